This is an optimization exercise on Yosys and OpenROAD, whose aim is small area, a short achievable clock period and few clock cycles per item, not a production implementation.
Only simulation tests tie the RTL to the original design; equivalence was not proved.
The runs stand in the order in which they began. Some may have run side by side, so a run need not build on the results above it, and the first need not be the original design.
Not every run is shown, and edits may drop behaviour that the tests do not exercise.
No activity file was given, so power comes from the tool's default toggle rates.

**flow/run.sh**
```bash
#!/bin/bash
# synth_recipe.tcl (not shown) runs the flow's synth.tcl, then flattens the netlist and writes it again
# the make line also repeats each setting of config.mk as NAME=value (left out here)
make -C /OpenROAD-flow-scripts/flow DESIGN_CONFIG=/design/flow/config.mk WORK_HOME=/design/flow/orfs CLKGATE_MAP_FILE= SYNTH_SCRIPT=/design/flow/synth_recipe.tcl finish
```
**flow/config.mk**
```make
export PLATFORM = sky130hd
export DESIGN_NAME = systolic_array_top
export DESIGN_NICKNAME = systolic_array_top
export VERILOG_FILES = /design/flow/design.v
export SDC_FILE = /design/flow/constraint.sdc
export NUM_CORES = 4
export LEC_CHECK = 0
export CAP_MARGIN = 20
export CORE_MARGIN = 2
export CORE_UTILIZATION = 40
export SLEW_MARGIN = 20
```
**flow/constraint.sdc**
```tcl
create_clock -name core_clock -period 10.0 [get_ports {sys_clk}]
set_input_delay 2.0000 -clock core_clock [delete_from_list [all_inputs] [get_ports {sys_clk}]]
set_output_delay 2.0000 -clock core_clock [all_outputs]
set_load 0.01 [all_outputs]
```
**flow/design.v**
```verilog
`timescale 1ns / 1ps
module multip_adder#(
           parameter BITWIDTH = 8,
           parameter IS_BITWIDTH_DOUBLE_SCALE = 1
       )
       (
           input wire signed [BITWIDTH - 1: 0] in_a,
           input wire signed [BITWIDTH - 1: 0] in_b,
           input wire signed [BITWIDTH * (IS_BITWIDTH_DOUBLE_SCALE + 1) - 1: 0] in_c,
           output wire signed [BITWIDTH * (IS_BITWIDTH_DOUBLE_SCALE + 1) - 1: 0] product
       );
assign product = in_c + (in_a * in_b);
endmodule
`timescale 1ns / 1ps
module pe_bit#(
           parameter BITWIDTH = 8,
           parameter IS_BITWIDTH_DOUBLE_SCALE = 1
       )(
           input wire clk,
           input wire rst_n,
           input wire en,
           input wire clr,  
           input wire signed [BITWIDTH - 1: 0] in_a,
           input wire signed [BITWIDTH - 1: 0] in_b,
           output reg signed [BITWIDTH - 1: 0] out_a_delay,  
           output reg signed [BITWIDTH - 1: 0] out_b_delay,  
           output wire signed [BITWIDTH * (IS_BITWIDTH_DOUBLE_SCALE + 1) - 1: 0] result  
       );
reg signed [BITWIDTH * (IS_BITWIDTH_DOUBLE_SCALE + 1) - 1: 0] product_acc;
wire signed [BITWIDTH * (IS_BITWIDTH_DOUBLE_SCALE + 1) - 1: 0] product;
assign result = product_acc;
multip_adder #(
                 .BITWIDTH ( BITWIDTH ),
                 .IS_BITWIDTH_DOUBLE_SCALE(IS_BITWIDTH_DOUBLE_SCALE)
                 )
             u_multip_adder(
                 .in_a ( in_a ),
                 .in_b ( in_b ),
                 .in_c ( product_acc ),
                 .product ( product )
             );
always @(posedge clk or negedge rst_n) begin
    if (!rst_n) begin
        product_acc <= {(BITWIDTH * (IS_BITWIDTH_DOUBLE_SCALE + 1)){1'b0}};
        out_a_delay <= {BITWIDTH{1'b0}};
        out_b_delay <= {BITWIDTH{1'b0}};
    end
    else begin
        if (clr) begin
            product_acc <= {(BITWIDTH * (IS_BITWIDTH_DOUBLE_SCALE + 1)){1'b0}};
            out_a_delay <= {BITWIDTH{1'b0}};
            out_b_delay <= {BITWIDTH{1'b0}};
        end
        else if (en) begin
            product_acc <= product;
            out_a_delay <= in_a;
            out_b_delay <= in_b;
        end
        else begin
            product_acc <= product_acc;
            out_a_delay <= out_a_delay;
            out_b_delay <= out_b_delay;
        end
    end
end
endmodule
`timescale 1ns / 1ps 
module pe_row#(
           parameter BITWIDTH = 8,
           parameter IS_BITWIDTH_DOUBLE_SCALE = 1,
           parameter Y_COL = 3
       )(
           input wire clk,
           input wire rst_n,
           input wire en,
           input wire clr,
           input wire signed [BITWIDTH - 1: 0] in_row,  
           input wire signed [Y_COL * BITWIDTH - 1: 0] in_col,  
           output wire signed [Y_COL * BITWIDTH - 1: 0] out_col,  
           output wire signed [Y_COL * BITWIDTH * (IS_BITWIDTH_DOUBLE_SCALE + 1) - 1: 0] row_result  
       );
wire signed [BITWIDTH - 1: 0] PulsedArray_ROW [0: Y_COL - 1];  
genvar i;
generate
    for (i = 0;i < Y_COL;i = i + 1) begin
        if (i == 0) begin  
            pe_bit #(
                       .BITWIDTH ( BITWIDTH ),
                       .IS_BITWIDTH_DOUBLE_SCALE(IS_BITWIDTH_DOUBLE_SCALE)
                       )
                   u_PE_top(
                       .clk ( clk ),
                       .rst_n ( rst_n ),
                       .en ( en ),
                       .clr ( clr ),
                       .in_a ( in_row ),   
                       .in_b ( in_col[Y_COL * BITWIDTH - 1 -: BITWIDTH] ),   
                       .out_a_delay ( PulsedArray_ROW[i] ),   
                       .out_b_delay ( out_col[(Y_COL * BITWIDTH - 1) -: BITWIDTH] ),   
                       .result ( row_result[Y_COL * BITWIDTH * (IS_BITWIDTH_DOUBLE_SCALE + 1) - 1 -: BITWIDTH * (IS_BITWIDTH_DOUBLE_SCALE + 1)] )  
                   );
        end
        else begin  
            pe_bit #(
                       .BITWIDTH ( BITWIDTH ),
                       .IS_BITWIDTH_DOUBLE_SCALE(IS_BITWIDTH_DOUBLE_SCALE)
                       )
                   u_PE_top(
                       .clk ( clk ),
                       .rst_n ( rst_n ),
                       .en ( en ),
                       .clr ( clr ),
                       .in_a ( PulsedArray_ROW[i - 1] ),
                       .in_b ( in_col[((Y_COL * BITWIDTH - 1) - (i * BITWIDTH)) -: BITWIDTH] ),
                       .out_a_delay ( PulsedArray_ROW[i] ),
                       .out_b_delay ( out_col[(Y_COL * BITWIDTH - 1) - (i * BITWIDTH) -: BITWIDTH] ),
                       .result ( row_result[(Y_COL * BITWIDTH * (IS_BITWIDTH_DOUBLE_SCALE + 1)) - 1 - (i * BITWIDTH * (IS_BITWIDTH_DOUBLE_SCALE + 1)) -: BITWIDTH * (IS_BITWIDTH_DOUBLE_SCALE + 1)] )
                   );
        end
    end
endgenerate
endmodule
`timescale 1ns / 1ps
module pe_array#(
           parameter BITWIDTH = 8,
           parameter IS_BITWIDTH_DOUBLE_SCALE = 1,
           parameter X_ROW = 3,
           parameter Y_COL = 3
       )(
           input clk,
           input rst_n,
           input en,
           input clr,
           input wire signed [X_ROW * BITWIDTH - 1: 0] in_row,  
           input wire signed [Y_COL * BITWIDTH - 1: 0] in_col,  
           output wire signed [X_ROW * Y_COL * BITWIDTH * (IS_BITWIDTH_DOUBLE_SCALE + 1) - 1: 0] result  
       );
wire signed [Y_COL * BITWIDTH - 1: 0] PulsedArray_COL [0: X_ROW - 1];  
genvar i;
generate
    for (i = 0;i < X_ROW;i = i + 1) begin
        if (i == 0) begin  
            pe_row #(
                       .BITWIDTH ( BITWIDTH ),
                       .IS_BITWIDTH_DOUBLE_SCALE(IS_BITWIDTH_DOUBLE_SCALE),
                       .Y_COL ( Y_COL ))
                   u_pe_row(
                       .clk ( clk ),
                       .rst_n ( rst_n ),
                       .en ( en ),
                       .clr ( clr ),
                       .in_row ( in_row[(X_ROW * BITWIDTH - 1) -: BITWIDTH] ),
                       .in_col ( in_col ),
                       .out_col ( PulsedArray_COL[i] ),
                       .row_result ( result[((X_ROW * Y_COL * BITWIDTH * (IS_BITWIDTH_DOUBLE_SCALE + 1)) - 1) -: (Y_COL * BITWIDTH * (IS_BITWIDTH_DOUBLE_SCALE + 1))] )  
                   );
        end
        else begin  
            pe_row #(
                       .BITWIDTH ( BITWIDTH ),
                       .IS_BITWIDTH_DOUBLE_SCALE(IS_BITWIDTH_DOUBLE_SCALE),
                       .Y_COL ( Y_COL ))
                   u_pe_row(
                       .clk ( clk ),
                       .rst_n ( rst_n ),
                       .en ( en ),
                       .clr ( clr ),
                       .in_row ( in_row[((X_ROW * BITWIDTH - 1) - (i * BITWIDTH)) -: BITWIDTH] ),
                       .in_col ( PulsedArray_COL[i - 1] ),
                       .out_col ( PulsedArray_COL[i] ),
                       .row_result ( result[(((X_ROW * Y_COL * BITWIDTH * (IS_BITWIDTH_DOUBLE_SCALE + 1)) - 1) - (i * Y_COL * BITWIDTH * (IS_BITWIDTH_DOUBLE_SCALE + 1))) -: (Y_COL * BITWIDTH * (IS_BITWIDTH_DOUBLE_SCALE + 1))] )
                   );
        end
    end
endgenerate
endmodule
`timescale 1ns / 1ps
module array_regenerate#(
           parameter BITWIDTH = 8,
           parameter X_ROW = 3,
           parameter XCOL_YROW = 3,
           parameter Y_COL = 3
       )(
           input wire sys_clk,
           input wire sys_rst_n,
           input wire calculate_flag,
           input wire signed [BITWIDTH * X_ROW * XCOL_YROW - 1: 0] X,  
           input wire signed [BITWIDTH * XCOL_YROW * Y_COL - 1: 0] Y,  
           output wire signed [Y_COL * BITWIDTH - 1: 0] in_col,
           output wire signed [X_ROW * BITWIDTH - 1: 0] in_row
       );
reg signed [BITWIDTH - 1: 0] data_buffer_row [0: XCOL_YROW + X_ROW - 2][0: X_ROW - 1];  
reg signed [BITWIDTH - 1: 0] data_buffer_col [0: XCOL_YROW + Y_COL - 2][0: Y_COL - 1];  
genvar r, s;
generate
    for (s = 0;s < X_ROW;s = s + 1) begin
        assign in_row[(X_ROW * BITWIDTH - 1) - (s * BITWIDTH) -: BITWIDTH] = data_buffer_row[0][s];
    end
    for (r = 0;r < XCOL_YROW + X_ROW - 1;r = r + 1) begin
        for (s = 0;s < X_ROW;s = s + 1) begin
            always @(posedge sys_clk or negedge sys_rst_n) begin
                if (!sys_rst_n) begin
                    data_buffer_row[r][s] <= {BITWIDTH{1'b0}};
                end
                else if (calculate_flag) begin
                    if (r < XCOL_YROW + X_ROW - 2) begin
                        data_buffer_row[r][s] <= data_buffer_row[r + 1][s];
                    end
                    else begin
                        data_buffer_row[r][s] <= {BITWIDTH{1'b0}};
                    end
                end
                else begin
                    if ((s <= r) && (s >= r - (XCOL_YROW - 1))) begin
                        data_buffer_row[r][s] <= X[((BITWIDTH * XCOL_YROW * X_ROW - 1) - ((s * BITWIDTH * XCOL_YROW) + ((r - s) * BITWIDTH))) -: BITWIDTH];
                    end
                    else begin
                        data_buffer_row[r][s] <= {BITWIDTH{1'b0}};
                    end
                end
            end
        end
    end
endgenerate
genvar p, q;
generate
    for (q = 0;q < Y_COL;q = q + 1) begin
        assign in_col[(Y_COL * BITWIDTH - 1) - (q * BITWIDTH) -: BITWIDTH] = data_buffer_col[0][q];
    end
    for (p = 0;p < XCOL_YROW + Y_COL - 1;p = p + 1) begin
        for (q = 0;q < Y_COL;q = q + 1) begin
            always @(posedge sys_clk or negedge sys_rst_n) begin
                if (!sys_rst_n) begin
                    data_buffer_col[p][q] <= {BITWIDTH{1'b0}};
                end
                else if (calculate_flag) begin
                    if (p < XCOL_YROW + Y_COL - 2) begin
                        data_buffer_col[p][q] <= data_buffer_col[p + 1][q];
                    end
                    else begin
                        data_buffer_col[p][q] <= {BITWIDTH{1'b0}};
                    end
                end
                else begin
                    if ((q <= p) && (q >= p - (XCOL_YROW - 1))) begin
                        data_buffer_col[p][q] <= Y[((BITWIDTH * Y_COL * XCOL_YROW - 1) - (((p - q) * BITWIDTH * Y_COL) + (q * BITWIDTH))) -: BITWIDTH];
                    end
                    else begin
                        data_buffer_col[p][q] <= {BITWIDTH{1'b0}};
                    end
                end
            end
        end
    end
endgenerate
endmodule
`timescale 1ns / 1ps 
module systolic_array_top#(
           parameter BITWIDTH = 8,
           parameter IS_BITWIDTH_DOUBLE_SCALE = 1,
           parameter X_ROW = 8,
           parameter XCOL_YROW = 8,
           parameter Y_COL = 8
       )(
           input sys_clk,
           input sys_rst_n,
           input start,
           output reg done,
           input signed [BITWIDTH * X_ROW * XCOL_YROW - 1: 0] X,   
           input signed [BITWIDTH * XCOL_YROW * Y_COL - 1: 0] Y,   
           output signed [BITWIDTH * (IS_BITWIDTH_DOUBLE_SCALE + 1) * X_ROW * Y_COL - 1: 0] Z  
       );
localparam IDLE = 2'b01;
localparam BUSY = 2'b10;
reg [1: 0] current_state;
reg [1: 0] next_state;
reg cal_en;
wire cal_clr;
wire signed [Y_COL * BITWIDTH - 1: 0] in_col;
wire signed [X_ROW * BITWIDTH - 1: 0] in_row;
pe_array #(
             .BITWIDTH ( BITWIDTH ),
             .IS_BITWIDTH_DOUBLE_SCALE(IS_BITWIDTH_DOUBLE_SCALE),
             .X_ROW ( X_ROW ),
             .Y_COL ( Y_COL )
         )
         u_pe_array(
             .clk ( sys_clk ),
             .rst_n ( sys_rst_n ),
             .en ( cal_en ),
             .clr ( cal_clr ),
             .in_row ( in_row ),
             .in_col ( in_col ),
             .result ( Z )
         );
reg calculate_flag;
array_regenerate #(
                     .BITWIDTH ( BITWIDTH ),
                     .X_ROW ( X_ROW ),
                     .XCOL_YROW ( XCOL_YROW ),
                     .Y_COL ( Y_COL )
                 )
                 u_array_regenerate(
                     .sys_clk ( sys_clk ),
                     .sys_rst_n ( sys_rst_n ),
                     .calculate_flag ( calculate_flag ),
                     .X ( X ),
                     .Y ( Y ),
                     .in_col ( in_col ),
                     .in_row ( in_row )
                 );
wire start_pos_sig;
assign start_pos_sig = start & (current_state == IDLE);
assign cal_clr = start_pos_sig;  
reg [31: 0] cal_cnt;
always @(posedge sys_clk or negedge sys_rst_n) begin
    if (!sys_rst_n) begin
        cal_cnt <= 32'b0;
    end
    else begin
        if (cal_cnt > XCOL_YROW + X_ROW + Y_COL - 4) begin
            cal_cnt <= 32'b0;
        end
        else if (current_state == BUSY) begin
            cal_cnt <= cal_cnt + 1'd1;
        end
        else begin
            cal_cnt <= 32'b0;
        end
    end
end
always @(posedge sys_clk or negedge sys_rst_n) begin
    if (!sys_rst_n) begin
        current_state <= IDLE;
    end
    else begin
        current_state <= next_state;
    end
end
always @( * ) begin
    case (current_state)
        IDLE: begin
            if (start_pos_sig) begin  
                next_state = BUSY;
            end
            else begin
                next_state = IDLE;
            end
        end
        BUSY: begin
            if (cal_cnt > XCOL_YROW + X_ROW + Y_COL - 4) begin  
                next_state = IDLE;
            end
            else begin
                next_state = BUSY;
            end
        end
        default: begin
            next_state = IDLE;
        end
    endcase
end
always @(posedge sys_clk or negedge sys_rst_n) begin
    if (!sys_rst_n) begin
        calculate_flag <= 1'b0;
        cal_en <= 1'b0;
        done <= 1'b1;
    end
    else begin
        case (next_state)
            IDLE: begin
                calculate_flag <= 1'b0;
                cal_en <= 1'b0;
                done <= 1'b1;
            end
            BUSY: begin
                calculate_flag <= 1'b1;
                cal_en <= 1'b1;
                done <= 1'b0;
            end
            default: begin
                calculate_flag <= 1'b0;
                cal_en <= 1'b0;
                done <= 1'b1;
            end
        endcase
    end
end
endmodule
```
==> results of run 1 <==
[layout make-up]
cell class	count	area, µm²
fillers	70600	412000
multi-input cells	18700	198000
flip-flops and latches	3428	85800
repair buffers	2222	22400
inverters	4738	17800
well taps	10200	12700
clock buffers	576	12100
clock inverters	209	2960
diodes	112	280
[power by group through the flow]
stage / Clock (mW) / Sequential, mW / Combinational (mW)
6_report: 16.9 / 16.8 / 13.3
4_1_cts: 17.3 / 16.8 / 13.5
5_1_grt: 17.8 / 16.9 / 14.8
3_3_place_gp: 0 / 17.0 / 13.2
3_5_place_dp: 0 / 17.1 / 13.3
2_1_floorplan: 0 / 16.0 / 8.99
[kinds of logic (layout without fill, tap and decap cells)]
group | after synthesis | count (layout) | share of synthesized area (%)
buffers and inverters | 6154 | 7745 | 7.56
DFF | 3428 | 3428 | 28.0
xor gates and xnor gates | 1088 | 1088 | 3.11
muxes | 960 | 960 | 3.52
adders and majority gates | 6916 | 6916 | 39.3
and+or+nand+nor | 6245 | 6245 | 10.5
AOI/OAI and AO/OA | 3462 | 3462 | 7.99
other | 1 | 139 | 0.00122
[layout by cell type, fill, tap and decap left out, types with 75 or more instances in the layout]
cell type,Yosys,routed
inv_1,4738,4738
buf_4,0,130
a21o_1,91,91
o21a_1,122,122
dfrtp_1,3426,3425
o21ai_0,901,901
diode_2,0,112
ha_1,2372,2372
fa_1,4544,4544
a31oi_1,102,102
o31ai_1,98,98
a211oi_1,222,222
clkdlybuf4s50_1,0,2047
nand2_1,2202,2201
nor2_1,410,410
and2_1,2498,2498
xnor2_1,891,891
a22o_1,1271,1271
a32o_1,75,75
a21oi_1,383,382
mux2_2,960,960
xor2_1,197,197
nand2b_1,135,135
clkbuf_16,0,432
nor3_1,170,170
nor2b_1,576,576
[routing by layer]
metal	wire, µm	global-route usage [%]
met1	397000	32.6
met5	681	0
met4	78500	15.9
met3	69300	6.12
met2	471000	42.5
[path summary, 6_finish.rpt]
path	from	to	depth (start not counted)
setup / recovery	flop	flop	14
max in group asynchronous	sys_rst_n	u_array_regenerate.data_buffer_row[69][1]	3
hold reg to reg	u_array_regenerate.data_buffer_row[23][1]	u_array_regenerate.data_buffer_row[15][1]	1
min in group asynchronous	sys_rst_n	async pin	1
setup reg to reg	flop	flop	14
hold / removal	u_array_regenerate.data_buffer_row[23][1]	u_array_regenerate.data_buffer_row[15][1]	1
[synth_stat cells (all sizes together) (10+ instances only)]
master,count
nor2b,576
nand3,48
nor3,170
a21o,91
o21a,122
ha,2372
mux2,960
nor4,14
fa,4544
a32o,75
o31ai,98
nor2,410
nand2b,135
xnor2,891
or3,35
a211oi,223
buf,80
and3b,10
nand3b,45
a21oi,383
clkbuf,1336
and2,2499
or2,50
a22o,1271
o21bai,57
dfrtp,3426
o211ai,58
a31oi,102
o21ai,914
xor2,197
o31a,10
nand4,46
inv,4738
nand2,2202
==> flow_summary.yaml, run 1 <==
status:
  status: "timing/DRC/antenna clean"
synthesis:
  yosysWarnings: 7
  synth_ff_type: "dfrtp_1"
  synth_area_leader_cell: "fa_1"
  yosys-top-cells-area: "fa_1 (30%), dfrtp_1 (28%), ha_1 (9.7%), inv_1 (5.8%), and2_1 (5.1%)"
  netlist_area_mm2: 0.307
  ys_ff_latch: 3428
  synthDistinctLibCells: 58
  async_flop_share_pct: 100
  netlist_instances: 28300
  avgSynthCellArea_um2: 10.9
  synth-seq-area-share_pct: 28.0
  synth_edf_count: 0
  synth_top_area_share_pct: 29.6
clock_network:
  clkLatencyLatePin_ns: 1.12
  post_cts_resize_count: 0
  clk_path_buf_depth: 4
  h-tree-depth: 5
  post-cts-setup-buffers: 0
  clk_pin_slew_ns: 0.06
  cts_sinks: 3428
  cts_root_buf: "clkbuf_16"
  cts_buffers: 430
  cts_tree: "built"
  cts_hold_buf: 0
sta:
  finalSetupViolations: 0
  worst_slack_ns: 4.05
  drv_slew: 0
  worstMarginPinSlew_ns: 1.20
  rsz0062_at_grt: "no"
  fin_skew_ns: 0.0969
  max_freq_mhz: 168
  tns_ns: 0
  fin_worst_hold_slack_ns: 0.438
  period_share_pct: 59.5
  max_slew_margin_pct: 19.6
  fin_crit_ns: 5.95
  hold_viol_final: 0
floorplan:
  start_util_pct: 40.1
  die_x_um: 880
  die_y_um: 880
  rows: 321
  fp.dieArea_mm2: 0.774
  core_region_area_mm2: 0.764
  ioPinCount: 2052
worst_setup_path:
  crit_path_start_kind: "flop"
  cp_cell_sequence: "and2_1, inv_1, fa_1, inv_1, fa_1, fa_1, fa_1, fa_1, ha_1, o21a_1, o21ai_0, a31oi_1, or2_2, a32o_1"
  slowest_delay_ns: 0.99
  crit_path_frequent_cell: "fa_1"
  critical_path_class: "flop to flop"
  worst_ep_arrival_time_ns: 6.86
  slowest_stage: "dfrtp_1"
  required_ns: 10.91
  worst_setup_path_end_kind: "flop"
  crit_family: "adder cells"
  rrSetupSlack_ns: 4.05
  path_buf_inv: 2
  cp_max_fo: 10
hold_path:
  min_path_type: "flop to flop"
pwr:
  powerDensity_mw_per_mm2: 133
  ir_worst_vdd_v: 0.000375
  p_leak_nw: 178
  pwr-share-comb_pct: 28.3
  p_seq_share_pct: 35.8
  intPower_mw: 30.3
  switching_share_pct: 35.5
  netSwitchingPower_mw: 16.7
  p_total_mw: 46.9
  power_frac_clock_pct: 35.9
global_route:
  grt_pass1_wl_mm: 1520
  grt_pass1_vias: 224000
  grt_usage_pct: 26.4
  grt_max_degree: 213
  antenna_found_initial: 173
  grt_overflow: 0
detailed_routing:
  vias_per_cell: 5.13
  drt_iter0_drc: 12300
  postRouteAntennaNets: 0
  wl_mm: 1020
  avgRoutedWirePerCell_um: 25.3
  vias: 206000
  firstDrtPassIters: 6
  drc_errors: 0
cells_and_area:
  drive_gt1_share_pct: 6.41
  stdcell_count: 40200
  final_util_pct: 46.0
  synthToLayoutAreaGrowth_pct: 14.7
  design_area_mm2: 0.352
  nNetsFinal: 37500
placed_design:
  placed_cell_area_mm2: 0.337
  numPortBuffers: 2051
  dp_slack_ns: 4.02
  dpl.cell_count: 39300
  dp_hpwl_mm: 833
  place_congestion: 0.950
job:
  maxCapViolCount: 0
Testbench counts, summed over its fixed seeds: cycles 36,800, items 1,600.
==> run 2, diff against run 1 <==
==> flow/design.v (replaced) <==
`timescale 1ns / 1ps
module systolic_array_top (
    input sys_clk,
    input sys_rst_n,
    input start,
    output done,
    input [511:0] X,
    input [511:0] Y,
    output [1023:0] Z
);
reg [3:0] cnt;
reg first;
assign done = (cnt == 4'd0);
wire accept = start & done;
always @(posedge sys_clk or negedge sys_rst_n) begin
    if (!sys_rst_n) begin
        cnt <= 4'd0;
        first <= 1'b0;
    end else begin
        first <= accept;
        if (accept) cnt <= 4'd1;
        else if (cnt == 4'd8) cnt <= 4'd0;
        else if (cnt != 4'd0) cnt <= cnt + 4'd1;
    end
end
wire load = accept | (cnt != 4'd0 && cnt != 4'd8);
wire [2:0] k = cnt[2:0];
reg [7:0] opx [0:7];
reg [7:0] opy [0:7];
genvar s, q;
generate
    for (s = 0; s < 8; s = s + 1) begin : g_op
        wire [63:0] xr = X[512 - 64 * s - 1 -: 64];
        wire [7:0] xs = xr[63 - 8 * k -: 8];
        wire [63:0] yr;
        for (q = 0; q < 8; q = q + 1) begin : g_yr
            assign yr[63 - 8 * q -: 8] = Y[8 * (64 - 8 * q - s) - 1 -: 8];
        end
        wire [7:0] ys = yr[63 - 8 * k -: 8];
        always @(posedge sys_clk) begin
            opx[s] <= load ? xs : 8'd0;
            opy[s] <= ys;
        end
    end
    for (s = 0; s < 8; s = s + 1) begin : g_row
        for (q = 0; q < 8; q = q + 1) begin : g_col
            mac_pe u_pe (
                .clk(sys_clk),
                .first(first),
                .x(opx[s]),
                .y(opy[q]),
                .acc(Z[16 * (64 - 8 * s - q) - 1 -: 16])
            );
        end
    end
endgenerate
endmodule
module mac_pe (
    input wire clk,
    input wire first,
    input wire [7:0] x,
    input wire [7:0] y,
    output reg [15:0] acc
);
wire [15:0] a = first ? 16'h0000 : acc;
wire p0_0 = x[0] & y[0];
wire p0_1 = x[0] & y[1];
wire p0_2 = x[0] & y[2];
wire p0_3 = x[0] & y[3];
wire p0_4 = x[0] & y[4];
wire p0_5 = x[0] & y[5];
wire p0_6 = x[0] & y[6];
wire p0_7 = ~(x[0] & y[7]);
wire p1_0 = x[1] & y[0];
wire p1_1 = x[1] & y[1];
wire p1_2 = x[1] & y[2];
wire p1_3 = x[1] & y[3];
wire p1_4 = x[1] & y[4];
wire p1_5 = x[1] & y[5];
wire p1_6 = x[1] & y[6];
wire p1_7 = ~(x[1] & y[7]);
wire p2_0 = x[2] & y[0];
wire p2_1 = x[2] & y[1];
wire p2_2 = x[2] & y[2];
wire p2_3 = x[2] & y[3];
wire p2_4 = x[2] & y[4];
wire p2_5 = x[2] & y[5];
wire p2_6 = x[2] & y[6];
wire p2_7 = ~(x[2] & y[7]);
wire p3_0 = x[3] & y[0];
wire p3_1 = x[3] & y[1];
wire p3_2 = x[3] & y[2];
wire p3_3 = x[3] & y[3];
wire p3_4 = x[3] & y[4];
wire p3_5 = x[3] & y[5];
wire p3_6 = x[3] & y[6];
wire p3_7 = ~(x[3] & y[7]);
wire p4_0 = x[4] & y[0];
wire p4_1 = x[4] & y[1];
wire p4_2 = x[4] & y[2];
wire p4_3 = x[4] & y[3];
wire p4_4 = x[4] & y[4];
wire p4_5 = x[4] & y[5];
wire p4_6 = x[4] & y[6];
wire p4_7 = ~(x[4] & y[7]);
wire p5_0 = x[5] & y[0];
wire p5_1 = x[5] & y[1];
wire p5_2 = x[5] & y[2];
wire p5_3 = x[5] & y[3];
wire p5_4 = x[5] & y[4];
wire p5_5 = x[5] & y[5];
wire p5_6 = x[5] & y[6];
wire p5_7 = ~(x[5] & y[7]);
wire p6_0 = x[6] & y[0];
wire p6_1 = x[6] & y[1];
wire p6_2 = x[6] & y[2];
wire p6_3 = x[6] & y[3];
wire p6_4 = x[6] & y[4];
wire p6_5 = x[6] & y[5];
wire p6_6 = x[6] & y[6];
wire p6_7 = ~(x[6] & y[7]);
wire p7_0 = ~(x[7] & y[0]);
wire p7_1 = ~(x[7] & y[1]);
wire p7_2 = ~(x[7] & y[2]);
wire p7_3 = ~(x[7] & y[3]);
wire p7_4 = ~(x[7] & y[4]);
wire p7_5 = ~(x[7] & y[5]);
wire p7_6 = ~(x[7] & y[6]);
wire p7_7 = x[7] & y[7];
wire t0, t1, t2, t3, t4, t5, t6, t7, t8, t9, t10, t11, t12, t13, t14, t15, t16, t17, t18, t19, t20, t21, t22, t23, t24, t25, t26, t27, t28, t29, t30, t31, t32, t33, t34, t35, t36, t37, t38, t39, t40, t41, t42, t43, t44, t45, t46, t47, t48, t49, t50, t51, t52, t53, t54, t55, t56, t57, t58, t59, t60, t61, t62, t63, t64, t65, t66, t67, t68, t69, t70, t71, t72, t73, t74, t75, t76, t77, t78, t79, t80, t81, t82, t83, t84, t85, t86, t87, t88, t89, t90, t91, t92, t93, t94, t95, t96, t97, t98, t99, t100, t101, t102, t103, t104, t105, t106, t107, t108, t109, t110, t111, t112, t113;
assign t0 = p0_5 ^ p1_4;
assign t1 = p0_5 & p1_4;
assign t2 = p0_6 ^ p1_5 ^ p2_4;
assign t3 = (p0_6 & p1_5) | (p0_6 & p2_4) | (p1_5 & p2_4);
assign t4 = p3_3 ^ p4_2;
assign t5 = p3_3 & p4_2;
assign t6 = p0_7 ^ p1_6 ^ p2_5;
assign t7 = (p0_7 & p1_6) | (p0_7 & p2_5) | (p1_6 & p2_5);
assign t8 = p3_4 ^ p4_3 ^ p5_2;
assign t9 = (p3_4 & p4_3) | (p3_4 & p5_2) | (p4_3 & p5_2);
assign t10 = p6_1 ^ p7_0;
assign t11 = p6_1 & p7_0;
assign t12 = p1_7 ^ p2_6 ^ p3_5;
assign t13 = (p1_7 & p2_6) | (p1_7 & p3_5) | (p2_6 & p3_5);
assign t14 = p4_4 ^ p5_3 ^ p6_2;
assign t15 = (p4_4 & p5_3) | (p4_4 & p6_2) | (p5_3 & p6_2);
assign t16 = p7_1 ^ a[8] ^ 1'b1;
assign t17 = (p7_1 & a[8]) | (p7_1 & 1'b1) | (a[8] & 1'b1);
assign t18 = p2_7 ^ p3_6 ^ p4_5;
assign t19 = (p2_7 & p3_6) | (p2_7 & p4_5) | (p3_6 & p4_5);
assign t20 = p5_4 ^ p6_3 ^ p7_2;
assign t21 = (p5_4 & p6_3) | (p5_4 & p7_2) | (p6_3 & p7_2);
assign t22 = p3_7 ^ p4_6 ^ p5_5;
assign t23 = (p3_7 & p4_6) | (p3_7 & p5_5) | (p4_6 & p5_5);
assign t24 = p0_3 ^ p1_2;
assign t25 = p0_3 & p1_2;
assign t26 = p0_4 ^ p1_3 ^ p2_2;
assign t27 = (p0_4 & p1_3) | (p0_4 & p2_2) | (p1_3 & p2_2);
assign t28 = p3_1 ^ p4_0;
assign t29 = p3_1 & p4_0;
assign t30 = t0 ^ p2_3 ^ p3_2;
assign t31 = (t0 & p2_3) | (t0 & p3_2) | (p2_3 & p3_2);
assign t32 = p4_1 ^ p5_0 ^ a[5];
assign t33 = (p4_1 & p5_0) | (p4_1 & a[5]) | (p5_0 & a[5]);
assign t34 = t2 ^ t4 ^ p5_1;
assign t35 = (t2 & t4) | (t2 & p5_1) | (t4 & p5_1);
assign t36 = p6_0 ^ a[6] ^ t1;
assign t37 = (p6_0 & a[6]) | (p6_0 & t1) | (a[6] & t1);
assign t38 = t6 ^ t8 ^ t10;
assign t39 = (t6 & t8) | (t6 & t10) | (t8 & t10);
assign t40 = a[7] ^ t3 ^ t5;
assign t41 = (a[7] & t3) | (a[7] & t5) | (t3 & t5);
assign t42 = t12 ^ t14 ^ t16;
assign t43 = (t12 & t14) | (t12 & t16) | (t14 & t16);
assign t44 = t7 ^ t9 ^ t11;
assign t45 = (t7 & t9) | (t7 & t11) | (t9 & t11);
assign t46 = t18 ^ t20 ^ a[9];
assign t47 = (t18 & t20) | (t18 & a[9]) | (t20 & a[9]);
assign t48 = t13 ^ t15 ^ t17;
assign t49 = (t13 & t15) | (t13 & t17) | (t15 & t17);
assign t50 = t22 ^ p6_4 ^ p7_3;
assign t51 = (t22 & p6_4) | (t22 & p7_3) | (p6_4 & p7_3);
assign t52 = a[10] ^ t19 ^ t21;
assign t53 = (a[10] & t19) | (a[10] & t21) | (t19 & t21);
assign t54 = p4_7 ^ p5_6 ^ p6_5;
assign t55 = (p4_7 & p5_6) | (p4_7 & p6_5) | (p5_6 & p6_5);
assign t56 = p7_4 ^ a[11] ^ t23;
assign t57 = (p7_4 & a[11]) | (p7_4 & t23) | (a[11] & t23);
assign t58 = p5_7 ^ p6_6 ^ p7_5;
assign t59 = (p5_7 & p6_6) | (p5_7 & p7_5) | (p6_6 & p7_5);
assign t60 = p0_2 ^ p1_1;
assign t61 = p0_2 & p1_1;
assign t62 = t24 ^ p2_1 ^ p3_0;
assign t63 = (t24 & p2_1) | (t24 & p3_0) | (p2_1 & p3_0);
assign t64 = t26 ^ t28 ^ a[4];
assign t65 = (t26 & t28) | (t26 & a[4]) | (t28 & a[4]);
assign t66 = t30 ^ t32 ^ t27;
assign t67 = (t30 & t32) | (t30 & t27) | (t32 & t27);
assign t68 = t34 ^ t36 ^ t31;
assign t69 = (t34 & t36) | (t34 & t31) | (t36 & t31);
assign t70 = t38 ^ t40 ^ t35;
assign t71 = (t38 & t40) | (t38 & t35) | (t40 & t35);
assign t72 = t42 ^ t44 ^ t39;
assign t73 = (t42 & t44) | (t42 & t39) | (t44 & t39);
assign t74 = t46 ^ t48 ^ t43;
assign t75 = (t46 & t48) | (t46 & t43) | (t48 & t43);
assign t76 = t50 ^ t52 ^ t47;
assign t77 = (t50 & t52) | (t50 & t47) | (t52 & t47);
assign t78 = t54 ^ t56 ^ t51;
assign t79 = (t54 & t56) | (t54 & t51) | (t56 & t51);
assign t80 = t58 ^ a[12] ^ t55;
assign t81 = (t58 & a[12]) | (t58 & t55) | (a[12] & t55);
assign t82 = p6_7 ^ p7_6 ^ a[13];
assign t83 = (p6_7 & p7_6) | (p6_7 & a[13]) | (p7_6 & a[13]);
assign t84 = p0_1 ^ p1_0;
assign t85 = p0_1 & p1_0;
assign t86 = t60 ^ p2_0 ^ a[2];
assign t87 = (t60 & p2_0) | (t60 & a[2]) | (p2_0 & a[2]);
assign t88 = t62 ^ a[3] ^ t61;
assign t89 = (t62 & a[3]) | (t62 & t61) | (a[3] & t61);
assign t90 = t64 ^ t25 ^ t63;
assign t91 = (t64 & t25) | (t64 & t63) | (t25 & t63);
assign t92 = t66 ^ t29 ^ t65;
assign t93 = (t66 & t29) | (t66 & t65) | (t29 & t65);
assign t94 = t68 ^ t33 ^ t67;
assign t95 = (t68 & t33) | (t68 & t67) | (t33 & t67);
assign t96 = t70 ^ t37 ^ t69;
assign t97 = (t70 & t37) | (t70 & t69) | (t37 & t69);
assign t98 = t72 ^ t41 ^ t71;
assign t99 = (t72 & t41) | (t72 & t71) | (t41 & t71);
assign t100 = t74 ^ t45 ^ t73;
assign t101 = (t74 & t45) | (t74 & t73) | (t45 & t73);
assign t102 = t76 ^ t49 ^ t75;
assign t103 = (t76 & t49) | (t76 & t75) | (t49 & t75);
assign t104 = t78 ^ t53 ^ t77;
assign t105 = (t78 & t53) | (t78 & t77) | (t53 & t77);
assign t106 = t80 ^ t57 ^ t79;
assign t107 = (t80 & t57) | (t80 & t79) | (t57 & t79);
assign t108 = t82 ^ t59 ^ t81;
assign t109 = (t82 & t59) | (t82 & t81) | (t59 & t81);
assign t110 = p7_7 ^ a[14] ^ t83;
assign t111 = (p7_7 & a[14]) | (p7_7 & t83) | (a[14] & t83);
assign t112 = a[15] ^ 1'b1;
assign t113 = a[15] & 1'b1;
wire [15:0] ra = {t112, t110, t108, t106, t104, t102, t100, t98, t96, t94, t92, t90, t88, t86, t84, p0_0};
wire [15:0] rb = {t111, t109, t107, t105, t103, t101, t99, t97, t95, t93, t91, t89, t87, t85, a[1], a[0]};
always @(posedge clk) acc <= ra + rb;
endmodule
==> flow_summary.yaml, run 2 <==
sta:
  worstMarginPinSlew_ns: 1.65
  tns_ns: 0
  finalSetupViolations: 0
  hold_viol_final: 0
  max_slew_margin_pct: -10.2
  drv_slew: 13
  period_share_pct: 57.4
  fin_crit_ns: 5.74
  rsz0062_at_grt: "no"
  max_freq_mhz: 174
  fin_skew_ns: 0.0901
synthesis:
  yosysWarnings: 6
  synthDistinctLibCells: 91
  synth_edf_count: 0
  yosys-top-cells-count: "inv_1 (4251), fa_1 (3136), nand2_1 (2485)"
  yosys-top-cells-area: "fa_1 (34%), dfxtp_1 (12%), ha_1 (9.9%), inv_1 (8.5%), and2_1 (6.7%)"
  netlist_area_mm2: 0.187
  avgSynthCellArea_um2: 8.70
  synth_top_area_share_pct: 33.6
  ys_ff_latch: 1157
  async_flop_share_pct: 0.432
  synth-seq-area-share_pct: 12.4
  synth.most_common_cell: "inv_1"
  synth_ff_type: "dfxtp_1"
  synth_area_leader_cell: "fa_1"
  netlist_instances: 21500
floorplan:
  ioPinCount: 2052
  core_region_area_mm2: 0.464
  start_util_pct: 40.2
  die_x_um: 687
  fp.dieArea_mm2: 0.472
  die_y_um: 687
  rows: 250
status:
  so_faults: "capacitance limit, slew limit"
  status: "complete, but fails checks"
worst_setup_path:
  worst_ep_arrival_time_ns: 6.56
  required_ns: 10.82
  crit_path_start_kind: "flop"
  worst_setup_path_end_kind: "flop"
  critical_path_class: "flop to flop"
  cp_max_fo: 41
  reg2regPathDepth: 17
placed_design:
  numPortBuffers: 2051
  place_congestion: 1.08
  dpl.cell_count: 28700
  dp_hpwl_mm: 699
cells_and_area:
  fillers: 45200
  final_cell_mix: "inv_1 (4251), fa_1 (3136), nand2_1 (2485)"
  synthToLayoutAreaGrowth_pct: 18.2
  multiInputGateArea_mm2: 0.143
  regArea_mm2: 0.0235
  stdcell_count: 29800
  final_common_cell: "inv_1"
  nNetsFinal: 28400
  largest_reg_flops: 1024
  largest-register: "g_row.g_col.u_pe.acc"
  drive_gt1_share_pct: 4.27
  reg.largest.list: "g_row.g_col.u_pe.acc: 1024 flops, opx: 64 flops, opy: 64 flops"
global_route:
  grt_pass1_wl_mm: 1210
  grt_usage_pct: 36.3
  antenna_found_initial: 316
  grt_max_degree: 121
  grt_pass1_vias: 160000
  grt_overflow: 0
detailed_routing:
  avgRoutedWirePerCell_um: 29.1
  vias: 157000
  vias_per_cell: 5.28
  wl_mm: 867
  drc_errors: 0
  drt_iter0_drc: 12400
  postRouteAntennaNets: 0
  firstDrtPassIters: 6
clock_network:
  clk_pin_slew_ns: 0.07
  clkLatencyLatePin_ns: 0.98
  cts_tree: "built"
  cts_sinks: 1157
  post_cts_resize_count: 0
  cts_buffers: 176
  h-tree-depth: 4
  post-cts-setup-buffers: 0
  cts_hold_buf: 0
  clk_path_buf_depth: 4
  cts_root_buf: "clkbuf_16"
hold_path:
  min_path_cells: 1
  min_path_type: "flop to flop"
job:
  maxCapViolCount: 1
## run 2: cell types whose count changed after synthesis, moves of 257 or more
cell      previous run  this run
dfrtp_1           3426         5
fa_1              4544      3136
a22o_1            1271         0
dfxtp_1              0      1152
ha_1              2372      1474
mux2_2             960       125
o21ai_0            901       295
and2_1            2498      1987
inv_1             4738      4251
a21oi_1            383       764
nand2_1           2202      2485
xnor2_1            891       613
nand2b_1           135       392
## run 2: cell families after synthesis
| family | after synthesis | synth area share (%) |
|---|---|---|
| AND/OR/NAND/NOR | 6756 | 18.5 |
| buffers and inverters | 5431 | 10.9 |
| adder cells (fa/ha/maj) | 4610 | 43.5 |
| AO/OA/AOI/OAI | 2370 | 8.20 |
| flip-flops | 1157 | 12.4 |
| XOR/XNOR | 847 | 3.97 |
| multiplexers | 288 | 2.49 |
## run 2: path summary, 6_finish.rpt
check,start,to,slack (ns)
worst max register to register,opy[2][4],g_row[6].g_col[2].u_pe.acc[13],4.26
min in group asynchronous,sys_rst_n,cnt[3],1.64
worst max-delay path,opy[2][4],g_row[6].g_col[2].u_pe.acc[13],4.26
worst min register to register,cnt[3],cnt[0],0.57
max in group asynchronous,sys_rst_n,first,7.64
worst min-delay path,cnt[3],cnt[0],0.57
## run 2: worst max-delay path: stages, from the launching register on
cell	delay [ns]
dfxtp_4	0.83
buf_4	0.50
nand2_1	0.14
fa_1	0.55
inv_1	0.05
fa_1	0.47
inv_1	0.05
fa_1	0.49
inv_1	0.06
fa_1	0.44
ha_1	0.34
a21o_1	0.19
or3_1	0.35
o211ai_2	0.19
a21oi_2	0.11
o31ai_4	0.20
or4b_1	0.46
o311ai_1	0.10
## run 2: stage by stage
| stage | setup WS, ns | util (%) | instance area [µm²] | hold slack, ns |
|---|---|---|---|---|
| after CTS | 4.31 | 47.2 | 219000 | 0.566 |
| after floorplan | 4.95 | - | 187000 | 0.510 |
| final | 4.26 | 47.6 | 221000 | 0.567 |
| after global placement | 4.36 | 45.9 | 213000 | 0.543 |
| after global routing | 4.03 | 47.5 | 221000 | 0.588 |
| after detailed placement | 4.29 | 45.9 | 213000 | 0.559 |
## run 2: cell type report
type	instances	share of cell area [%]
multi-input combinational	14900	64.9
sequential	1157	10.7
timing repair buffer	2284	10.2
inverter	4252	7.23
tap	6174	3.50
clock buffer	255	2.39
antenna	699	0.792
clock inverter	63	0.351
## run 2: metal layers
metal	global-route usage (%)	part of all wire (%)
met5	0	0.081
met2	57.5	46
met4	34.7	11
met1	39.6	34
met3	9.21	8.7
Testbench counts for the RTL of run 2, summed over its fixed seeds: cycles 14,400, items 1,600.
Power of run 2 is not shown: default switching activity piles up to over one toggle a cycle in this logic, so the estimate is an artifact.
==> run 3, diff against run 2 <==
--- a/flow/config.mk
+++ b/flow/config.mk
@@ -5,7 +5,8 @@
 export SDC_FILE = /design/flow/constraint.sdc
 export NUM_CORES = 4
 export LEC_CHECK = 0
-export CAP_MARGIN = 20
+export CAP_MARGIN = 35
 export CORE_MARGIN = 2
 export CORE_UTILIZATION = 40
-export SLEW_MARGIN = 20
+export SETUP_SLACK_MARGIN = 4.0
+export SLEW_MARGIN = 35
==> flow_summary.yaml, run 3 <==
status:
  status: "timing/DRC/antenna clean"
floorplan:
  ioPinCount: 2052
  start_util_pct: 40.2
  die_y_um: 687
  core_region_area_mm2: 0.464
  die_x_um: 687
  rows: 250
  fp.dieArea_mm2: 0.472
clock_network:
  h-tree-depth: 4
  cts_buffers: 179
  post-cts-setup-buffers: 0
  cts_tree: "built"
  clkLatencyLatePin_ns: 0.99
  cts_root_buf: "clkbuf_16"
  post_cts_resize_count: 0
  clk_path_buf_depth: 4
  clk_pin_slew_ns: 0.06
  cts_sinks: 1157
  cts_hold_buf: 0
worst_setup_path:
  crit_path_frequent_cell: "fa_1"
  rr_startpoint: "opy[2][4]"
  worst_ep_arrival_time_ns: 6.57
  rrSetupSlack_ns: 4.27
  slowest_delay_ns: 0.82
  worst_setup_path_end_kind: "flop"
  reg2regPathDepth: 17
  cp_max_fo: 41
  critical_path_class: "flop to flop"
  required_ns: 10.84
  cp_cell_sequence: "buf_4, nand2_1, fa_1, inv_1, fa_1, inv_1, fa_1, inv_1, fa_1, ha_1, a21o_1, or3_1, o211ai_2, a21oi_2, o31ai_4, or4b_1, o311ai_1"
  crit_start: "opy[2][4]"
  crit_path_start_kind: "flop"
  rr_endpoint: "g_row[6].g_col[2].u_pe.acc[13]"
  slowest_stage: "dfxtp_4"
synthesis:
  synth_top_area_share_pct: 33.6
  async_flop_share_pct: 0.432
  yosysWarnings: 6
  yosys-top-cells-area: "fa_1 (34%), dfxtp_1 (12%), ha_1 (9.9%), inv_1 (8.5%), and2_1 (6.7%)"
  netlist_instances: 21500
  synth-seq-area-share_pct: 12.4
  synth_edf_count: 0
  synth_area_leader_cell: "fa_1"
  synthDistinctLibCells: 91
  avgSynthCellArea_um2: 8.70
  synth.most_common_cell: "inv_1"
  synth_ff_type: "dfxtp_1"
  yosys-top-cells-count: "inv_1 (4251), fa_1 (3136), nand2_1 (2485)"
  netlist_area_mm2: 0.187
  ys_ff_latch: 1157
global_route:
  grt_max_degree: 121
  grt_overflow: 0
  grt_pass1_vias: 159000
  grt_usage_pct: 36.3
  grt_pass1_wl_mm: 1200
  antenna_found_initial: 315
detailed_routing:
  postRouteAntennaNets: 0
  vias_per_cell: 5.27
  firstDrtPassIters: 7
  vias: 158000
  drc_errors: 0
  avgRoutedWirePerCell_um: 29.0
  wl_mm: 867
  drt_iter0_drc: 12300
cells_and_area:
  largest_reg_flops: 1024
  fillers: 45100
  multiInputGateArea_mm2: 0.143
  synthToLayoutAreaGrowth_pct: 18.5
  regArea_mm2: 0.0235
  reg.largest.list: "g_row.g_col.u_pe.acc: 1024 flops, opx: 64 flops, opy: 64 flops"
  final_cell_mix: "inv_1 (4251), fa_1 (3136), nand2_1 (2485)"
  final_common_cell: "inv_1"
  drive_gt1_share_pct: 4.35
  nNetsFinal: 28400
  largest-register: "g_row.g_col.u_pe.acc"
placed_design:
  place_congestion: 1.08
  dp_hpwl_mm: 699
  numPortBuffers: 2051
sta:
  drv_slew: 0
  finalSetupViolations: 0
  period_share_pct: 57.3
  rsz0062_at_grt: "no"
  max_freq_mhz: 175
  fin_worst_hold_slack_ns: 0.556
  worstMarginPinSlew_ns: 1.20
  tns_ns: 0
  fin_skew_ns: 0.121
  fin_crit_ns: 5.73
  max_slew_margin_pct: 19.4
  hold_viol_final: 0
hold_path:
  min_from: "cnt[3]"
  min_path_type: "flop to flop"
  min_path_cells: 1
  holdPathEnd: "cnt[0]"
job:
  maxCapViolCount: 0
## run 3: changes by cell type in the layout (fill, tap and decap cells not counted), sizes merged
cell | previous run | this run
buf | 233 | 243
clkbuf | 255 | 269
clkdlybuf4s50 | 2051 | 2045
clkinvlp | 10 | 4
diode | 699 | 811
## run 3: layout make-up
cell class / instances / share of cell area [%]
antenna: 811 / 0.917
clock buffer: 269 / 2.44
clock inverter: 57 / 0.322
inverter: 4252 / 7.21
multi-input combinational: 14900 / 64.8
sequential: 1157 / 10.6
tap: 6174 / 3.49
timing repair buffer: 2288 / 10.2
## run 3: critical path: cells and delay by family (launching register included)
kind,cells,cell delay [ns]
fa+ha+maj,5,2.29
simple gates,3,0.95
flops,1,0.82
compound gates,5,0.79
buf+inv,4,0.65
## run 3: worst max-delay path by stage
stage,to,depth (start not counted)
floorplan,g_row[2].g_col[3].u_pe.acc[13],21
global placement,opx[1][3],9
detailed placement,g_row[4].g_col[0].u_pe.acc[14],18
CTS,g_row[6].g_col[2].u_pe.acc[13],17
global route,g_row[6].g_col[2].u_pe.acc[13],17
finish,g_row[6].g_col[2].u_pe.acc[13],17
## run 3: through the flow
stage,std cells,cell area (µm²),util [%],setup slack (ns)
floorplan,21500,187000,-,4.95
global placement,28700,213000,45.9,4.36
detailed placement,28700,213000,45.9,4.36
CTS,29100,219000,47.2,4.32
global route,29800,221000,47.6,4.06
finish,29900,221000,47.7,4.27
## run 3: cell families after synthesis
| group | count (synthesis) | synth area share [%] |
|---|---|---|
| simple gates | 6756 | 18.5 |
| flops | 1157 | 12.4 |
| xor+xnor | 847 | 3.97 |
| buf+inv | 5431 | 10.9 |
| fa+ha+maj | 4610 | 43.5 |
| compound gates | 2370 | 8.20 |
| mux | 288 | 2.49 |
## run 3: layer usage
layer  GRT usage, %  up-vias  share of wire [%]
met4           35.1       78                 11
met3           8.73     1992                8.4
li1               -    69000                  -
met1           39.9    79700                 35
met5              0        -              0.055
met2           57.3     6745                 46
Power of run 3 is left out for the same reason.
==> run 4, diff against run 3 <==
==> flow/design.v (replaced) <==
`timescale 1ns / 1ps
module systolic_array_top (
    input sys_clk,
    input sys_rst_n,
    input start,
    output done,
    input [511:0] X,
    input [511:0] Y,
    output [1023:0] Z
);
reg [1:0] cnt [0:15];
wire busy = cnt[0] != 2'd0;
assign done = ~busy;
genvar s, q, j, i;
generate
    for (i = 0; i < 16; i = i + 1) begin : g_cnt
        always @(posedge sys_clk or negedge sys_rst_n) begin
            if (!sys_rst_n) cnt[i] <= 2'd0;
            else if (cnt[i] != 2'd0) cnt[i] <= cnt[i] + 2'd1;
            else if (start) cnt[i] <= 2'd1;
        end
    end
endgenerate
reg [15:0] zs [0:63];
reg [15:0] zc [0:63];
generate
    for (s = 0; s < 8; s = s + 1) begin : g_row
        for (j = 0; j < 2; j = j + 1) begin : g_x
            wire [7:0] x0 = X[8 * (64 - 8 * s - j) - 1 -: 8];
            wire [7:0] x1 = X[8 * (64 - 8 * s - j - 2) - 1 -: 8];
            wire [7:0] x2 = X[8 * (64 - 8 * s - j - 4) - 1 -: 8];
            wire [7:0] x3 = X[8 * (64 - 8 * s - j - 6) - 1 -: 8];
            wire [1:0] h = cnt[s];
            wire [7:0] xo = h[1] ? (h[0] ? x3 : x2) : (h[0] ? x1 : x0);
        end
    end
    for (q = 0; q < 8; q = q + 1) begin : g_col
        for (j = 0; j < 2; j = j + 1) begin : g_y
            wire [1:0] h = cnt[8 + q];
            wire [3:0] onev [0:3];
            wire [3:0] twov [0:3];
            wire [3:0] negv [0:3];
            for (i = 0; i < 4; i = i + 1) begin : g_h
                wire [7:0] ya = Y[8 * (64 - 8 * (2 * i + j) - q) - 1 -: 8];
                assign onev[i] = {ya[6] ^ ya[5], ya[4] ^ ya[3], ya[2] ^ ya[1], ya[0]};
                assign twov[i] = {(ya[7] & ~ya[6] & ~ya[5]) | (~ya[7] & ya[6] & ya[5]),
                                  (ya[5] & ~ya[4] & ~ya[3]) | (~ya[5] & ya[4] & ya[3]),
                                  (ya[3] & ~ya[2] & ~ya[1]) | (~ya[3] & ya[2] & ya[1]),
                                  ya[1] & ~ya[0]};
                assign negv[i] = {ya[7], ya[5], ya[3], ya[1]};
            end
            wire [3:0] one = onev[h];
            wire [3:0] two = twov[h];
            wire [3:0] neg = negv[h];
        end
    end
    for (s = 0; s < 8; s = s + 1) begin : g_pe_row
        for (q = 0; q < 8; q = q + 1) begin : g_pe
            wire [15:0] so, co;
            wire [7:0] x0 = g_row[s].g_x[0].xo;
            wire [3:0] one0 = g_col[q].g_y[0].one;
            wire [3:0] two0 = g_col[q].g_y[0].two;
            wire [3:0] neg0 = g_col[q].g_y[0].neg;
            wire [7:0] x1 = g_row[s].g_x[1].xo;
            wire [3:0] one1 = g_col[q].g_y[1].one;
            wire [3:0] two1 = g_col[q].g_y[1].two;
            wire [3:0] neg1 = g_col[q].g_y[1].neg;
            wire bs = cnt[s] != 2'd0;
            wire [15:0] sa = bs ? zs[8 * s + q] : 16'd0;
            wire [15:0] ca = bs ? zc[8 * s + q] : 16'd0;
            wire [8:0] x0a = {x0[7], x0};
            wire [8:0] x0b = {x0, 1'b0};
            wire b0_0_0 = ((x0a[0] & one0[0]) | (x0b[0] & two0[0])) ^ neg0[0];
            wire b0_0_1 = ((x0a[1] & one0[0]) | (x0b[1] & two0[0])) ^ neg0[0];
            wire b0_0_2 = ((x0a[2] & one0[0]) | (x0b[2] & two0[0])) ^ neg0[0];
            wire b0_0_3 = ((x0a[3] & one0[0]) | (x0b[3] & two0[0])) ^ neg0[0];
            wire b0_0_4 = ((x0a[4] & one0[0]) | (x0b[4] & two0[0])) ^ neg0[0];
            wire b0_0_5 = ((x0a[5] & one0[0]) | (x0b[5] & two0[0])) ^ neg0[0];
            wire b0_0_6 = ((x0a[6] & one0[0]) | (x0b[6] & two0[0])) ^ neg0[0];
            wire b0_0_7 = ((x0a[7] & one0[0]) | (x0b[7] & two0[0])) ^ neg0[0];
            wire b0_0_8 = ~(((x0a[8] & one0[0]) | (x0b[8] & two0[0])) ^ neg0[0]);
            wire b0_1_0 = ((x0a[0] & one0[1]) | (x0b[0] & two0[1])) ^ neg0[1];
            wire b0_1_1 = ((x0a[1] & one0[1]) | (x0b[1] & two0[1])) ^ neg0[1];
            wire b0_1_2 = ((x0a[2] & one0[1]) | (x0b[2] & two0[1])) ^ neg0[1];
            wire b0_1_3 = ((x0a[3] & one0[1]) | (x0b[3] & two0[1])) ^ neg0[1];
            wire b0_1_4 = ((x0a[4] & one0[1]) | (x0b[4] & two0[1])) ^ neg0[1];
            wire b0_1_5 = ((x0a[5] & one0[1]) | (x0b[5] & two0[1])) ^ neg0[1];
            wire b0_1_6 = ((x0a[6] & one0[1]) | (x0b[6] & two0[1])) ^ neg0[1];
            wire b0_1_7 = ((x0a[7] & one0[1]) | (x0b[7] & two0[1])) ^ neg0[1];
            wire b0_1_8 = ~(((x0a[8] & one0[1]) | (x0b[8] & two0[1])) ^ neg0[1]);
            wire b0_2_0 = ((x0a[0] & one0[2]) | (x0b[0] & two0[2])) ^ neg0[2];
            wire b0_2_1 = ((x0a[1] & one0[2]) | (x0b[1] & two0[2])) ^ neg0[2];
            wire b0_2_2 = ((x0a[2] & one0[2]) | (x0b[2] & two0[2])) ^ neg0[2];
            wire b0_2_3 = ((x0a[3] & one0[2]) | (x0b[3] & two0[2])) ^ neg0[2];
            wire b0_2_4 = ((x0a[4] & one0[2]) | (x0b[4] & two0[2])) ^ neg0[2];
            wire b0_2_5 = ((x0a[5] & one0[2]) | (x0b[5] & two0[2])) ^ neg0[2];
            wire b0_2_6 = ((x0a[6] & one0[2]) | (x0b[6] & two0[2])) ^ neg0[2];
            wire b0_2_7 = ((x0a[7] & one0[2]) | (x0b[7] & two0[2])) ^ neg0[2];
            wire b0_2_8 = ~(((x0a[8] & one0[2]) | (x0b[8] & two0[2])) ^ neg0[2]);
            wire b0_3_0 = ((x0a[0] & one0[3]) | (x0b[0] & two0[3])) ^ neg0[3];
            wire b0_3_1 = ((x0a[1] & one0[3]) | (x0b[1] & two0[3])) ^ neg0[3];
            wire b0_3_2 = ((x0a[2] & one0[3]) | (x0b[2] & two0[3])) ^ neg0[3];
            wire b0_3_3 = ((x0a[3] & one0[3]) | (x0b[3] & two0[3])) ^ neg0[3];
            wire b0_3_4 = ((x0a[4] & one0[3]) | (x0b[4] & two0[3])) ^ neg0[3];
            wire b0_3_5 = ((x0a[5] & one0[3]) | (x0b[5] & two0[3])) ^ neg0[3];
            wire b0_3_6 = ((x0a[6] & one0[3]) | (x0b[6] & two0[3])) ^ neg0[3];
            wire b0_3_7 = ((x0a[7] & one0[3]) | (x0b[7] & two0[3])) ^ neg0[3];
            wire b0_3_8 = ~(((x0a[8] & one0[3]) | (x0b[8] & two0[3])) ^ neg0[3]);
            wire [8:0] x1a = {x1[7], x1};
            wire [8:0] x1b = {x1, 1'b0};
            wire b1_0_0 = ((x1a[0] & one1[0]) | (x1b[0] & two1[0])) ^ neg1[0];
            wire b1_0_1 = ((x1a[1] & one1[0]) | (x1b[1] & two1[0])) ^ neg1[0];
            wire b1_0_2 = ((x1a[2] & one1[0]) | (x1b[2] & two1[0])) ^ neg1[0];
            wire b1_0_3 = ((x1a[3] & one1[0]) | (x1b[3] & two1[0])) ^ neg1[0];
            wire b1_0_4 = ((x1a[4] & one1[0]) | (x1b[4] & two1[0])) ^ neg1[0];
            wire b1_0_5 = ((x1a[5] & one1[0]) | (x1b[5] & two1[0])) ^ neg1[0];
            wire b1_0_6 = ((x1a[6] & one1[0]) | (x1b[6] & two1[0])) ^ neg1[0];
            wire b1_0_7 = ((x1a[7] & one1[0]) | (x1b[7] & two1[0])) ^ neg1[0];
            wire b1_0_8 = ~(((x1a[8] & one1[0]) | (x1b[8] & two1[0])) ^ neg1[0]);
            wire b1_1_0 = ((x1a[0] & one1[1]) | (x1b[0] & two1[1])) ^ neg1[1];
            wire b1_1_1 = ((x1a[1] & one1[1]) | (x1b[1] & two1[1])) ^ neg1[1];
            wire b1_1_2 = ((x1a[2] & one1[1]) | (x1b[2] & two1[1])) ^ neg1[1];
            wire b1_1_3 = ((x1a[3] & one1[1]) | (x1b[3] & two1[1])) ^ neg1[1];
            wire b1_1_4 = ((x1a[4] & one1[1]) | (x1b[4] & two1[1])) ^ neg1[1];
            wire b1_1_5 = ((x1a[5] & one1[1]) | (x1b[5] & two1[1])) ^ neg1[1];
            wire b1_1_6 = ((x1a[6] & one1[1]) | (x1b[6] & two1[1])) ^ neg1[1];
            wire b1_1_7 = ((x1a[7] & one1[1]) | (x1b[7] & two1[1])) ^ neg1[1];
            wire b1_1_8 = ~(((x1a[8] & one1[1]) | (x1b[8] & two1[1])) ^ neg1[1]);
            wire b1_2_0 = ((x1a[0] & one1[2]) | (x1b[0] & two1[2])) ^ neg1[2];
            wire b1_2_1 = ((x1a[1] & one1[2]) | (x1b[1] & two1[2])) ^ neg1[2];
            wire b1_2_2 = ((x1a[2] & one1[2]) | (x1b[2] & two1[2])) ^ neg1[2];
            wire b1_2_3 = ((x1a[3] & one1[2]) | (x1b[3] & two1[2])) ^ neg1[2];
            wire b1_2_4 = ((x1a[4] & one1[2]) | (x1b[4] & two1[2])) ^ neg1[2];
            wire b1_2_5 = ((x1a[5] & one1[2]) | (x1b[5] & two1[2])) ^ neg1[2];
            wire b1_2_6 = ((x1a[6] & one1[2]) | (x1b[6] & two1[2])) ^ neg1[2];
            wire b1_2_7 = ((x1a[7] & one1[2]) | (x1b[7] & two1[2])) ^ neg1[2];
            wire b1_2_8 = ~(((x1a[8] & one1[2]) | (x1b[8] & two1[2])) ^ neg1[2]);
            wire b1_3_0 = ((x1a[0] & one1[3]) | (x1b[0] & two1[3])) ^ neg1[3];
            wire b1_3_1 = ((x1a[1] & one1[3]) | (x1b[1] & two1[3])) ^ neg1[3];
            wire b1_3_2 = ((x1a[2] & one1[3]) | (x1b[2] & two1[3])) ^ neg1[3];
            wire b1_3_3 = ((x1a[3] & one1[3]) | (x1b[3] & two1[3])) ^ neg1[3];
            wire b1_3_4 = ((x1a[4] & one1[3]) | (x1b[4] & two1[3])) ^ neg1[3];
            wire b1_3_5 = ((x1a[5] & one1[3]) | (x1b[5] & two1[3])) ^ neg1[3];
            wire b1_3_6 = ((x1a[6] & one1[3]) | (x1b[6] & two1[3])) ^ neg1[3];
            wire b1_3_7 = ((x1a[7] & one1[3]) | (x1b[7] & two1[3])) ^ neg1[3];
            wire b1_3_8 = ~(((x1a[8] & one1[3]) | (x1b[8] & two1[3])) ^ neg1[3]);
            wire t0, t1, t2, t3, t4, t5, t6, t7, t8, t9, t10, t11, t12, t13, t14, t15, t16, t17, t18, t19, t20, t21, t22, t23, t24, t25, t26, t27, t28, t29, t30, t31, t32, t33, t34, t35, t36, t37, t38, t39, t40, t41, t42, t43, t44, t45, t46, t47, t48, t49, t50, t51, t52, t53, t54, t55, t56, t57, t58, t59, t60, t61, t62, t63, t64, t65, t66, t67, t68, t69, t70, t71, t72, t73, t74, t75, t76, t77, t78, t79, t80, t81, t82, t83, t84, t85, t86, t87, t88, t89, t90, t91, t92, t93, t94, t95, t96, t97, t98, t99, t100, t101, t102, t103, t104, t105, t106, t107, t108, t109, t110, t111, t112, t113, t114, t115, t116, t117, t118, t119, t120, t121, t122, t123, t124, t125, t126, t127, t128, t129, t130, t131, t132, t133, t134, t135, t136, t137, t138, t139, t140, t141, t142, t143, t144, t145, t146, t147, t148, t149, t150, t151, t152, t153, t154, t155, t156, t157, t158, t159, t160, t161, t162, t163, t164, t165, t166, t167, t168, t169, t170, t171, t172, t173, t174, t175, t176, t177, t178, t179, t180, t181, t182, t183, t184, t185, t186, t187, t188, t189;
            ha_cell u_ha0 (.a(b0_0_4), .b(b0_1_2), .s(t0), .co(t1));
            fa_cell u_fa1 (.a(b0_0_6), .b(b0_1_4), .c(b0_2_2), .s(t2), .co(t3));
            ha_cell u_ha2 (.a(b0_3_0), .b(neg0[3]), .s(t4), .co(t5));
            fa_cell u_fa3 (.a(b0_0_7), .b(b0_1_5), .c(b0_2_3), .s(t6), .co(t7));
            ha_cell u_ha4 (.a(b0_3_1), .b(b1_0_7), .s(t8), .co(t9));
            fa_cell u_fa5 (.a(b0_0_8), .b(b0_1_6), .c(b0_2_4), .s(t10), .co(t11));
            ha_cell u_ha6 (.a(b0_3_2), .b(b1_0_8), .s(t12), .co(t13));
            fa_cell u_fa7 (.a(b0_1_7), .b(b0_2_5), .c(b0_3_3), .s(t14), .co(t15));
            ha_cell u_ha8 (.a(b0_1_8), .b(b0_2_6), .s(t16), .co(t17));
            fa_cell u_fa9 (.a(b0_0_2), .b(b0_1_0), .c(neg0[1]), .s(t18), .co(t19));
            ha_cell u_ha10 (.a(b0_0_3), .b(b0_1_1), .s(t20), .co(t21));
            fa_cell u_fa11 (.a(t0), .b(b0_2_0), .c(neg0[2]), .s(t22), .co(t23));
            fa_cell u_fa12 (.a(b1_0_4), .b(b1_1_2), .c(b1_2_0), .s(t24), .co(t25));
            fa_cell u_fa13 (.a(b0_0_5), .b(b0_1_3), .c(b0_2_1), .s(t26), .co(t27));
            fa_cell u_fa14 (.a(b1_0_5), .b(b1_1_3), .c(b1_2_1), .s(t28), .co(t29));
            ha_cell u_ha15 (.a(sa[5]), .b(ca[5]), .s(t30), .co(t31));
            fa_cell u_fa16 (.a(t2), .b(t4), .c(b1_0_6), .s(t32), .co(t33));
            fa_cell u_fa17 (.a(b1_1_4), .b(b1_2_2), .c(b1_3_0), .s(t34), .co(t35));
            fa_cell u_fa18 (.a(neg1[3]), .b(sa[6]), .c(ca[6]), .s(t36), .co(t37));
            fa_cell u_fa19 (.a(t6), .b(t8), .c(b1_1_5), .s(t38), .co(t39));
            fa_cell u_fa20 (.a(b1_2_3), .b(b1_3_1), .c(sa[7]), .s(t40), .co(t41));
            fa_cell u_fa21 (.a(ca[7]), .b(t3), .c(t5), .s(t42), .co(t43));
            fa_cell u_fa22 (.a(t10), .b(t12), .c(b1_1_6), .s(t44), .co(t45));
            fa_cell u_fa23 (.a(b1_2_4), .b(b1_3_2), .c(sa[8]), .s(t46), .co(t47));
            fa_cell u_fa24 (.a(ca[8]), .b(t7), .c(t9), .s(t48), .co(t49));
            fa_cell u_fa25 (.a(t14), .b(b1_1_7), .c(b1_2_5), .s(t50), .co(t51));
            fa_cell u_fa26 (.a(b1_3_3), .b(sa[9]), .c(ca[9]), .s(t52), .co(t53));
            fa_cell u_fa27 (.a(1'b1), .b(t11), .c(t13), .s(t54), .co(t55));
            fa_cell u_fa28 (.a(t16), .b(b0_3_4), .c(b1_1_8), .s(t56), .co(t57));
            fa_cell u_fa29 (.a(b1_2_6), .b(b1_3_4), .c(sa[10]), .s(t58), .co(t59));
            fa_cell u_fa30 (.a(ca[10]), .b(1'b1), .c(t15), .s(t60), .co(t61));
            fa_cell u_fa31 (.a(b0_2_7), .b(b0_3_5), .c(b1_2_7), .s(t62), .co(t63));
            fa_cell u_fa32 (.a(b1_3_5), .b(sa[11]), .c(ca[11]), .s(t64), .co(t65));
            fa_cell u_fa33 (.a(b0_2_8), .b(b0_3_6), .c(b1_2_8), .s(t66), .co(t67));
            ha_cell u_ha34 (.a(b1_3_6), .b(sa[12]), .s(t68), .co(t69));
            fa_cell u_fa35 (.a(b0_0_0), .b(neg0[0]), .c(b1_0_0), .s(t70), .co(t71));
            ha_cell u_ha36 (.a(b0_0_1), .b(b1_0_1), .s(t72), .co(t73));
            fa_cell u_fa37 (.a(t18), .b(b1_0_2), .c(b1_1_0), .s(t74), .co(t75));
            ha_cell u_ha38 (.a(neg1[1]), .b(sa[2]), .s(t76), .co(t77));
            fa_cell u_fa39 (.a(t20), .b(b1_0_3), .c(b1_1_1), .s(t78), .co(t79));
            fa_cell u_fa40 (.a(sa[3]), .b(ca[3]), .c(t19), .s(t80), .co(t81));
            fa_cell u_fa41 (.a(t22), .b(t24), .c(neg1[2]), .s(t82), .co(t83));
            fa_cell u_fa42 (.a(sa[4]), .b(ca[4]), .c(t21), .s(t84), .co(t85));
            fa_cell u_fa43 (.a(t26), .b(t28), .c(t30), .s(t86), .co(t87));
            fa_cell u_fa44 (.a(t1), .b(t23), .c(t25), .s(t88), .co(t89));
            fa_cell u_fa45 (.a(t32), .b(t34), .c(t36), .s(t90), .co(t91));
            fa_cell u_fa46 (.a(t27), .b(t29), .c(t31), .s(t92), .co(t93));
            fa_cell u_fa47 (.a(t38), .b(t40), .c(t42), .s(t94), .co(t95));
            fa_cell u_fa48 (.a(t33), .b(t35), .c(t37), .s(t96), .co(t97));
            fa_cell u_fa49 (.a(t44), .b(t46), .c(t48), .s(t98), .co(t99));
            fa_cell u_fa50 (.a(t39), .b(t41), .c(t43), .s(t100), .co(t101));
            fa_cell u_fa51 (.a(t50), .b(t52), .c(t54), .s(t102), .co(t103));
            fa_cell u_fa52 (.a(t45), .b(t47), .c(t49), .s(t104), .co(t105));
            fa_cell u_fa53 (.a(t56), .b(t58), .c(t60), .s(t106), .co(t107));
            fa_cell u_fa54 (.a(t51), .b(t53), .c(t55), .s(t108), .co(t109));
            fa_cell u_fa55 (.a(t62), .b(t64), .c(t17), .s(t110), .co(t111));
            fa_cell u_fa56 (.a(t57), .b(t59), .c(t61), .s(t112), .co(t113));
            fa_cell u_fa57 (.a(t66), .b(t68), .c(ca[12]), .s(t114), .co(t115));
            fa_cell u_fa58 (.a(1'b1), .b(t63), .c(t65), .s(t116), .co(t117));
            fa_cell u_fa59 (.a(b0_3_7), .b(b1_3_7), .c(sa[13]), .s(t118), .co(t119));
            fa_cell u_fa60 (.a(ca[13]), .b(t67), .c(t69), .s(t120), .co(t121));
            fa_cell u_fa61 (.a(b0_3_8), .b(b1_3_8), .c(sa[14]), .s(t122), .co(t123));
            ha_cell u_ha62 (.a(ca[14]), .b(1'b1), .s(t124), .co(t125));
            ha_cell u_ha63 (.a(t70), .b(neg1[0]), .s(t126), .co(t127));
            fa_cell u_fa64 (.a(t72), .b(sa[1]), .c(ca[1]), .s(t128), .co(t129));
            fa_cell u_fa65 (.a(t74), .b(t76), .c(ca[2]), .s(t130), .co(t131));
            fa_cell u_fa66 (.a(t78), .b(t80), .c(t75), .s(t132), .co(t133));
            fa_cell u_fa67 (.a(t82), .b(t84), .c(t79), .s(t134), .co(t135));
            fa_cell u_fa68 (.a(t86), .b(t88), .c(t83), .s(t136), .co(t137));
            fa_cell u_fa69 (.a(t90), .b(t92), .c(t87), .s(t138), .co(t139));
            fa_cell u_fa70 (.a(t94), .b(t96), .c(t91), .s(t140), .co(t141));
            fa_cell u_fa71 (.a(t98), .b(t100), .c(t95), .s(t142), .co(t143));
            fa_cell u_fa72 (.a(t102), .b(t104), .c(t99), .s(t144), .co(t145));
            fa_cell u_fa73 (.a(t106), .b(t108), .c(t103), .s(t146), .co(t147));
            fa_cell u_fa74 (.a(t110), .b(t112), .c(t107), .s(t148), .co(t149));
            fa_cell u_fa75 (.a(t114), .b(t116), .c(t111), .s(t150), .co(t151));
            fa_cell u_fa76 (.a(t118), .b(t120), .c(t115), .s(t152), .co(t153));
            fa_cell u_fa77 (.a(t122), .b(t124), .c(t119), .s(t154), .co(t155));
            fa_cell u_fa78 (.a(sa[15]), .b(ca[15]), .c(t123), .s(t156), .co(t157));
            ha_cell u_ha79 (.a(t126), .b(sa[0]), .s(t158), .co(t159));
            fa_cell u_fa80 (.a(t128), .b(t71), .c(t127), .s(t160), .co(t161));
            fa_cell u_fa81 (.a(t130), .b(t73), .c(t129), .s(t162), .co(t163));
            fa_cell u_fa82 (.a(t132), .b(t77), .c(t131), .s(t164), .co(t165));
            fa_cell u_fa83 (.a(t134), .b(t81), .c(t133), .s(t166), .co(t167));
            fa_cell u_fa84 (.a(t136), .b(t85), .c(t135), .s(t168), .co(t169));
            fa_cell u_fa85 (.a(t138), .b(t89), .c(t137), .s(t170), .co(t171));
            fa_cell u_fa86 (.a(t140), .b(t93), .c(t139), .s(t172), .co(t173));
            fa_cell u_fa87 (.a(t142), .b(t97), .c(t141), .s(t174), .co(t175));
            fa_cell u_fa88 (.a(t144), .b(t101), .c(t143), .s(t176), .co(t177));
            fa_cell u_fa89 (.a(t146), .b(t105), .c(t145), .s(t178), .co(t179));
            fa_cell u_fa90 (.a(t148), .b(t109), .c(t147), .s(t180), .co(t181));
            fa_cell u_fa91 (.a(t150), .b(t113), .c(t149), .s(t182), .co(t183));
            fa_cell u_fa92 (.a(t152), .b(t117), .c(t151), .s(t184), .co(t185));
            fa_cell u_fa93 (.a(t154), .b(t121), .c(t153), .s(t186), .co(t187));
            fa_cell u_fa94 (.a(t156), .b(t125), .c(t155), .s(t188), .co(t189));
            assign so = {t188, t186, t184, t182, t180, t178, t176, t174, t172, t170, t168, t166, t164, t162, t160, t158};
            assign co = {t187, t185, t183, t181, t179, t177, t175, t173, t171, t169, t167, t165, t163, t161, t159, ca[0]};
            always @(posedge sys_clk) begin
                if (start | bs) begin
                    zs[8 * s + q] <= so;
                    zc[8 * s + q] <= co;
                end
            end
            assign Z[16 * (64 - 8 * s - q) - 1 -: 16] = zs[8 * s + q] + zc[8 * s + q];
        end
    end
endgenerate
endmodule
module fa_cell (input wire a, input wire b, input wire c, output wire s, output wire co);
assign s = a ^ b ^ c;
assign co = (a & b) | (a & c) | (b & c);
endmodule
module ha_cell (input wire a, input wire b, output wire s, output wire co);
assign s = a ^ b;
assign co = a & b;
endmodule
==> flow/config.mk (replaced) <==
export PLATFORM = sky130hd
export DESIGN_NAME = systolic_array_top
export DESIGN_NICKNAME = systolic_array_top
export VERILOG_FILES = /design/flow/design.v
export SDC_FILE = /design/flow/constraint.sdc
export NUM_CORES = 4
export LEC_CHECK = 0
export CAP_MARGIN = 30
export CORE_MARGIN = 2
export CORE_UTILIZATION = 28
export PLACE_DENSITY = 0.35
export SETUP_SLACK_MARGIN = 3.5
export SLEW_MARGIN = 30
export SYNTH_HIERARCHICAL = 1
export SYNTH_MINIMUM_KEEP_SIZE = 0
==> flow_summary.yaml, run 4 <==
sta:
  worstMarginPinSlew_ns: 1.30
  finalSetupViolations: 0
  drv_slew: 0
  rsz0062_at_grt: "yes"
  fin_crit_ns: 6.48
  max_slew_margin_pct: 13.5
  hold_viol_final: 0
  fin_skew_ns: 0.0850
  period_share_pct: 64.8
  max_freq_mhz: 154
  tns_ns: 0
clock_network:
  clk_path_buf_depth: 5
  cts_root_buf: "clkbuf_16"
  clk_pin_slew_ns: 0.06
  h-tree-depth: 5
  cts_sinks: 2016
  clkLatencyLatePin_ns: 1.11
  cts_buffers: 344
  cts_tree: "built"
floorplan:
  fp.dieArea_mm2: 1.17
  core_region_area_mm2: 1.16
  die_x_mm: 1.08
  rows: 395
  ioPinCount: 2052
  die_y_mm: 1.08
  start_util_pct: 28.1
synthesis:
  synth_area_leader_cell: "fa_1"
  synth-seq-area-share_pct: 18.6
  synth_top_area_share_pct: 32.8
  yosysWarnings: 10
  synth.most_common_cell: "fa_1"
  synth_edf_count: 1984
  avgSynthCellArea_um2: 11.2
  yosys-top-cells-count: "fa_1 (5312), xnor2_1 (4682), a22oi_1 (3606)"
  synth_ff_type: "edfxtp_1"
  yosys-top-cells-area: "fa_1 (33%), edfxtp_1 (18%), xnor2_1 (13%), a22oi_1 (8.3%), ha_1 (6.8%)"
  netlist_instances: 28800
  ys_ff_latch: 2016
  async_flop_share_pct: 1.59
  synthDistinctLibCells: 78
  netlist_area_mm2: 0.324
worst_setup_path:
  rr_startpoint: "cnt[14][0]"
  required_ns: 10.81
  critical_path_class: "input port to flop"
  crit_path_start_kind: "input port"
  worst_ep_arrival_time_ns: 7.29
  cp_max_fo: 25
  rr_endpoint: "zs[22][5]"
  rrSetupSlack_ns: 3.69
  worst_setup_path_end_kind: "flop"
  reg2regPathDepth: 15
global_route:
  grt_overflow: 0
  top_usage_layer: "met2"
  grt_pass1_vias: 269000
  grt_pass1_wl_mm: 2320
  grt_use_met1_pct: 37.6
  grt_use_met3_pct: 4.82
  grt_max_degree: 109
  grt_usage_pct: 28.6
  met2_usage_pct: 46.7
  antenna_found_initial: 209
detailed_routing:
  wl_mm: 1700
  vias: 247000
  postRouteAntennaNets: 0
  avgRoutedWirePerCell_um: 37.5
  firstDrtPassIters: 9
  drc_errors: 0
  vias_per_cell: 5.44
  drt_iter0_drc: 23100
job:
  maxCapViolCount: 0
cells_and_area:
  nNetsFinal: 37800
  largest-register: "zs"
  synthToLayoutAreaGrowth_pct: 16.9
  largest_reg_flops: 1024
  reg.largest.list: "zs: 1024 flops, zc: 960 flops, cnt: 32 flops"
  final_cell_mix: "fa_1 (5305), xnor2_1 (4554), a22oi_1 (3605)"
  drive_gt1_share_pct: 7.71
  final_common_cell: "fa_1"
hold_path:
  min_from: "cnt[12][0]"
  min_path_cells: 1
  holdPathEnd: "cnt[12][0]"
  min_path_type: "flop to flop"
placed_design:
  dp_hpwl_mm: 1240
  numPortBuffers: 2051
  place_congestion: 0.859
status:
  status: "timing/DRC/antenna clean"
## run 4: cell types whose count changed in the layout (fill, tap and decap cells not counted), moves of 1313 or more
cell | before | now
a22oi_1 | 4 | 3605
and2_1 | 1987 | 45
edfxtp_1 | 0 | 1984
fa_1 | 3136 | 5305
inv_1 | 4251 | 221
nor2b_1 | 775 | 2088
xnor2_1 | 612 | 4554
## run 4: what timing repair did
action / 4_1_cts / 5_1_grt
hold endpoints to repair: 0 / 0
setup endpoints to repair: 274 / 504
hold buffers: 0 / 0
setup buffers: 16 / 27
gates resized for setup: 457 / 130
pin swaps: 64 / 53
cloned: 0 / 1
## run 4: cell families (layout without fill, tap and decap cells)
family / after synthesis / after routing / synth area share, %
adders and majority gates: 7088 / 7088 / 39.6
AOI/OAI and AO/OA: 6177 / 6178 / 13.5
xor gates and xnor gates: 5593 / 5593 / 15.1
and+or+nand+nor: 4829 / 4829 / 7.76
buffers and inverters: 2945 / 3817 / 4.27
DFF: 2016 / 2016 / 18.6
muxes: 189 / 189 / 1.08
other: 1 / 347 / 0.00116
## run 4: final cells by class
cell class,instances,area (µm²)
diodes,91,228
clock buffers,438,9280
clock inverters,172,1520
fillers,116000,777000
inverters,231,872
multi-input cells,24100,257000
flip-flops and latches,2016,60400
well taps,15300,19100
repair buffers,2976,30800
## run 4: per-layer routing
| layer | vias up | part of all wire (%) |
|---|---|---|
| met4 | 48 | 5.1 |
| li1 | 101000 | - |
| met5 | - | 0.019 |
| met1 | 134000 | 42 |
| met2 | 9845 | 46 |
| met3 | 1911 | 6.4 |
## run 4: modules after synthesis (local to each module, per instance)
module | area [µm²] | cells inside | times used | flip-flops and latches
fa_cell | 20.0 | 1 | 5248 | 0
ha_cell | 12.5 | 1 | 832 | 0
systolic_array_top | 209000 | 22800 | 1 | 2016
## run 4: how the worst max path moves through the flow
stage             start    endpoint  slack [ns]  cells past startpoint
3_3_place_gp     Y[347]  zs[36][10]        1.89                     13
2_1_floorplan    Y[465]   zs[29][6]        3.93                     12
5_1_grt        zc[6][8]      Z[925]        3.45                      8
3_5_place_dp     Y[123]   zs[8][10]        2.19                     13
6_report          X[75]   zs[49][6]        3.52                     10
4_1_cts        zs[8][1]      Z[895]        3.25                     11
## run 4: critical path, stage by stage
cell and delay (ns):
clkdlybuf4s50_1 0.47, mux4_4 0.97, buf_4 0.41, a22oi_1 0.39, xnor2_1 0.18, fa_1 0.48, fa_1 0.53, fa_1 0.52
fa_1 0.53, fa_1 0.48
## run 4: stage by stage
step / cell area [µm²] / instances / utilization, % / hold WS, ns / worst slack (ns)
final: 379000 / 45300 / 32.8 / 0.544 / 3.52
after global routing: 379000 / 45300 / 32.8 / 0.569 / 3.45
after CTS: 378000 / 45200 / 32.7 / 0.541 / 3.25
after detailed placement: 365000 / 44600 / 31.6 / 0.534 / 2.19
after global placement: 364000 / 44600 / 31.5 / 0.528 / 1.89
after floorplan: 325000 / 29100 / - / 0.500 / 3.93
Testbench counts for the RTL of run 4, summed over its fixed seeds: cycles 6,400, items 1,600.
Power of run 4 is left out for the same reason.

static timing again, ports no longer ideal:
How much do the figures lean on ideal ports? The routed layouts below were timed once more, with nothing changed but the port constraints. Step 1 assumes that a clkbuf_16 drives the clock port and a buf_2 every other input. Step 2 adds t to the input delays and takes it off the output delays; t is the mean of the earliest and latest rising clock arrival at the registers after step 1. Input paths then give back, and output paths get back, about the clock's delay inside the block. Three values: ideal ports, drivers, drivers and shift; two values: the first two.
run | shift t [ns] | setup WS [ns] | worst register clock-pin slew, ns | worst slew at a driven data input, ns | cell pins on the clock port's net
run 1 | 1.214 | 4.052 / 4.052 / 4.052 | 0.07 / 0.07 | 0.41 | 1
run 2 | 1.054 | 4.259 / 4.259 / 4.259 | 0.07 / 0.07 | 0.77 | 1
run 3 | 1.055 | 4.271 / 4.271 / 4.271 | 0.07 / 0.07 | 0.82 | 1
run 4 | 1.244 | 3.518 / 3.404 / 2.312 | 0.07 / 0.07 | 0.21 | 1
For run 4, which loses most, drivers alone change the setup slack by -0.114 ns; drivers and shift together by -1.206 ns.
